This design comes from an exercise in tuning for small area on the open sky130 flow, not from production work.
At most, simulation tests tie the RTL to the original design; equivalence was not proved.
Runs are listed by start time; runs that overlapped did not see each other's results, and the first one shown may already differ from the original design.
The series may have gaps, and a smaller design here may also do less where the tests do not look.
Function not checked in run 3: the RTL went through the layout flow alone.
No activity file was given, so power comes from the tool's default toggle rates.

===== flow/run.sh =====
#!/bin/bash
# synth_recipe.tcl (not shown) runs the flow's synth.tcl, then flattens the netlist and writes it again
# the make line also repeats each setting of config.mk as NAME=value (left out here)
make -C /OpenROAD-flow-scripts/flow DESIGN_CONFIG=/design/flow/config.mk WORK_HOME=/design/flow/orfs CLKGATE_MAP_FILE= SYNTH_SCRIPT=/design/flow/synth_recipe.tcl finish

===== flow/design.v =====
`timescale 10 ns / 1 ns
module alu(
	input  [32 - 1:0]  A,
	input  [32 - 1:0]  B,
	input  [              2:0]  ALUop,
	output                      Overflow,
	output                      CarryOut,
	output                      Zero,
	output [32 - 1:0]  Result
); 
	wire[32-1:0] ADD_ ={32{ALUop==3'b010}};
	wire[32-1:0] AND_ ={32{ALUop==3'b000}};
	wire[32-1:0] SUB_ ={32{ALUop==3'b110}};
	wire[32-1:0] SLT_ ={32{ALUop==3'b111}};
	wire[32-1:0] OR_ ={32{ALUop==3'b001}};
	wire[32-1:0] XOR_={32{ALUop==3'b100}};
	wire[32-1:0]NOR_={32{ALUop==3'b101}};
	wire[32-1:0]SLTU_={32{ALUop==3'b011}};
	wire cin,Cout;
	wire[31:0]a;
	wire[31:0]b;
	wire[32-1:0]sum;
	assign {Cout,sum}=a+b+cin;
	assign a=A;
	assign b=(ADD_&B)|(SUB_&~B)|(SLT_&~B)|(SLTU_&~B); 
	assign cin=	((ALUop==3'b110)&1)|
			((ALUop==3'b111)&1)|
			((ALUop==3'b011)&1);
	assign Result=	(AND_&(A&B))|
			(OR_&(A|B))|
			(ADD_&sum)|
			(SUB_&sum)|
			{32{ALUop==3'b111}}&{31'b0,(Overflow^sum[32-1])}|
			({32{(ALUop==3'b100)}}&((A&~B)|(~A&B)))|
			({32{(ALUop==3'b101)}}&~(A|B))| 
			({32{ALUop==3'b011}}&{31'b0,(~Cout)}); 
	assign CarryOut=(ALUop==3'b110)?(B?~Cout:0):Cout;
	assign Zero=(Result==32'b0)?1:0;
	assign Overflow=(ALUop==3'b010)?(A[31]==B[31]?((~sum[31]==A[31])?1:0):0):((A[31]==B[31])?0:((sum[31]==~A[31])?1:0));
endmodule
`timescale 10 ns / 1 ns
module shifter (
	input  [32 - 1:0] A,
	input  [              4:0] B,
	input  [              1:0] Shiftop,
	output [32 - 1:0] Result
);
	assign Result =	{(32){~Shiftop[1] & ~Shiftop[0]}} & (A<<B)
				  |	{(32){ Shiftop[1] & ~Shiftop[0]}} & (A>>B)	 
				  |	{(32){ Shiftop[1] &  Shiftop[0]}} & (		 
					(A>>B) | ~((~32'b0)>>B) & {(32){A[31]}}
				);
endmodule
`timescale 10 ns / 1 ns
module reg_file(
	input                       clk,
	input  [5 - 1:0]  waddr,
	input  [5 - 1:0]  raddr1,
	input  [5 - 1:0]  raddr2,
	input                       wen,
	input  [32 - 1:0]  wdata,
	output [32 - 1:0]  rdata1,
	output [32 - 1:0]  rdata2
);
	reg [32-1:0] rf[31:0];
	always @(posedge clk ) begin
		if(wen&&waddr!=0)
		rf[waddr]<=wdata;
	end
	assign rdata1=(raddr1==32'b0)?32'b0:rf[raddr1];
	assign rdata2=(raddr2==32'b0)?32'b0:rf[raddr2];
endmodule
`timescale 10ns / 1ns
module simple_cpu(
	input             clk,
	input             rst,
	output reg [31:0] PC,
	input  [31:0]     Instruction,
	output [31:0]     Address,
	output            MemWrite,
	output [31:0]     Write_data,
	output [ 3:0]     Write_strb,
	input  [31:0]     Read_data,
	output            MemRead
);
	wire			RF_wen;
	wire [4:0]		RF_waddr;
	wire [31:0]		RF_wdata;
	wire[5:0]opcode,func;
	wire[4:0]rs,rt,rd,shamt;
	wire[15:0]immediate;
	wire[25:0]target_addr;
	wire RegDst,ALUSrc,MemtoReg,Branch,RFtoALU; 
	assign {opcode,rs,rt,rd,shamt,func}=Instruction[31:0];
	assign immediate=Instruction[15:0];
	assign target_addr=Instruction[25:0];
	wire Rtype,REGIMM,Jtype,Itype_branch,Itype_calc,Itype_r,Itype_w,Itype;
	wire[31:0]SWL_data,SWR_data;
	wire[31:0]Load_WL,Load_WR;
	wire [7:0] Load_B;
	wire [15:0] Load_H;
	wire[31:0] Readdata1,Readdata2;
	reg_file SM_reg_file(
		.clk(clk),
		.waddr(RF_waddr),
		.raddr1(rs),
		.raddr2(rt),
		.rdata1(Readdata1),
		.rdata2(Readdata2),
		.wen(RF_wen),
		.wdata(RF_wdata)
	);
	wire[31:0] result,ALU_B;
	wire[2:0]ALUop;
	wire Zero;
	wire [31:0]Wdata_IR;
	alu SM_alu(
		.A(Readdata1),
		.B(ALU_B),
		.ALUop(ALUop),
		.Overflow(), 
		.CarryOut(),
		.Zero(Zero),
		.Result(result)
	);
	assign ALU_B=RFtoALU?Readdata2:(
		{32{Itype_r||Itype_w||opcode[5:1]==5'b00100||opcode[5:1]==5'b00101}}&{{16{Instruction[15]}},Instruction[15:0]}|
		{32{opcode[5:2]==4'b0011&&(~opcode[1]|~opcode[0])}}&{16'd0,Instruction[15:0]}|
		{32{opcode==6'b001111}}&({16'd0,Instruction[15:0]}<<16)
	);
	wire[31:0] Shifter_Result;
	wire[1:0]Shiftop;
	wire[4:0]Shifter_B;
	shifter SM_Shifter(
		.A(Readdata2),
		.B(Shifter_B),
		.Shiftop(Shiftop),
		.Result(Shifter_Result)
	);
	assign Rtype = (opcode == 6'b000000);
	assign REGIMM = (opcode == 6'b000001);
	assign Jtype = (opcode[5:1] == 5'b00001);
	assign Itype_branch = (opcode[5:2] == 4'b0001);
	assign Itype_calc = (opcode[5:3] == 3'b001);
	assign Itype_r = (opcode[5:3] == 3'b100);
	assign Itype_w = (opcode[5:3] == 3'b101);
	assign Itype=Itype_branch|Itype_calc|Itype_r|Itype_w;
	assign RF_waddr=Jtype?5'b11111:(({5{RegDst}}&rd)|{5{~{RegDst}}}&rt);
	assign RF_wdata=(
		{32{(Rtype&func[5])||(Itype_calc)}}&result|
		{32{(Rtype&&func[5:3]==3'b000)}}&Shifter_Result|
		{32{Rtype&&{func[5:3],func[1]}==4'b0010||Jtype}}&(PC+32'd8)|
		{32{Rtype&&{func[5:3],func[1]}==4'b0011}}&Readdata1|
		{32{Itype_r}}&Wdata_IR
	);
	wire[15:0]SignEX_lh;
	wire[23:0]SignEX_lb;
	assign SignEX_lh=(opcode[2]?16'b0:{16{Load_H[15]}});
	assign SignEX_lb=(opcode[2]?24'b0:{24{Load_B[7]}});
	assign Wdata_IR=(
		{32{opcode[1:0]==2'b00}}&{SignEX_lb,Load_B}|
		{32{opcode[1:0]==2'b01}}&{SignEX_lh,Load_H}|
		{32{opcode[1:0]==2'b10}}&(opcode[2]?Load_WR:Load_WL)|
		{32{opcode[1:0]==2'b11}}&Read_data
	);
	assign Load_B=Read_data[{result[1:0],3'd0}+:8];
	assign Load_H=Read_data[{result[1],4'd0}+:16];
	assign Load_WL=(
		{32{result[1:0]==2'b00}}&{Read_data[7:0],Readdata2[23:0]}|
		{32{result[1:0]==2'b01}}&{Read_data[15:0],Readdata2[15:0]}|
		{32{result[1:0]==2'b10}}&{Read_data[23:0],Readdata2[7:0]}|
		{32{result[1:0]==2'b11}}&Read_data
	);
	assign Load_WR=(
		{32{result[1:0]==2'b00}}&Read_data |
		{32{result[1:0]==2'b01}}&{Readdata2[31:24],Read_data[31:8]}|
		{32{result[1:0]==2'b10}}&{Readdata2[31:16],Read_data[31:16]}|
		{32{result[1:0]==2'b11}}&{Readdata2[31:8],Read_data[31:24]}
	);
	assign RF_wen=((Rtype&&func[5:0]!=6'b001000&&func[5:1]!=5'b00101)|(Rtype&&func[5:1] == 5'b00101&&(|Readdata2)==func[0]))|(Jtype&&(opcode[0]))|Itype_calc|Itype_r;
	assign Shiftop=func[1:0];
	assign Shifter_B=func[2]?Readdata1:Instruction[10:6];
	wire[31:0]PC4;
	assign PC4=PC+32'd4;
	always @(posedge clk) begin
		if(rst!=1'b0)begin
				PC<=32'b0;
		end
		else begin
			if(Rtype&&({func[3],func[1]}==2'b10))begin
				PC<=Readdata1;
			end
			else if((Zero^(REGIMM&~Instruction[16]|Itype_branch&(opcode[0]^(opcode[1]&|Readdata1))))&Branch)
				begin
					PC<=(PC+32'd4)+({{16{Instruction[15]}},Instruction[15:0]}<<2);
				end
			else if(Jtype)begin
					PC<={PC4[31:28],Instruction[25:0],2'b00};
			end
			else
				PC<=PC4;
		end
	end
	assign RegDst=Rtype;
	assign ALUSrc=Itype_branch|REGIMM;
	assign RFtoALU=(Rtype&&func[5]==1||Itype_branch);
	assign Branch = REGIMM | Itype_branch;
	assign MemtoReg=Itype_r;
	assign MemWrite=opcode[5]&opcode[3];
	assign MemRead=opcode[5]&(~opcode[3]);
	assign ALUop= (
		({3{Rtype}}&(
			{3{func[3:2]==2'b00}}&{func[1],2'b10}|
			{3{func[3:2]==2'b01}}&{func[1],1'b0,func[0]}|
			{3{func[3:2]==2'b10}}&{~func[0],2'b11}
		))|
		({3{Itype_calc}}&(
			{3{opcode[2:1]==2'b00}}&{opcode[1],2'b10}|
			{3{opcode[2]==1'b1&&opcode!=6'b001111}}&{opcode[1],1'b0,opcode[0]}|
			{3{opcode[2:1]==2'b01}}&{~opcode[0],2'b11}|
			{3{opcode==6'b001111}}&{3'b001}
		))|
		({3{Itype_r|Itype_w}}&3'b010)|
		({3{Itype_branch}}&(({3{opcode[2:1]==2'b11}}&3'b111)|({3{opcode[2:1]==2'b10}}&3'b110)))|
		({3{REGIMM}}&3'b111)
	);
	assign Address={result[31:2],2'b00};
	assign Write_data={32{opcode[1]==0}}&Readdata2<<{result[1:0],3'd0}|
			{32{opcode[1:0]==2'b11}}&Readdata2|
			{32{opcode[1:0]==2'b10}}&(opcode[2]?SWR_data:SWL_data);
	assign SWL_data=(
		{32{result[1:0]==2'b11}}&Readdata2|
		{32{result[1:0]==2'b00}}&{24'b0,Readdata2[31:24]}|
		{32{result[1:0]==2'b01}}&{16'b0,Readdata2[31:16]}|
		{32{result[1:0]==2'b10}}&{8'b0,Readdata2[31:8]}
	);
	assign SWR_data=(
		{32{result[1:0]==2'b00}}&Readdata2|
		{32{result[1:0]==2'b01}}&{Readdata2[23:0],8'b0}|
		{32{result[1:0]==2'b10}}&{Readdata2[15:0],16'b0}|
		{32{result[1:0]==2'b11}}&{Readdata2[7:0],24'b0}
	);
	assign Write_strb=(
		{4{opcode[1:0]==2'b00}}&(4'd1<<result[1:0])|
		{4{opcode[1:0]==2'b01}}&(4'd3<<result[1:0])|
		{4{opcode[1:0]==2'b11}}&4'd15|
		{4{opcode[1:0]==2'b10}}&(opcode[2]?(4'd15<<result[1:0]):~(4'd14<<result[1:0]))
	);
endmodule

===== flow/constraint.sdc =====
create_clock -name core_clock -period 11.0 [get_ports {clk}]
set_input_delay 2.2000 -clock core_clock [delete_from_list [all_inputs] [get_ports {clk}]]
set_output_delay 2.2000 -clock core_clock [all_outputs]
set_load 0.01 [all_outputs]

===== flow/config.mk =====
export PLATFORM = sky130hd
export DESIGN_NAME = simple_cpu
export DESIGN_NICKNAME = simple_cpu
export VERILOG_FILES = /design/flow/design.v
export SDC_FILE = /design/flow/constraint.sdc
export NUM_CORES = 4
export LEC_CHECK = 0
export CAP_MARGIN = 20
export CORE_MARGIN = 2
export CORE_UTILIZATION = 40
export PLACE_DENSITY = 0.6
export SLEW_MARGIN = 20

==> impl_metrics.env, run 1 <==
export IMPL_synth_main_ff_cell="edfxtp_1"
export IMPL_h_tree_depth=3
export IMPL_grt_pass1_wl_um=380000
export IMPL_r2r_setup_slack_ps=2910
export IMPL_p_clk_share_pct=32.7
export IMPL_synth_seq_cells=1056
export IMPL_powerDensity_nw_per_um2=144
export IMPL_crit_family="compound AO/OA/AOI/OAI gates"
export IMPL_hpwlAfterDp_um=186000
export IMPL_firstDrtPassIters=13
export IMPL_switching_power_w=0.00351
export IMPL_pwr_share_seq_pct=40.5
export IMPL_fin_crit_sh_pct=98.9
export IMPL_crit_fanout=14
export IMPL_worst_path_max_delay_cell="mux4_2"
export IMPL_synth_async_reset_ratio_pct=0
export IMPL_vias=52200
export IMPL_status="no timing/DRC/antenna violations"
export IMPL_instances_no_fill=7667
export IMPL_syn_area_sq_um=64800
export IMPL_hold_viol=0
export IMPL_final_layout_size_suffix_gt1_share_pct=28.0
export IMPL_place_area_sq_um=73200
export IMPL_rows=147
export IMPL_cp_buffers_inverters=7
export IMPL_antenna_found_initial=12
export IMPL_cp_end_kind="primary output"
export IMPL_critPathRequiredTime_ps=8800
export IMPL_r2r_end="SM_reg_file.rf[23][27]"
export IMPL_postLayoutSetupSlackWorst_ps=123
export IMPL_hold_buffers=0
export IMPL_vdd_ir_drop_max_v=0.000141
export IMPL_core_area_sq_um=161000
export IMPL_final_area_sq_um=77100
export IMPL_areaGrowthSynthToFinish_pct=18.9
export IMPL_worst_r2r_startpoint="SM_reg_file.rf[7][0]"
export IMPL_clock_skew_ps=43.4
export IMPL_track_usage_pct=32.5
export IMPL_whs_path_depth=2
export IMPL_clk_latency_ps=760
export IMPL_avgRoutedWirePerCell_um=35.7
export IMPL_initial_utilization_pct=40.3
export IMPL_grt_overflow=0
export IMPL_worst_pin_slew_ps=1280
export IMPL_swShare_pct=31.5
export IMPL_dieHeight_um=407
export IMPL_hp_start="PC[1]"
export IMPL_synthCells=4889
export IMPL_cellLeakagePower_nw=27.5
export IMPL_setup_viol=0
export IMPL_drc=0
export IMPL_synth_warnings=2
export IMPL_internal_power_w=0.00762
export IMPL_combPwrFrac_pct=26.8
export IMPL_critPathArrivalTime_ps=8680
export IMPL_place_worst_setup_slack_ps=-168
export IMPL_timing_fmax_mhz=91.9
export IMPL_fill_cells=14100
export IMPL_crit_path_max_incr_delay_ps=630
export IMPL_cts_buffers=110
export IMPL_hold_path_endpoint="PC[1]"
export IMPL_crit_type="in -> out"
export IMPL_ios=168
export IMPL_cap_violations=0
export IMPL_slew_viol_final=0
export IMPL_startpoint_type="input port"
export IMPL_hold_path_class="reg -> reg"
export IMPL_rr_worst_depth=27
export IMPL_min_period_ps=10880
export IMPL_grt_max_degree=79
export IMPL_place_congestion=1.07
export IMPL_ys_types=97
export IMPL_drt_iter0_drc=8339
export IMPL_wl_um=274000
export IMPL_grt_pass1_vias=49600
export IMPL_postSynthAreaPerCell_sq_um=13.3
export IMPL_die_area_sq_um=165000
export IMPL_clk_path_buf_depth=3
export IMPL_io_buffers=165
export IMPL_clkSinkCount=1056
export IMPL_routed_via_density=6.81
export IMPL_cts_root_buffer_cell="clkbuf_16"
export IMPL_antenna_left=0
export IMPL_dp_cells=7443
export IMPL_synth_edf_count=1024
export IMPL_fin_util_pct=48.0
export IMPL_finalNetCount=5616
export IMPL_rsz0062_at_grt="true"
export IMPL_tritoncts="built"
export IMPL_die_width_um=407
export IMPL_relSlewSlack_pct=14.0
export IMPL_synth_seq_area_share_pct=48.4
export IMPL_clk_pin_slew_worst_paths_ps=100
[routing by layer]
metal  up-vias  share of wire (%)  routed length, um  global-route usage [%]
li1      21100                  -                  -                       -
met1     26600                 38             104000                    44.9
met2      3795                 44             120000                    49.0
met3       726                 12              34000                    7.40
met4        12                5.6              15300                    14.6
met5         -              0.032                 88                       0
[registers in the layout, indices dropped and copies added (netlist names)]
name            cells
SM_reg_file.rf   1024
PC                 32
[worst min-delay path, cell delays in order, from the launching register on]
cell and delay, ps:
dfxtp_1 340, nand3_1 70, a21oi_1 60
[layout make-up]
type	count	area (sq um)	area share, %
Inverter	95	367	0.476
Tap cell	2160	2700	3.51
Timing Repair Buffer	817	7290	9.46
Antenna cell	5	12.5	0.0162
Sequential cell	1056	31400	40.7
Clock inverter	68	578	0.750
Multi-Input combinational cell	3336	31900	41.3
Clock buffer	130	2870	3.72
[cells in the final DEF, fill, tap and decap left out, types with 33 or more instances in the layout]
master,netlist,final
buf_4,14,594
o211ai_1,42,42
buf_12,2,50
edfxtp_1,1024,1024
nand2_1,392,391
a22oi_1,143,134
a22o_1,42,40
xnor2_1,92,92
ha_1,131,126
o22ai_1,68,66
nor3_1,95,72
a21o_1,52,50
a21oi_1,224,219
conb_1,1,34
nand4_1,35,35
mux2i_1,185,183
nor2_1,267,262
xor2_1,33,33
nand3_1,99,98
inv_1,91,91
a221oi_1,63,60
mux4_2,563,563
a31oi_1,42,42
clkbuf_16,0,113
and3_1,35,34
clkdlybuf4s50_1,0,145
a211oi_1,60,59
o21ai_0,177,169
[logic make-up after synthesis]
logic type | share of synthesized area [%]
xor+xnor | 1.76
simple gates | 7.70
fa+ha+maj | 2.62
mux | 23.4
other cells | 0.00579
compound gates | 12.6
buf+inv | 3.50
flops | 48.4
[metrics by stage]
step,TNS [ps],power (W),hold slack [ps]
detailed placement,-1850,0.00743,492
global route,-40.2,0.0114,567
finish,0,0.0111,510
CTS,0,0.0111,507
floorplan,0,0.00614,504
global placement,-1360,0.00743,481
[Yosys cell counts, drive strengths merged, types with 36 or more instances]
| cell | instances | area share, % |
|---|---|---|
| mux2i | 185 | 2.9 |
| o211ai | 42 | 0.49 |
| mux4 | 577 | 20 |
| a22o | 42 | 0.57 |
| nor2 | 267 | 1.5 |
| a22oi | 143 | 1.7 |
| xnor2 | 93 | 1.3 |
| edfxtp | 1024 | 47 |
| a211oi | 60 | 0.69 |
| a21o | 52 | 0.60 |
| nand3 | 100 | 0.78 |
| a221oi | 63 | 0.85 |
| o21ai | 178 | 1.4 |
| a21oi | 224 | 1.7 |
| o22ai | 70 | 0.69 |
| a31oi | 42 | 0.41 |
| nand2 | 393 | 2.3 |
| ha | 131 | 2.5 |
| inv | 92 | 0.53 |
| nor4 | 36 | 0.37 |
| buf | 155 | 1.3 |
| clkbuf | 278 | 1.6 |
| nor3 | 96 | 0.75 |
[how the worst max path moves through the flow]
| stage | from | end | slack, ps | depth (start not counted) |
|---|---|---|---|---|
| floorplan | Instruction[16] | Write_data[20] | 2 | 32 |
| global placement | Instruction[16] | Write_data[4] | -130 | 26 |
| detailed placement | Instruction[16] | Write_data[4] | -170 | 26 |
| CTS | Instruction[19] | Write_data[4] | 6 | 25 |
| global route | Instruction[19] | Write_data[23] | -20 | 29 |
| finish | Instruction[19] | Write_data[23] | 120 | 27 |
[power groups by stage]
stage / combinational (W) / clock, W / sequential, W
2_1_floorplan: 0.00155 / 0 / 0.00459
3_3_place_gp: 0.00283 / 0 / 0.00460
3_5_place_dp: 0.00284 / 0 / 0.00460
4_1_cts: 0.00285 / 0.00369 / 0.00451
5_1_grt: 0.00309 / 0.00383 / 0.00451
6_report: 0.00298 / 0.00364 / 0.00451
[timing repair]
action,in CTS,in global routing
pin swaps,2,5
gates resized for setup,7,45
setup buffers,1,18
setup endpoints to repair,34,35
cloned,0,2
==> run 2, diff against run 1 <==
==> flow/design.v (replaced) <==
`timescale 10 ns / 1 ns
module alu(
	input  [31:0] A,
	input  [31:0] B,
	input         sub,
	input         sgn,
	input         sl,
	input         st,
	input  [ 3:0] lop,
	output [31:0] Sum,
	output [31:0] Result
);
	assign Sum = A + (sub ? ~B : B) + {31'd0, sub};
	wire lt = (A[31] ^ B[31]) ? (sgn ? A[31] : B[31]) : Sum[31];
	reg [31:0] logic_r;
	integer i;
	always @(*)
		for (i = 0; i < 32; i = i + 1)
			logic_r[i] = lop[{A[i], B[i]}];
	assign Result = sl ? logic_r : st ? {31'd0, lt} : Sum;
endmodule
`timescale 10 ns / 1 ns
module shifter (
	input  [31:0] A,
	input  [ 4:0] R,
	output [31:0] Rot
);
	wire [31:0] s0 = R[0] ? {A[0],     A[31:1]}  : A;
	wire [31:0] s1 = R[1] ? {s0[1:0],  s0[31:2]} : s0;
	wire [31:0] s2 = R[2] ? {s1[3:0],  s1[31:4]} : s1;
	wire [31:0] s3 = R[3] ? {s2[7:0],  s2[31:8]} : s2;
	assign Rot     = R[4] ? {s3[15:0], s3[31:16]} : s3;
endmodule
`timescale 10 ns / 1 ns
module reg_file(
	input         clk,
	input  [4:0]  waddr,
	input  [4:0]  raddr1,
	input  [4:0]  raddr2,
	input         wen,
	input  [31:0] wdata,
	output [31:0] rdata1,
	output [31:0] rdata2
);
	reg [31:0] rf [31:1];
	genvar r;
	generate
		for (r = 1; r < 32; r = r + 1) begin : g_row
			always @(posedge clk)
				if (wen && waddr == r)
					rf[r] <= wdata;
		end
	endgenerate
	reg [31:0] d1, d2;
	integer k;
	always @(*) begin
		d1 = 32'd0;
		d2 = 32'd0;
		for (k = 1; k < 32; k = k + 1) begin
			d1 = d1 | ({32{raddr1 == k}} & rf[k]);
			d2 = d2 | ({32{raddr2 == k}} & rf[k]);
		end
	end
	assign rdata1 = d1;
	assign rdata2 = d2;
endmodule
`timescale 10ns / 1ns
module simple_cpu(
	input             clk,
	input             rst,
	output reg [31:0] PC,
	input  [31:0]     Instruction,
	output [31:0]     Address,
	output            MemWrite,
	output [31:0]     Write_data,
	output [ 3:0]     Write_strb,
	input  [31:0]     Read_data,
	output            MemRead
);
	wire [5:0] op = Instruction[31:26];
	wire [5:0] fn = Instruction[5:0];
	wire [4:0] rs = Instruction[25:21];
	wire [4:0] rt = Instruction[20:16];
	wire [4:0] rd = Instruction[15:11];
	wire [4:0] sa = Instruction[10:6];
	wire [15:0] imm = Instruction[15:0];
	wire Rtype  = op == 6'b000000;
	wire REGIMM = op == 6'b000001;
	wire Jtype  = op[5:1] == 5'b00001;
	wire Branch = op[5:2] == 4'b0001;
	wire Icalc  = op[5:3] == 3'b001;
	wire Load   = op[5] & ~op[3];
	wire Store  = op[5] & op[3];
	wire jal    = Jtype & op[0];
	wire r_jr   = Rtype & fn[3] & ~fn[1];           
	wire jalr   = r_jr & fn[0];
	wire r_mov  = fn[3] & fn[1] & ~fn[5];           
	wire r_sh   = Rtype & ~fn[5] & ~fn[3];          
	wire link   = jal | jalr;
	assign MemRead  = Load;
	assign MemWrite = Store;
	wire [31:0] rdata1, rdata2, wdata;
	wire rt_zero = rdata2 == 32'd0;
	wire wen_r = ~(fn[3] & ~fn[5] & (fn[1] ? ~(rt_zero ^ fn[0]) : ~fn[0]));
	wire wen = (Rtype & wen_r) | jal | Icalc | Load;
	wire [4:0] waddr = jal ? 5'd31 : Rtype ? rd : rt;
	reg_file u_rf(
		.clk(clk), .waddr(waddr), .raddr1(rs), .raddr2(rt),
		.wen(wen), .wdata(wdata), .rdata1(rdata1), .rdata2(rdata2)
	);
	wire use_rt = ~op[5] & ~op[3];
	wire sext   = op[5] | ~op[2];
	wire lui    = op[1] & op[0];
	wire [15:0] b_hi = sext ? {16{imm[15]}} : lui ? imm : 16'd0;
	wire [15:0] b_lo = (~sext & lui) ? 16'd0 : imm;
	wire [31:0] alu_b = use_rt ? rdata2 : {b_hi, b_lo};
	wire sub = Rtype ? fn[1] : (~op[5] & (~op[3] | op[1]));
	wire sgn = ~(Rtype ? fn[0] : op[0]);
	wire sl  = Rtype ? (fn[2] | ~fn[5]) : op[2];
	wire st  = Rtype ? fn[3] : op[1];
	wire [1:0] lsel = Rtype ? fn[1:0] : op[1:0];
	reg  [3:0] lop;
	always @(*) begin
		case (lsel)
			2'b00: lop = 4'b1000;                   
			2'b01: lop = 4'b1110;                   
			2'b10: lop = 4'b0110;                   
			default: lop = Rtype ? 4'b0001 : 4'b1110;  
		endcase
		if (Rtype & ~fn[5])
			lop = 4'b1100;                          
	end
	wire [31:0] sum, alu_res;
	alu u_alu(
		.A(rdata1), .B(alu_b), .sub(sub), .sgn(sgn), .sl(sl), .st(st),
		.lop(lop), .Sum(sum), .Result(alu_res)
	);
	wire [1:0] e = sum[1:0];
	assign Address = {sum[31:2], 2'b00};
	wire [4:0] s_amt = fn[2] ? rdata1[4:0] : sa;
	reg  [1:0] m_amt;
	always @(*) begin
		case (op[1:0])
			2'b00: m_amt = op[3] ? -e : e;                               
			2'b01: m_amt = op[3] ? -e : {e[1], 1'b0};                    
			2'b10: m_amt = op[3] ? (op[2] ? -e : ~e) : (op[2] ? e : e + 2'd1);  
			default: m_amt = 2'b00;                                      
		endcase
	end
	wire [4:0] rot_amt = Rtype ? (fn[1] ? s_amt : -s_amt) : {m_amt, 3'b000};
	wire [31:0] sh_in = Load ? Read_data : rdata2;
	wire [31:0] rot;
	shifter u_sh(.A(sh_in), .R(rot_amt), .Rot(rot));
	assign Write_data = rot;
	reg [31:0] keep, take_rt;
	reg fill;
	integer i;
	always @(*) begin
		if (Rtype) begin
			for (i = 0; i < 32; i = i + 1)
				keep[i] = fn[1] ? ({1'b0, s_amt} <= 6'd31 - i) : ({1'b0, s_amt} <= i);
			take_rt = 32'd0;
			fill = fn[1] & fn[0] & rdata2[31];
		end else begin
			for (i = 0; i < 4; i = i + 1) begin
				case (op[1:0])
					2'b00: keep[8*i +: 8] = {8{i == 0}};
					2'b01: keep[8*i +: 8] = {8{i <= 1}};
					2'b10: keep[8*i +: 8] = {8{op[2] ? (i <= 3 - e) : (i >= 3 - e)}};
					default: keep[8*i +: 8] = 8'hff;
				endcase
				take_rt[8*i +: 8] = {8{op[1] & ~op[0]}};
			end
			fill = ~op[2] & (op[0] ? rot[15] : rot[7]);
		end
	end
	wire [31:0] sh_res;
	genvar g;
	generate
		for (g = 0; g < 32; g = g + 1) begin : g_sel
			assign sh_res[g] = keep[g] ? rot[g] : take_rt[g] ? rdata2[g] : fill;
		end
	endgenerate
	wire [31:0] pc4 = {PC[31:2] + 30'd1, PC[1:0]};
	wire [15:0] boff = link ? 16'd1 : imm;
	wire [31:0] bt = {pc4[31:2] + {{14{boff[15]}}, boff}, PC[1:0]};
	wire zero = sum == 32'd0;
	wire taken = (Branch & (op[0] ^ (zero | (op[1] & rdata1[31])))) |
	             (REGIMM & (rt[0] ^ rdata1[31]));
	assign wdata = link ? bt : (r_sh | Load) ? sh_res : alu_res;
	always @(posedge clk) begin
		if (rst)
			PC <= 32'd0;
		else if (r_jr)
			PC <= rdata1;
		else if (taken)
			PC <= bt;
		else if (Jtype)
			PC <= {pc4[31:28], Instruction[25:0], 2'b00};
		else
			PC <= pc4;
	end
	assign Write_strb =
		{4{op[1:0] == 2'b00}} & (4'd1 << e) |
		{4{op[1:0] == 2'b01}} & (4'd3 << e) |
		{4{op[1:0] == 2'b11}} & 4'd15 |
		{4{op[1:0] == 2'b10}} & (op[2] ? (4'd15 << e) : ~(4'd14 << e));
endmodule
==> impl_metrics.env, run 2 <==
export IMPL_areaGrowthSynthToFinish_pct=23.0
export IMPL_antenna_found_initial=16
export IMPL_syn_area_sq_um=53900
export IMPL_drt_iter0_drc=11800
export IMPL_io_buffers=165
export IMPL_top_register="u_rf.rf"
export IMPL_clk_latency_ps=780
export IMPL_startpoint_type="input port"
export IMPL_r2r_end="PC[18]"
export IMPL_grt_pass1_wl_um=398000
export IMPL_cts_root_buffer_cell="clkbuf_16"
export IMPL_critPathArrivalTime_ps=8400
export IMPL_dieHeight_um=371
export IMPL_multi_input_area_sq_um=22900
export IMPL_synth_area_leaders="edfxtp_1 (55%), a22oi_1 (12%), nand2_1 (2.7%)"
export IMPL_top_regs="u_rf.rf x992, PC x32"
export IMPL_cp_end_kind="primary output"
export IMPL_netlist_top_cells_count="edfxtp_1 (992), a22oi_1 (855), nand2_1 (381), nor2_1 (327), clkbuf_1 (291)"
export IMPL_status="no timing/DRC/antenna violations"
export IMPL_vias=51700
export IMPL_hold_viol=0
export IMPL_synth_seq_cells=1024
export IMPL_hpwlAfterDp_um=198000
export IMPL_antenna_left=0
export IMPL_h_tree_depth=3
export IMPL_critPathRequiredTime_ps=8800
export IMPL_track_usage_pct=42.1
export IMPL_clk_path_buf_depth=3
export IMPL_timing_fmax_mhz=94.3
export IMPL_setup_viol=0
export IMPL_r2r_setup_slack_ps=2740
export IMPL_synth_main_ff_cell="edfxtp_1"
export IMPL_rr_worst_depth=26
export IMPL_grt_overflow=0
export IMPL_initial_utilization_pct=40.4
export IMPL_final_cell_mix="edfxtp_1 (992), a22oi_1 (855), buf_4 (555)"
export IMPL_rsz0062_at_grt="false"
export IMPL_worst_r2r_startpoint="u_rf.rf[31][0]"
export IMPL_synthCells=4704
export IMPL_vdd_ir_drop_max_v=0.000172
export IMPL_fill_cells=11800
export IMPL_clkSinkCount=1024
export IMPL_grt_max_degree=64
export IMPL_rows=134
export IMPL_crit_fanout=14
export IMPL_ys_types=89
export IMPL_firstDrtPassIters=14
export IMPL_grt_pass1_vias=47800
export IMPL_cellLeakagePower_nw=23.2
export IMPL_cts_buffers=108
export IMPL_crit_path_end="Address[26]"
export IMPL_synth_seq_area_share_pct=56.4
export IMPL_postLayoutSetupSlackWorst_ps=400
export IMPL_synth_edf_count=992
export IMPL_final_layout_size_suffix_gt1_share_pct=19.9
export IMPL_place_worst_setup_slack_ps=-82.5
export IMPL_synth_warnings=4
export IMPL_hold_path_class="reg -> reg"
export IMPL_slew_viol_final=0
export IMPL_synth_top_area_cell="edfxtp_1"
export IMPL_clk_pin_slew_worst_paths_ps=60
export IMPL_core_area_sq_um=134000
export IMPL_drc=0
export IMPL_avgRoutedWirePerCell_um=41.9
export IMPL_synth_async_reset_ratio_pct=0
export IMPL_tritoncts="built"
export IMPL_die_area_sq_um=138000
export IMPL_finalNetCount=5375
export IMPL_mostFrequentLayoutCell="edfxtp_1"
export IMPL_powerDensity_nw_per_um2=177
export IMPL_synth_most_common_cell="edfxtp_1"
export IMPL_cap_violations=0
export IMPL_clock_skew_ps=60.5
export IMPL_synth_top_area_share_pct=55.2
export IMPL_crit_type="in -> out"
export IMPL_wl_um=297000
export IMPL_die_width_um=371
export IMPL_layout_area_seq_sq_um=30400
export IMPL_relSlewSlack_pct=14.2
export IMPL_largest_reg_flops=992
export IMPL_routed_via_density=7.29
export IMPL_postSynthAreaPerCell_sq_um=11.5
export IMPL_fin_util_pct=49.7
export IMPL_fin_crit_sh_pct=96.4
export IMPL_ios=168
export IMPL_place_congestion=1.06
export IMPL_min_period_ps=10600
export IMPL_cp_startpoint="Instruction[20]"
export IMPL_worst_pin_slew_ps=1290
## run 2: changes by cell type after synthesis, sizes merged, moves of 44 or more
cell,change
a22oi,+712
mux4,-544
buf,-100
mux2i,-89
nand4,+85
nor2,+62
ha,-60
o21ai,-57
o22ai,-57
a221oi,-45
a222oi,+44
mux2,+44
## run 2: how the worst min path moves through the flow
stage	start	end	slack, ps	cells after the start
2_1_floorplan	PC[0]	PC[0]	500	2
3_3_place_gp	PC[0]	PC[0]	490	2
3_5_place_dp	PC[0]	PC[0]	500	2
4_1_cts	PC[0]	PC[0]	510	2
5_1_grt	PC[0]	PC[0]	550	2
6_report	PC[0]	PC[0]	510	2
## run 2: per-layer routing
metal  vias up  GRT usage (%)  share of wire (%)
met4        14           30.7                9.4
met3      1456           14.8                 15
met1     24900           52.6                 35
li1      20000              -                  -
met2      5338           60.1                 41
met5         -              0              0.038
## run 2: cell type report
class / count / share of cell area [%]
Antenna cell: 4 / 0.0151
Clock buffer: 120 / 4.14
Clock inverter: 80 / 1.61
Inverter: 63 / 0.356
Multi-Input combinational cell: 3272 / 34.5
Sequential cell: 1024 / 45.8
Tap cell: 1768 / 3.33
Timing Repair Buffer: 767 / 10.2
## run 2: kinds of logic (layout without fill, tap and decap cells)
group	Yosys count	after routing	synth area share, %
compound gates	1584	1584	20.8
fa+ha+maj	73	73	1.72
flops	1024	1024	56.4
simple gates	1298	1298	11.6
buf+inv	409	1030	2.92
other cells	1	6	0.00695
xor+xnor	118	118	1.92
mux	197	197	4.59
## run 2: power by group
group          total [W]  switching, W  internal (W)
Combinational    0.00310       0.00201       0.00109
Clock            0.00398       0.00167       0.00231
Sequential       0.00464     0.0000320       0.00461
Total             0.0117       0.00371       0.00801
## run 2: worst max-delay path, cell delays in order
cell             delay (ps)
clkdlybuf4s50_1         520
buf_12                  150
or3b_1                  350
buf_4                   190
nor2_4                  240
buf_4                   200
buf_4                   420
a22oi_1                 150
nand4_1                 140
nor2_1                   60
nand2_1                 280
a21oi_1                 170
xnor2_1                 160
ha_1                    320
nor3_1                   50
nor2_1                  100
a31oi_1                 130
buf_4                   170
o211ai_1                250
nand3_1                 180
a31oi_1                 240
o21a_1                  150
o21ai_0                  70
a21boi_0                320
buf_4                   170
nor2_1                   50
xnor2_2                 320
clkdlybuf4s50_1         620
## run 2: timing repair
| item | in CTS | in global routing |
|---|---|---|
| setup endpoints to repair | 1 | 6 |
| resized for setup | 2 | 13 |
| hold buffers | 0 | 0 |
| cloned | 0 | 0 |
| buffers inserted | 0 | 4 |
| hold endpoints to repair | 0 | 0 |
| pin swaps | 0 | 2 |
## run 2: stage by stage
step	hold slack (ps)	setup TNS [ps]	cells	instance area [sq um]	total power [W]
after detailed placement	498	-82.5	6890	62400	0.00767
after floorplan	505	0	4705	54000	0.00609
after CTS	510	0	7090	66300	0.0116
after global routing	554	0	7094	66400	0.0120
final	511	0	7098	66400	0.0117
after global placement	494	-72.3	6890	62400	0.00767
==> run 3, diff against run 2 <==
--- a/flow/design.v
+++ b/flow/design.v
@@ -33,35 +33,98 @@
 endmodule
 `timescale 10 ns / 1 ns
+module rf_hold(input q, input w, input we, input hold, output d);
+	assign d = (q & hold) | (w & we);
+endmodule
+module rf_aoi222(input a0, input b0, input a1, input b1, input a2, input b2, output y);
+	assign y = ~((a0 & b0) | (a1 & b1) | (a2 & b2));
+endmodule
+module rf_nand2(input a, input b, output y);
+	assign y = ~(a & b);
+endmodule
+module rf_nand3(input a, input b, input c, output y);
+	assign y = ~(a & b & c);
+endmodule
+module rf_nand4(input a, input b, input c, input d, output y);
+	assign y = ~(a & b & c & d);
+endmodule
+module rf_or3(input a, input b, input c, output y);
+	assign y = a | b | c;
+endmodule
+module reg_dec(
+	input  [4:0]  a,
+	output [30:0] y
+);
+	genvar r;
+	generate
+		for (r = 1; r < 32; r = r + 1) begin : g
+			assign y[r-1] = a == r;
+		end
+	endgenerate
+endmodule
+module reg_wdec(
+	input  [4:0]  waddr,
+	input         wen,
+	output [30:0] we,
+	output [30:0] hold
+);
+	genvar r;
+	generate
+		for (r = 1; r < 32; r = r + 1) begin : g
+			assign we[r-1]   = wen & (waddr == r);
+			assign hold[r-1] = ~(wen & (waddr == r));
+		end
+	endgenerate
+endmodule
+module reg_rbit(
+	input  [30:0] sel,
+	input  [30:0] q,
+	output        y
+);
+	wire [10:0] n;
+	genvar k;
+	generate
+		for (k = 0; k < 10; k = k + 1) begin : g
+			rf_aoi222 u(.a0(sel[3*k]), .b0(q[3*k]), .a1(sel[3*k+1]), .b1(q[3*k+1]),
+			            .a2(sel[3*k+2]), .b2(q[3*k+2]), .y(n[k]));
+		end
+	endgenerate
+	rf_nand2 u_n(.a(sel[30]), .b(q[30]), .y(n[10]));
+	wire x0, x1, x2;
+	rf_nand4 u_x0(.a(n[0]), .b(n[1]), .c(n[2]), .d(n[3]), .y(x0));
+	rf_nand4 u_x1(.a(n[4]), .b(n[5]), .c(n[6]), .d(n[7]), .y(x1));
+	rf_nand3 u_x2(.a(n[8]), .b(n[9]), .c(n[10]), .y(x2));
+	rf_or3 u_y(.a(x0), .b(x1), .c(x2), .y(y));
+endmodule
 module reg_file(
-	input         clk,
-	input  [4:0]  waddr,
-	input  [4:0]  raddr1,
-	input  [4:0]  raddr2,
-	input         wen,
-	input  [31:0] wdata,
-	output [31:0] rdata1,
-	output [31:0] rdata2
-);
-	reg [31:0] rf [31:1];
-	genvar r;
-	generate
-		for (r = 1; r < 32; r = r + 1) begin : g_row
-			always @(posedge clk)
-				if (wen && waddr == r)
-					rf[r] <= wdata;
-		end
-	endgenerate
-	reg [31:0] d1, d2;
-	integer k;
-	always @(*) begin
-		d1 = 32'd0;
-		d2 = 32'd0;
-		for (k = 1; k < 32; k = k + 1) begin
-			d1 = d1 | ({32{raddr1 == k}} & rf[k]);
-			d2 = d2 | ({32{raddr2 == k}} & rf[k]);
-		end
-	end
-	assign rdata1 = d1;
-	assign rdata2 = d2;
+	input  [4:0]   waddr,
+	input  [4:0]   raddr1,
+	input  [4:0]   raddr2,
+	input          wen,
+	input  [31:0]  wdata,
+	input  [991:0] q,
+	output [991:0] d,
+	output [31:0]  rdata1,
+	output [31:0]  rdata2
+);
+	wire [30:0] we, hold, s1, s2;
+	reg_wdec u_wdec(.waddr(waddr), .wen(wen), .we(we), .hold(hold));
+	reg_dec u_dec1(.a(raddr1), .y(s1));
+	reg_dec u_dec2(.a(raddr2), .y(s2));
+	genvar r, b;
+	generate
+		for (r = 0; r < 31; r = r + 1) begin : g_row
+			for (b = 0; b < 32; b = b + 1) begin : g_b
+				rf_hold u(.q(q[32*r + b]), .w(wdata[b]), .we(we[r]), .hold(hold[r]), .d(d[32*r + b]));
+			end
+		end
+		for (b = 0; b < 32; b = b + 1) begin : g_bit
+			wire [30:0] col;
+			for (r = 0; r < 31; r = r + 1) begin : g_c
+				assign col[r] = q[32*r + b];
+			end
+			reg_rbit u_r1(.sel(s1), .q(col), .y(rdata1[b]));
+			reg_rbit u_r2(.sel(s2), .q(col), .y(rdata2[b]));
+		end
+	endgenerate
 endmodule
 `timescale 10ns / 1ns
@@ -105,6 +168,9 @@
 	wire wen = (Rtype & wen_r) | jal | Icalc | Load;
 	wire [4:0] waddr = jal ? 5'd31 : Rtype ? rd : rt;
+	reg [991:0] rf_q;
+	wire [991:0] rf_d;
+	always @(posedge clk) rf_q <= rf_d;
 	reg_file u_rf(
-		.clk(clk), .waddr(waddr), .raddr1(rs), .raddr2(rt),
+		.q(rf_q), .d(rf_d), .waddr(waddr), .raddr1(rs), .raddr2(rt),
 		.wen(wen), .wdata(wdata), .rdata1(rdata1), .rdata2(rdata2)
 	);
--- a/flow/config.mk
+++ b/flow/config.mk
@@ -8,5 +8,7 @@
 export CAP_MARGIN = 20
 export CORE_MARGIN = 2
-export CORE_UTILIZATION = 40
-export PLACE_DENSITY = 0.6
+export CORE_UTILIZATION = 55
+export CTS_BUF_LIST = sky130_fd_sc_hd__clkbuf_4 sky130_fd_sc_hd__clkbuf_8
+export PLACE_DENSITY = 0.7
 export SLEW_MARGIN = 20
+export SYNTH_HIERARCHICAL = 1
==> impl_metrics.env, run 3 <==
export IMPL_synth_top_family_by_area="compound AO/OA/AOI/OAI gates"
export IMPL_avgRoutedWirePerCell_um=38.6
export IMPL_clk_latency_ps=870
export IMPL_cap_violations=0
export IMPL_netlist_top_cells_count="a22o_1 (1037), dfxtp_1 (1024), a222oi_1 (641), nand2_1 (248), nor2_1 (240)"
export IMPL_drc=0
export IMPL_h_tree_depth=4
export IMPL_syn_area_sq_um=50700
export IMPL_synth_warnings=8
export IMPL_fin_tns_setup_ps=-273
export IMPL_top_register="rf_q"
export IMPL_synth_compound_area_share_pct=36.8
export IMPL_place_congestion=1.09
export IMPL_timing_fmax_mhz=90.2
export IMPL_place_area_sq_um=56400
export IMPL_synth_async_reset_ratio_pct=0
export IMPL_synth_main_ff_cell="dfxtp_1"
export IMPL_hpwlAfterDp_um=165000
export IMPL_drt_iter0_drc=13900
export IMPL_crit_fanout=31
export IMPL_die_area_sq_um=94600
export IMPL_setup_viol=5
export IMPL_final_cell_mix="a22o_1 (1037), dfxtp_1 (1024), a222oi_1 (641)"
export IMPL_power_w=0.0118
export IMPL_cts_buffers=164
export IMPL_mostFrequentLayoutCell="a22o_1"
export IMPL_areaGrowthSynthToFinish_pct=19.0
export IMPL_grt_pass1_vias=50600
export IMPL_vdd_ir_drop_max_v=0.000158
export IMPL_synth_simple_gate_area_share_pct=10.7
export IMPL_clk_pin_slew_worst_paths_ps=60
export IMPL_antenna_found_initial=28
export IMPL_synth_most_common_cell="a22o_1"
export IMPL_rows=111
export IMPL_largest_reg_flops=992
export IMPL_clk_path_buf_depth=3
export IMPL_die_width_um=308
export IMPL_synth_area_leaders="dfxtp_1 (40%), a22o_1 (18%), a222oi_1 (13%)"
export IMPL_powerDensity_nw_per_um2=196
export IMPL_hold_viol=0
export IMPL_fill_cells=7406
export IMPL_slew_viol_final=0
export IMPL_grt_overflow=0
export IMPL_worst_pin_slew_ps=1290
export IMPL_fin_crit_sh_pct=101
export IMPL_initial_utilization_pct=55.4
export IMPL_crit_type="in -> out"
export IMPL_firstDrtPassIters=17
export IMPL_clkSinkCount=1024
export IMPL_postSynthAreaPerCell_sq_um=10.5
export IMPL_synth_seq_area_share_pct=40.5
export IMPL_fin_util_pct=65.9
export IMPL_critPathRequiredTime_ps=8800
export IMPL_clock_skew_ps=78.9
export IMPL_grt_pass1_wl_um=359000
export IMPL_instances_no_fill=6634
export IMPL_status="complete, but fails checks"
export IMPL_layout_area_seq_sq_um=20500
export IMPL_rsz0062_at_grt="false"
export IMPL_track_usage_pct=51.5
export IMPL_ios=168
export IMPL_postLayoutSetupSlackWorst_ps=-84.1
export IMPL_ys_types=101
export IMPL_top_regs="rf_q x992, PC x32"
export IMPL_min_period_ps=11080
export IMPL_synth_top_area_cell="dfxtp_1"
export IMPL_synthCells=4818
export IMPL_synthXorXnorAreaFrac_pct=2.02
export IMPL_dieHeight_um=308
export IMPL_cp_end_kind="primary output"
export IMPL_cellLeakagePower_nw=22.7
export IMPL_finalNetCount=5440
export IMPL_final_area_sq_um=60300
export IMPL_core_area_sq_um=91500
export IMPL_vias=55000
export IMPL_final_layout_size_suffix_gt1_share_pct=17.9
export IMPL_critPathArrivalTime_ps=8880
export IMPL_yosys_area_share_adder_pct=1.71
export IMPL_so_violations="negative setup slack"
export IMPL_multi_input_area_sq_um=30300
export IMPL_synth_top_area_share_pct=40.5
export IMPL_cts_root_buffer_cell="clkbuf_8"
export IMPL_antenna_left=0
export IMPL_routed_via_density=8.29
export IMPL_relSlewSlack_pct=13.9
export IMPL_dp_cells=6316
export IMPL_startpoint_type="input port"
export IMPL_synth_seq_cells=1024
export IMPL_wl_um=256000
export IMPL_synth_edf_count=0
export IMPL_synthMuxAreaShare_pct=6.62
export IMPL_hold_path_class="reg -> reg"
export IMPL_tritoncts="built"
export IMPL_io_buffers=165
export IMPL_grt_max_degree=54
## run 3: cell count changes in the layout (fill, tap and decap cells not counted), moves of 108 or more
cell      change
a21oi_1     -108
a222oi_1    +585
a22o_1     +1029
a22oi_1     -853
buf_4       -260
clkbuf_8    +209
dfxtp_1     +992
edfxtp_1    -992
nand2_1     -135
## run 3: what timing repair did
item                                    4_1_cts  5_1_grt
hold endpoints to repair                      0        0
endpoints found under the setup margin        0       41
buffers inserted                              0        4
hold buffers                                  0        0
resized for setup                             0       22
## run 3: kinds of logic after synthesis
| family | after synthesis |
|---|---|
| XOR/XNOR | 116 |
| buffers and inverters | 196 |
| adder cells (fa/ha/maj) | 68 |
| multiplexers | 206 |
| flip-flops | 1024 |
| other | 1 |
| AND/OR/NAND/NOR | 1049 |
| AO/OA/AOI/OAI | 2158 |
## run 3: worst max-delay path: stages
cell and delay, ps:
clkdlybuf4s50_1 680, buf_4 210, nand3b_1 400, nor2_4 70
buf_4 330, a222oi_1 360, nand4_1 720, or3_4 680
ha_1 450, nand2_1 110, o211ai_1 300, o211ai_1 240
a31oi_1 380, o211ai_1 150, a2111o_1 460, nor2b_1 180
xnor2_1 310, clkdlybuf4s50_1 600
## run 3: path summary, 6_finish.rpt
kind                         from          end  slack [ps]  cells past startpoint
setup reg to reg        rf_q[673]    rf_q[370]        3060                     32
hold / removal          rf_q[349]    rf_q[349]         510                      1
hold reg to reg         rf_q[349]    rf_q[349]         510                      1
setup / recovery  Instruction[21]  Address[28]         -80                     18
## run 3: area by class of cell
class	count	area share, %
multi-input combinational	3600	50.2
sequential	1024	34.0
timing repair buffer	478	7.05
clock buffer	260	5.40
tap	1186	2.46
clock inverter	37	0.604
inverter	38	0.236
antenna	11	0.0456
## run 3: power breakdown
group / switching (W) / internal (W)
Clock: 0.00162 / 0.00199
Combinational: 0.00192 / 0.00141
Sequential: 0.000525 / 0.00436
## run 3: through the flow
stage | worst slack [ps] | hold slack, ps
6_report | -84.1 | 508
3_3_place_gp | 102 | 486
2_1_floorplan | 517 | 475
3_5_place_dp | 80.5 | 492
4_1_cts | 67.9 | 503
5_1_grt | 16.2 | 520
## run 3: routing by layer
metal,share of wire [%],track usage [%],routed length [um],vias to the layer above
li1,-,-,-,22100
met1,34,62.7,86800,26100
met2,40,71.8,102000,5458
met3,17,21.6,43200,1349
met4,9.5,39.3,24300,26
met5,0.077,0.310,198,-
## run 3: modules after synthesis, one instance, submodules excluded, excerpt
| module | copies in the design | flip-flops and latches | area [sq um] | cells inside |
|---|---|---|---|---|
| rf_nand2 | 64 | 0 | 3.75 | 1 |
| shifter | 1 | 0 | 1950 | 116 |
| rf_nand4 | 128 | 0 | 6.26 | 1 |
| rf_hold | 992 | 0 | 8.76 | 1 |
| simple_cpu | 1 | 1024 | 27600 | 2149 |
| rf_aoi222 | 640 | 0 | 10.0 | 1 |
| rf_or3 | 64 | 0 | 6.26 | 1 |
| rf_nand3 | 64 | 0 | 5.00 | 1 |
| alu | 1 | 0 | 3370 | 413 |
| reg_dec | 2 | 0 | 218 | 46 |
| reg_wdec | 1 | 0 | 492 | 96 |
==> run 4, diff against run 3 <==
==> flow/design.v (replaced) <==
`timescale 10 ns / 1 ns
module alu_se(
	input  a, input rt, input ix, input use_rt, input sub,
	input  c, input s_x, input s_g, input s_sum, input s_inv,
	output p, output g, output res
);
	wire bx = use_rt ? (rt ^ sub) : ix;
	assign p = a ^ bx;
	assign g = a & bx;
	wire qn = ~((s_x & p) | (s_g & g));
	wire tn = ~((c & s_sum) | s_inv);
	assign res = qn ^ tn;
endmodule
module alu_so(
	input  a, input rt, input ix, input use_rt, input sub,
	input  cn, input s_xn, input s_gn, input s_sum_n, input s_inv_n,
	output pn, output gn, output res
);
	wire bx = use_rt ? (rt ^ sub) : ix;
	c_xnor2 u_p(.a(a), .b(bx), .y(pn));
	c_nand2 u_g(.a(a), .b(bx), .y(gn));
	wire q = ~((s_xn | pn) & (s_gn | gn));
	wire t = ~((cn | s_sum_n) & s_inv_n);
	assign res = q ^ t;
endmodule
module alu(
	input  [31:0] A,
	input  [31:0] rt,
	input  [31:0] ix,
	input         use_rt,
	input         sub,
	input         sgn,
	input         slt,
	input         s_x,
	input         s_g,
	input         s_sum,
	input         s_inv,
	output [31:0] Result,
	output [ 1:0] Low,       
	output        Equal
);
	wire [32:0] c;         
	wire [31:0] pz;        
	wire [31:0] gz;        
	wire [31:0] res;
	assign c[0] = sub;
	wire s_xn = ~s_x, s_gn = ~s_g, s_sum_n = ~s_sum, s_inv_n = ~s_inv;
	genvar i;
	generate
		for (i = 0; i < 32; i = i + 2) begin : g
			alu_se u_e(.a(A[i]), .rt(rt[i]), .ix(ix[i]), .use_rt(use_rt), .sub(sub),
			           .c(c[i]), .s_x(s_x), .s_g(s_g), .s_sum(s_sum), .s_inv(s_inv),
			           .p(pz[i]), .g(gz[i]), .res(res[i]));
			alu_so u_o(.a(A[i+1]), .rt(rt[i+1]), .ix(ix[i+1]), .use_rt(use_rt), .sub(sub),
			           .cn(c[i+1]), .s_xn(s_xn), .s_gn(s_gn), .s_sum_n(s_sum_n), .s_inv_n(s_inv_n),
			           .pn(pz[i+1]), .gn(gz[i+1]), .res(res[i+1]));
		end
		for (i = 0; i < 16; i = i + 2) begin : g_lo
			c_a21oi u_e(.a0(pz[i]), .a1(c[i]), .b(gz[i]), .y(c[i+1]));
			c_o21ai u_o(.a0(pz[i+1]), .a1(c[i+1]), .b(gz[i+1]), .y(c[i+2]));
		end
	endgenerate
	wire [31:17] c0, c1;
	assign c0[17] = ~gz[16];
	assign c1[17] = ~(pz[16] | gz[16]);
	generate
		for (i = 17; i < 31; i = i + 1) begin : g_hi
			if (i % 2) begin : g_o
				c_o21ai u0(.a0(pz[i]), .a1(c0[i]), .b(gz[i]), .y(c0[i+1]));
				c_o21ai u1(.a0(pz[i]), .a1(c1[i]), .b(gz[i]), .y(c1[i+1]));
			end else begin : g_e
				c_a21oi u0(.a0(pz[i]), .a1(c0[i]), .b(gz[i]), .y(c0[i+1]));
				c_a21oi u1(.a0(pz[i]), .a1(c1[i]), .b(gz[i]), .y(c1[i+1]));
			end
		end
		for (i = 17; i < 32; i = i + 1) begin : g_sel
			c_mux2 u(.a0(c0[i]), .a1(c1[i]), .s(c[16]), .y(c[i]));
		end
	endgenerate
	wire lt = pz[31] ? ~(A[31] ^ sgn) : c[31];
	assign Result = {res[31:1], res[0] | (slt & lt)};
	assign Low = res[1:0];
	assign Equal = ~|(pz & 32'h55555555) & &(pz | 32'h55555555);
endmodule
`timescale 10 ns / 1 ns
module shifter (
	input  [31:0] A,
	input  [31:0] B,
	input         selb,
	input  [ 4:0] amt,
	input         left,
	input         fill,
	output [31:0] Y
);
	wire [31:0] x [0:5];
	wire [4:0] L = {5{left}} & amt;
	wire [4:0] R = {5{~left}} & amt;
	wire [4:0] N = ~amt;
	wire [4:0] fp = {~fill, fill, ~fill, fill, ~fill};
	genvar i, k;
	generate
		for (i = 0; i < 32; i = i + 1) begin : g_in
			c_mux2i u(.a0(A[i]), .a1(B[i]), .s(selb), .y(x[0][i]));
		end
		for (k = 0; k < 5; k = k + 1) begin : g_st
			for (i = 0; i < 32; i = i + 1) begin : g_b
				if (i + (1 << k) > 31) begin : g_r
					c_a222oi u(.a0(L[k]), .b0(x[k][i - (1 << k)]), .a1(N[k]), .b1(x[k][i]),
					           .a2(R[k]), .b2(fp[k]), .y(x[k+1][i]));
				end else if (i < (1 << k)) begin : g_l
					if (k % 2 == 0) begin : g_e
						c_a222oi u(.a0(R[k]), .b0(x[k][i + (1 << k)]), .a1(N[k]), .b1(x[k][i]),
						           .a2(L[k]), .b2(L[k]), .y(x[k+1][i]));
					end else begin : g_o
						c_a22oi u(.a0(R[k]), .b0(x[k][i + (1 << k)]), .a1(N[k]), .b1(x[k][i]),
						          .y(x[k+1][i]));
					end
				end else begin : g_m
					c_a222oi u(.a0(L[k]), .b0(x[k][i - (1 << k)]), .a1(R[k]), .b1(x[k][i + (1 << k)]),
					           .a2(N[k]), .b2(x[k][i]), .y(x[k+1][i]));
				end
			end
		end
	endgenerate
	assign Y = x[5];
endmodule
`timescale 10 ns / 1 ns
module c_a22o(input a0, input b0, input a1, input b1, output y);
	assign y = (a0 & b0) | (a1 & b1);
endmodule
module c_a222oi(input a0, input b0, input a1, input b1, input a2, input b2, output y);
	assign y = ~((a0 & b0) | (a1 & b1) | (a2 & b2));
endmodule
module c_a21oi(input a0, input a1, input b, output y);
	assign y = ~((a0 & a1) | b);
endmodule
module c_o21ai(input a0, input a1, input b, output y);
	assign y = ~((a0 | a1) & b);
endmodule
module c_nand2(input a, input b, output y);
	assign y = ~(a & b);
endmodule
module c_nand3(input a, input b, input c, output y);
	assign y = ~(a & b & c);
endmodule
module c_nand4(input a, input b, input c, input d, output y);
	assign y = ~(a & b & c & d);
endmodule
module c_or3(input a, input b, input c, output y);
	assign y = a | b | c;
endmodule
module c_mux2i(input a0, input a1, input s, output y);
	assign y = ~(s ? a1 : a0);
endmodule
module c_ha(input a, input b, output s, output c);
	assign s = a ^ b;
	assign c = a & b;
endmodule
module c_a22oi(input a0, input b0, input a1, input b1, output y);
	assign y = ~((a0 & b0) | (a1 & b1));
endmodule
module c_a221oi(input a0, input b0, input a1, input b1, input c, output y);
	assign y = ~((a0 & b0) | (a1 & b1) | c);
endmodule
module c_xnor2(input a, input b, output y);
	assign y = ~(a ^ b);
endmodule
module c_xor2(input a, input b, output y);
	assign y = a ^ b;
endmodule
module c_mux2(input a0, input a1, input s, output y);
	assign y = s ? a1 : a0;
endmodule
module reg_dec(
	input  [4:0]  a,
	output [30:0] y
);
	genvar r;
	generate
		for (r = 1; r < 32; r = r + 1) begin : g
			assign y[r-1] = a == r;
		end
	endgenerate
endmodule
module reg_wdec(
	input  [4:0]  waddr,
	input         wen,
	output [30:0] we,
	output [30:0] hold
);
	genvar r;
	generate
		for (r = 1; r < 32; r = r + 1) begin : g
			assign we[r-1]   = wen & (waddr == r);
			assign hold[r-1] = ~(wen & (waddr == r));
		end
	endgenerate
endmodule
module reg_rbit(
	input  [30:0] sel,
	input  [30:0] q,
	output        y
);
	wire [10:0] n;
	genvar k;
	generate
		for (k = 0; k < 10; k = k + 1) begin : g
			c_a222oi u(.a0(sel[3*k]), .b0(q[3*k]), .a1(sel[3*k+1]), .b1(q[3*k+1]),
			           .a2(sel[3*k+2]), .b2(q[3*k+2]), .y(n[k]));
		end
	endgenerate
	c_nand2 u_n(.a(sel[30]), .b(q[30]), .y(n[10]));
	wire x0, x1, x2;
	c_nand4 u_x0(.a(n[0]), .b(n[1]), .c(n[2]), .d(n[3]), .y(x0));
	c_nand4 u_x1(.a(n[4]), .b(n[5]), .c(n[6]), .d(n[7]), .y(x1));
	c_nand3 u_x2(.a(n[8]), .b(n[9]), .c(n[10]), .y(x2));
	c_or3 u_y(.a(x0), .b(x1), .c(x2), .y(y));
endmodule
module reg_file(
	input  [4:0]   waddr,
	input  [4:0]   raddr1,
	input  [4:0]   raddr2,
	input          wen,
	input  [31:0]  wdata,
	input  [991:0] q,
	output [991:0] d,
	output [31:0]  rdata1,
	output [31:0]  rdata2
);
	wire [30:0] we, hold, s1, s2;
	reg_wdec u_wdec(.waddr(waddr), .wen(wen), .we(we), .hold(hold));
	reg_dec u_dec1(.a(raddr1), .y(s1));
	reg_dec u_dec2(.a(raddr2), .y(s2));
	genvar r, b;
	generate
		for (r = 0; r < 31; r = r + 1) begin : g_row
			for (b = 0; b < 32; b = b + 1) begin : g_b
				c_a22o u(.a0(q[32*r + b]), .b0(hold[r]), .a1(wdata[b]), .b1(we[r]), .y(d[32*r + b]));
			end
		end
		for (b = 0; b < 32; b = b + 1) begin : g_bit
			wire [30:0] col;
			for (r = 0; r < 31; r = r + 1) begin : g_c
				assign col[r] = q[32*r + b];
			end
			reg_rbit u_r1(.sel(s1), .q(col), .y(rdata1[b]));
			reg_rbit u_r2(.sel(s2), .q(col), .y(rdata2[b]));
		end
	endgenerate
endmodule
`timescale 10ns / 1ns
module add_se(input a, input b, input c, output cn, output s);
	wire p = a ^ b;
	wire g = a & b;
	c_a21oi u_c(.a0(p), .a1(c), .b(g), .y(cn));
	assign s = p ^ c;
endmodule
module add_so(input a, input b, input cn, output c, output s);
	wire pn, gn;
	c_xnor2 u_p(.a(a), .b(b), .y(pn));
	c_nand2 u_g(.a(a), .b(b), .y(gn));
	c_o21ai u_c(.a0(pn), .a1(cn), .b(gn), .y(c));
	c_xor2 u_s(.a(pn), .b(cn), .y(s));
endmodule
module wd_bit(
	input sh, input rt, input alu, input bt,
	input k, input r, input a, input l, input f,
	output y
);
	assign y = (sh & k) | (rt & r) | (alu & a) | (bt & l) | f;
endmodule
module pc_bit(
	input rs, input bt, input jt, input p4,
	input sj, input st, input sjt, input sp4,
	output y
);
	assign y = (rs & sj) | (bt & st) | (jt & sjt) | (p4 & sp4);
endmodule
module simple_cpu(
	input             clk,
	input             rst,
	output reg [31:0] PC,
	input  [31:0]     Instruction,
	output [31:0]     Address,
	output            MemWrite,
	output [31:0]     Write_data,
	output [ 3:0]     Write_strb,
	input  [31:0]     Read_data,
	output            MemRead
);
	wire [5:0] op = Instruction[31:26];
	wire [5:0] fn = Instruction[5:0];
	wire [4:0] rs = Instruction[25:21];
	wire [4:0] rt = Instruction[20:16];
	wire [4:0] rd = Instruction[15:11];
	wire [4:0] sa = Instruction[10:6];
	wire [15:0] imm = Instruction[15:0];
	wire Rtype  = op == 6'b000000;
	wire REGIMM = op == 6'b000001;
	wire Jtype  = op[5:1] == 5'b00001;
	wire Branch = op[5:2] == 4'b0001;
	wire Icalc  = op[5:3] == 3'b001;
	wire Load   = op[5] & ~op[3];
	wire Store  = op[5] & op[3];
	wire jal    = Jtype & op[0];
	wire r_jr   = Rtype & fn[3] & ~fn[1];           
	wire jalr   = r_jr & fn[0];
	wire r_mov  = Rtype & fn[3] & fn[1] & ~fn[5];   
	wire r_sh   = Rtype & ~fn[5] & ~fn[3];          
	wire link   = jal | jalr;
	assign MemRead  = Load;
	assign MemWrite = Store;
	reg  [991:0] rf_q;
	wire [991:0] rf_d;
	always @(posedge clk) rf_q <= rf_d;
	wire [31:0] rdata1, rdata2, wdata;
	wire rt_zero = rdata2 == 32'd0;
	wire wen_r = ~(fn[3] & ~fn[5] & (fn[1] ? ~(rt_zero ^ fn[0]) : ~fn[0]));
	wire wen = (Rtype & wen_r) | jal | Icalc | Load;
	wire [4:0] waddr = jal ? 5'd31 : Rtype ? rd : rt;
	reg_file u_rf(
		.q(rf_q), .d(rf_d), .waddr(waddr), .raddr1(rs), .raddr2(rt),
		.wen(wen), .wdata(wdata), .rdata1(rdata1), .rdata2(rdata2)
	);
	wire lg  = Rtype ? (fn[2] | ~fn[5]) : (Icalc & op[2]);            
	wire slt = Rtype ? (fn[5] & ~fn[2] & fn[3]) : (Icalc & ~op[2] & op[1]);
	wire [1:0] lc = Rtype ? (fn[5] ? fn[1:0] : 2'b01) : (op[1:0] == 2'b11 ? 2'b01 : op[1:0]);
	wire s_sum = ~lg & ~slt;
	wire s_x   = s_sum | (lg & lc != 2'b00);
	wire s_g   = lg & lc != 2'b10;
	wire s_inv = lg & lc == 2'b11;
	wire sub   = Rtype ? (fn[5] & ~fn[2] & fn[1]) : (Icalc & ~op[2] & op[1]);
	wire sgn   = ~(Rtype ? fn[0] : op[0]);
	wire use_rt = ~op[5] & ~op[3] & ~r_mov;
	wire sext   = op[5] | ~op[2];
	wire lui    = ~op[5] & op[2] & op[1] & op[0];
	wire [15:0] b_lo = imm & {16{~Rtype & ~lui}};
	wire [15:0] b_hi = lui ? imm : {16{sext & imm[15] & ~Rtype}};
	wire [31:0] ix = {b_hi, b_lo} ^ {32{sub}};
	wire [31:0] alu_res;
	wire equal;
	wire [1:0] e;
	alu u_alu(
		.A(rdata1), .rt(rdata2), .ix(ix), .use_rt(use_rt), .sub(sub), .sgn(sgn),
		.slt(slt), .s_x(s_x), .s_g(s_g), .s_sum(s_sum), .s_inv(s_inv),
		.Result(alu_res), .Low(e), .Equal(equal)
	);
	assign Address = {alu_res[31:2], 2'b00};
	reg  [1:0] m_amt;
	reg        m_left;
	always @(*) begin
		case (op[1:0])
			2'b00: begin m_amt = e; m_left = op[3]; end                        
			2'b01: begin m_amt = op[3] ? e : {e[1], 1'b0}; m_left = op[3]; end  
			2'b10: begin m_amt = op[2] ? e : ~e; m_left = op[3] ~^ op[2]; end   
			default: begin m_amt = 2'b00; m_left = 1'b0; end                   
		endcase
	end
	wire [4:0] sh_amt  = Rtype ? (fn[2] ? rdata1[4:0] : sa) : {m_amt, 3'b000};
	wire       sh_left = Rtype ? ~fn[1] : m_left;
	wire       sh_fill = Rtype & fn[1] & fn[0] & rdata2[31];
	wire [31:0] sh;
	shifter u_sh(.A(rdata2), .B(Read_data), .selb(Load), .amt(sh_amt), .left(sh_left),
	             .fill(sh_fill), .Y(sh));
	assign Write_data = sh;
	reg [3:0] lk, lr, lf;
	integer l;
	always @(*)
		for (l = 0; l < 4; l = l + 1) begin
			case (op[1:0])
				2'b00: lk[l] = l == 0;
				2'b01: lk[l] = l <= 1;
				2'b10: lk[l] = op[2] ? (l <= 3 - e) : (l >= 3 - e);
				default: lk[l] = 1'b1;
			endcase
			lr[l] = op[1] & ~op[0] & ~lk[l];
			lf[l] = ~op[1] & ~lk[l];
		end
	wire ext = ~op[2] & (op[0] ? sh[15] : sh[7]);
	wire [3:0] wk = {4{r_sh}} | ({4{Load}} & lk);
	wire [3:0] wr = {4{Load}} & lr;
	wire [3:0] wf = {4{Load & ext}} & lf;
	wire wa = ~link & ~r_sh & ~Load;
	wire [31:0] bt;
	genvar j;
	generate
		for (j = 0; j < 32; j = j + 1) begin : g_wd
			wd_bit u(.sh(sh[j]), .rt(rdata2[j]), .alu(alu_res[j]), .bt(bt[j]),
			         .k(wk[j/8]), .r(wr[j/8]), .a(wa), .l(link), .f(wf[j/8]), .y(wdata[j]));
		end
	endgenerate
	wire [31:0] pc4;
	wire [31:3] pc4c;
	assign pc4[1:0] = PC[1:0];
	assign pc4[2] = ~PC[2];
	assign pc4c[3] = PC[2];
	generate
		for (j = 3; j < 31; j = j + 1) begin : g_inc
			c_ha u(.a(PC[j]), .b(pc4c[j]), .s(pc4[j]), .c(pc4c[j+1]));
		end
	endgenerate
	assign pc4[31] = PC[31] ^ pc4c[31];
	wire [15:0] x = link ? 16'd1 : imm;
	wire [29:0] xb = {{14{x[15]}}, x};
	wire [30:0] bc;       
	assign bc[0] = 1'b1;
	assign bt[1:0] = PC[1:0];
	generate
		for (j = 0; j < 30; j = j + 2) begin : g_bt
			add_se u_e(.a(PC[j+2]), .b(xb[j]), .c(bc[j]), .cn(bc[j+1]), .s(bt[j+2]));
			add_so u_o(.a(PC[j+3]), .b(xb[j+1]), .cn(bc[j+1]), .c(bc[j+2]), .s(bt[j+3]));
		end
	endgenerate
	wire taken = (Branch & (op[0] ^ (equal | (op[1] & rdata1[31])))) |
	             (REGIMM & (rt[0] ^ rdata1[31]));
	wire p_jr  = ~rst & r_jr;
	wire p_bt  = ~rst & ~r_jr & taken;
	wire p_j   = ~rst & ~r_jr & ~taken & Jtype;
	wire p_seq = ~rst & ~r_jr & ~taken & ~Jtype;
	wire [31:0] jt = {pc4[31:28], Instruction[25:0], 2'b00};
	wire [31:0] pc_next;
	assign pc_next[1:0] = (rdata1[1:0] & {2{p_jr}}) | (PC[1:0] & {2{p_bt | p_seq}});
	generate
		for (j = 2; j < 32; j = j + 1) begin : g_pc
			pc_bit u(.rs(rdata1[j]), .bt(bt[j]), .jt(jt[j]), .p4(pc4[j]),
			         .sj(p_jr), .st(p_bt), .sjt(p_j), .sp4(p_seq), .y(pc_next[j]));
		end
	endgenerate
	always @(posedge clk) PC <= pc_next;
	assign Write_strb =
		{4{op[1:0] == 2'b00}} & (4'd1 << e) |
		{4{op[1:0] == 2'b01}} & (4'd3 << e) |
		{4{op[1:0] == 2'b11}} & 4'd15 |
		{4{op[1:0] == 2'b10}} & (op[2] ? (4'd15 << e) : ~(4'd14 << e));
endmodule
==> flow/flow/run.sh (new file) <==
#!/bin/bash
# Layout: the standard ORFS flow (standard.sh) with three changes:
#  - port buffers are buf_2 (the default pick is the slow clkdlybuf4s50_1),
#  - the clock tree uses clkbuf_8 leaves over clusters of up to 16 flip-flops
#    and no dummy loads,
#  - abc is told a module output drives 10 fF (the platform's setting reads as
#    5 pF, which upsizes every gate at a module boundary).
# standard.sh writes each tool's log under orfs/logs; its own output goes to
# standard.log here.
export BUFFER_PORTS_ARGS="-buffer_cell sky130_fd_sc_hd__buf_2"
export CTS_ARGS="-sink_clustering_enable -repair_clock_nets -dont_use_dummy_load -sink_clustering_size 16 -sink_clustering_max_diameter 50 -buf_list {sky130_fd_sc_hd__clkbuf_8}"
bash standard.sh ABC_LOAD_IN_FF=0.01 finish > standard.log 2>&1
==> flow/standard.sh (new file) <==
#!/bin/bash
# synth_recipe.tcl (not shown) runs the flow's synth.tcl, then flattens the netlist and writes it again
# the make line also repeats each setting of config.mk as NAME=value (left out here)
make -C /OpenROAD-flow-scripts/flow DESIGN_CONFIG=/design/flow/config.mk WORK_HOME=/design/flow/orfs CLKGATE_MAP_FILE= SYNTH_SCRIPT=/design/flow/synth_recipe.tcl "${@:-finish}"
--- a/flow/config.mk
+++ b/flow/config.mk
@@ -8,7 +8,7 @@
 export CAP_MARGIN = 20
 export CORE_MARGIN = 2
-export CORE_UTILIZATION = 55
-export CTS_BUF_LIST = sky130_fd_sc_hd__clkbuf_4 sky130_fd_sc_hd__clkbuf_8
-export PLACE_DENSITY = 0.7
+export CORE_UTILIZATION = 45
+export PLACE_DENSITY = 0.65
+export SETUP_SLACK_MARGIN = 0.2
 export SLEW_MARGIN = 20
 export SYNTH_HIERARCHICAL = 1
removed: flow/run.sh
==> impl_metrics.env, run 4 <==
export IMPL_slew_viol_final=0
export IMPL_top_register="rf_q"
export IMPL_final_layout_size_suffix_gt1_share_pct=15.8
export IMPL_clk_path_buf_depth=3
export IMPL_place_area_sq_um=52100
export IMPL_rows=117
export IMPL_critPathRequiredTime_ps=8800
export IMPL_fin_crit_sh_pct=97.2
export IMPL_core_area_sq_um=102000
export IMPL_postSynthAreaPerCell_sq_um=10.8
export IMPL_top_regs="rf_q x992, PC x32"
export IMPL_hpwlAfterDp_um=165000
export IMPL_cellLeakagePower_nw=20.3
export IMPL_powerDensity_nw_per_um2=237
export IMPL_largest_reg_flops=992
export IMPL_dieHeight_um=325
export IMPL_h_tree_depth=3
export IMPL_worst_path_max_delay_cell="or3_4"
export IMPL_grt_pass1_wl_um=347000
export IMPL_mostFrequentLayoutCell="dfxtp_1"
export IMPL_vdd_ir_drop_max_v=0.000230
export IMPL_final_cell_mix="dfxtp_1 (1024), a22o_1 (992), a222oi_1 (822)"
export IMPL_hold_path_class="reg -> reg"
export IMPL_grt_pass1_vias=45700
export IMPL_io_buffers=165
export IMPL_hold_buffers=0
export IMPL_ios=168
export IMPL_crit_fanout=14
export IMPL_synthCells=4284
export IMPL_routed_via_density=8.15
export IMPL_fin_tns_setup_ps=0
export IMPL_status="no timing/DRC/antenna violations"
export IMPL_grt_max_degree=53
export IMPL_cts_root_buffer_cell="clkbuf_8"
export IMPL_drt_iter0_drc=13400
export IMPL_setup_viol=0
export IMPL_track_usage_pct=44.3
export IMPL_clk_latency_ps=870
export IMPL_firstDrtPassIters=20
export IMPL_final_area_sq_um=53900
export IMPL_die_width_um=325
export IMPL_avgRoutedWirePerCell_um=39.8
export IMPL_relSlewSlack_pct=13.5
export IMPL_clock_skew_ps=139
export IMPL_areaGrowthSynthToFinish_pct=16.0
export IMPL_fill_cells=9162
export IMPL_vias=50800
export IMPL_clkSinkCount=1024
export IMPL_cap_violations=0
export IMPL_rsz0062_at_grt="true"
export IMPL_cp_end_kind="primary output"
export IMPL_synth_warnings=8
export IMPL_initial_utilization_pct=45.5
export IMPL_hold_viol=0
export IMPL_die_area_sq_um=106000
export IMPL_timing_fmax_mhz=93.5
export IMPL_antenna_found_initial=13
export IMPL_finalNetCount=4989
export IMPL_min_period_ps=10690
export IMPL_power_w=0.0128
export IMPL_antenna_left=0
export IMPL_drc=0
export IMPL_tritoncts="built"
export IMPL_place_congestion=1.10
export IMPL_clk_pin_slew_worst_paths_ps=30
export IMPL_cts_buffers=108
export IMPL_wl_um=248000
export IMPL_crit_path_max_incr_delay_ps=510
export IMPL_worst_pin_slew_ps=1290
export IMPL_critPathArrivalTime_ps=8490
export IMPL_grt_overflow=0
export IMPL_crit_type="in -> out"
export IMPL_startpoint_type="input port"
export IMPL_syn_area_sq_um=46400
## run 4: through the flow
stage	hold WS (ps)	setup slack [ps]	utilization, %	std cells
2_1_floorplan	455	451	-	4294
5_1_grt	518	129	52.8	6227
3_3_place_gp	486	510	51.0	6100
3_5_place_dp	493	432	51.0	6102
6_report	511	309	52.8	6233
4_1_cts	507	396	52.5	6210
## run 4: metal layers
layer | vias up | track usage, % | routed length (um)
met2 | 5047 | 61.8 | 97800
met3 | 968 | 14.6 | 39400
met5 | - | 0 | 65
met1 | 24300 | 57.7 | 89600
met4 | 8 | 29.9 | 21000
li1 | 20400 | - | -
## run 4: power by group
group / leakage [nW] / total [W] / internal (W) / switching [W]
Sequential: 8.46 / 0.00584 / 0.00487 / 0.000969
Clock: 0.777 / 0.00218 / 0.000864 / 0.00131
Combinational: 11.1 / 0.00476 / 0.00185 / 0.00291
Total: 20.3 / 0.0128 / 0.00758 / 0.00519
## run 4: layout make-up
| class | instances | area, sq um | share of cell area, % |
|---|---|---|---|
| flip-flops and latches | 1024 | 20500 | 38.1 |
| multi-input cells | 3205 | 26400 | 49.1 |
| clock buffers | 108 | 1490 | 2.76 |
| diodes | 9 | 22.5 | 0.0418 |
| inverters | 24 | 90.1 | 0.167 |
| repair buffers | 495 | 3610 | 6.70 |
| well taps | 1368 | 1710 | 3.18 |
## run 4: worst paths after layout
check / to / slack (ps) / cells after the start / start
max: Address[23] / 310 / 32 / Instruction[17]
min: rf_q[807] / 510 / 1 / rf_q[807]
max reg2reg: rf_q[543] / 3310 / 35 / PC[2]
min reg2reg: rf_q[807] / 510 / 1 / rf_q[807]
## run 4: worst max-delay path, delay by kind of cell
| family | cells | cell delay, ps |
|---|---|---|
| compound gates | 18 | 3270 |
| xor+xnor | 3 | 420 |
| buf+inv | 6 | 1100 |
| mux | 1 | 320 |
| simple gates | 4 | 1160 |
## run 4: what timing repair did
item / in CTS / in global routing
setup buffers: 0 / 11
resized for setup: 0 / 23
hold endpoints to repair: 0 / 0
setup endpoints to repair: 0 / 15
==> run 5, diff against run 4 <==
==> flow/flow/run.sh (replaced) <==
#!/bin/bash
# Layout: the standard ORFS flow (standard.sh) with two changes:
#  - port buffers are buf_2 (the default pick is the slow clkdlybuf4s50_1),
#  - the clock tree uses clkbuf_8 leaves over clusters of up to 16 flip-flops
#    and no dummy loads.
# standard.sh writes each tool's log under orfs/logs; its own output goes to
# standard.log here.
export BUFFER_PORTS_ARGS="-buffer_cell sky130_fd_sc_hd__buf_2"
export CTS_ARGS="-sink_clustering_enable -repair_clock_nets -dont_use_dummy_load -sink_clustering_size 16 -sink_clustering_max_diameter 50 -buf_list {sky130_fd_sc_hd__clkbuf_8}"
bash standard.sh > standard.log 2>&1
--- a/flow/config.mk
+++ b/flow/config.mk
@@ -10,5 +10,5 @@
 export CORE_UTILIZATION = 45
 export PLACE_DENSITY = 0.65
-export SETUP_SLACK_MARGIN = 0.2
+export SETUP_SLACK_MARGIN = 0.15
 export SLEW_MARGIN = 20
 export SYNTH_HIERARCHICAL = 1
==> impl_metrics.env, run 5 <==
export IMPL_status="no timing/DRC/antenna violations"
export IMPL_routed_via_density=8.11
export IMPL_hpwlAfterDp_um=164000
export IMPL_avgRoutedWirePerCell_um=39.8
export IMPL_grt_pass1_vias=44800
export IMPL_critPathRequiredTime_ps=8800
export IMPL_crit_family="compound AO/OA/AOI/OAI gates"
export IMPL_synthCells=4284
export IMPL_grt_pass1_wl_um=343000
export IMPL_cp_buffers_inverters=3
export IMPL_fin_tns_setup_ps=0
export IMPL_cap_violations=0
export IMPL_top_register="rf_q"
export IMPL_postSynthAreaPerCell_sq_um=10.9
export IMPL_antenna_left=0
export IMPL_track_usage_pct=43.8
export IMPL_layout_area_seq_sq_um=20500
export IMPL_drc=0
export IMPL_min_period_ps=10780
export IMPL_syn_area_sq_um=46700
export IMPL_combPwrFrac_pct=37.2
export IMPL_cellLeakagePower_nw=20.1
export IMPL_worst_path_max_delay_cell="a222oi_1"
export IMPL_clk_pin_slew_worst_paths_ps=70
export IMPL_crit_path_max_incr_delay_ps=630
export IMPL_final_cell_mix="dfxtp_1 (1024), a22o_1 (992), a222oi_1 (822)"
export IMPL_initial_utilization_pct=45.2
export IMPL_swShare_pct=41.0
export IMPL_clk_path_buf_depth=3
export IMPL_worst_pin_slew_ps=1300
export IMPL_fin_crit_sh_pct=98.0
export IMPL_io_buffers=165
export IMPL_p_clk_share_pct=17.0
export IMPL_die_area_sq_um=106000
export IMPL_pwr_share_seq_pct=45.8
export IMPL_hold_path_class="reg -> reg"
export IMPL_mostFrequentLayoutCell="dfxtp_1"
export IMPL_vias=50100
export IMPL_wl_um=246000
export IMPL_top_regs="rf_q x992, PC x32"
export IMPL_drt_iter0_drc=13300
export IMPL_ios=168
export IMPL_grt_max_degree=51
export IMPL_critPathArrivalTime_ps=8580
export IMPL_place_congestion=1.06
export IMPL_hold_viol=0
export IMPL_switching_power_w=0.00523
export IMPL_dieHeight_um=326
export IMPL_crit_fanout=31
export IMPL_synth_warnings=8
export IMPL_clock_skew_ps=103
export IMPL_rsz0062_at_grt="false"
export IMPL_fill_cells=9400
export IMPL_postLayoutSetupSlackWorst_ps=216
export IMPL_die_width_um=326
export IMPL_areaGrowthSynthToFinish_pct=14.9
export IMPL_hold_buffers=0
export IMPL_antenna_found_initial=36
export IMPL_h_tree_depth=3
export IMPL_slew_viol_final=0
export IMPL_tritoncts="built"
export IMPL_cpMostUsedCell="a21oi_2"
export IMPL_vdd_ir_drop_max_v=0.000223
export IMPL_relSlewSlack_pct=13.3
export IMPL_crit_type="in -> out"
export IMPL_final_layout_size_suffix_gt1_share_pct=15.8
export IMPL_firstDrtPassIters=17
export IMPL_finalNetCount=4916
export IMPL_cts_root_buffer_cell="clkbuf_8"
export IMPL_setup_viol=0
export IMPL_internal_power_w=0.00752
export IMPL_timing_fmax_mhz=92.7
export IMPL_cp_end_kind="primary output"
export IMPL_place_worst_setup_slack_ps=455
export IMPL_largest_reg_flops=992
export IMPL_startpoint_type="input port"
export IMPL_rows=118
export IMPL_grt_overflow=0
export IMPL_multi_input_area_sq_um=26600
export IMPL_core_area_sq_um=103000
export IMPL_cts_buffers=107
export IMPL_clk_latency_ps=840
export IMPL_powerDensity_nw_per_um2=238
export IMPL_clkSinkCount=1024
==> run 5: cell types whose count changed in the layout (fill, tap and decap cells not counted), sizes merged <==
cell / delta
clkbuf: -2
buf: -71
diode: +7
==> run 5: worst paths after layout <==
check,cells past startpoint,to,from,slack [ps]
setup / recovery,27,Address[31],Instruction[18],220
hold / removal,1,rf_q[968],rf_q[968],510
setup reg to reg,26,rf_q[160],rf_q[210],3360
hold reg to reg,1,rf_q[968],rf_q[968],510
==> run 5: what timing repair did <==
action	in CTS	in global routing
resized for setup	0	9
endpoints found under the hold margin	0	0
setup buffers	0	8
setup endpoints to repair	0	11
==> run 5: power groups by stage <==
stage / combinational, W / clock (W) / sequential, W
floorplan: 0.00269 / 0 / 0.00557
global placement: 0.00445 / 0 / 0.00582
detailed placement: 0.00449 / 0 / 0.00584
CTS: 0.00450 / 0.00216 / 0.00577
global route: 0.00484 / 0.00229 / 0.00594
finish: 0.00475 / 0.00217 / 0.00583
==> run 5: area by class of cell <==
type	instances	share of cell area, %
Timing Repair Buffer	423	6.00
Antenna cell	16	0.0746
Inverter	24	0.168
Tap cell	1380	3.22
Sequential cell	1024	38.2
Multi-Input combinational cell	3205	49.6
Clock buffer	107	2.74
==> run 5: worst reg2reg max path, stage by stage, from the launching register on <==
cell and delay (ps):
dfxtp_1 330, a222oi_1 690, nand4_1 610, or3_4 580, xnor2_1 230, a21oi_1 110, ha_2 430, a21oi_2 90
o21ai_2 220, a21oi_2 100, o21ai_1 230, a21oi_2 90, o21ai_1 210, a21oi_2 90, o21ai_1 200, a21oi_2 90
o21ai_1 230, a21oi_2 90, o21ai_1 230, a21oi_2 80, mux2_4 290, a31oi_1 930, nand2_1 250, a222oi_1 380
nand2_1 160, buf_4 290, a22o_1 280
==> run 5: metrics by stage <==
stage	utilization [%]	total power [W]	hold slack, ps	cell area [sq um]	instances
finish	52.0	0.0128	509	53700	6179
global route	52.0	0.0131	521	53600	6167
CTS	51.8	0.0124	509	53400	6152
global placement	50.2	0.0103	486	51800	6040
detailed placement	50.3	0.0103	493	52000	6045
floorplan	-	0.00826	455	46700	4294
==> run 5: per-layer routing <==
metal  GRT usage [%]  routed length (um)  vias to the layer above
li1                -                   -                    20300
met1            55.7               88400                    24300
met2            62.9               99600                     4596
met3            13.3               35900                      950
met4            31.1               21800                       18
met5               0                 126                        -
==> run 6, diff against run 5 <==
--- a/flow/design.v
+++ b/flow/design.v
@@ -335,7 +335,17 @@
 	wire sext   = op[5] | ~op[2];
 	wire lui    = ~op[5] & op[2] & op[1] & op[0];
-	wire [15:0] b_lo = imm & {16{~Rtype & ~lui}};
-	wire [15:0] b_hi = lui ? imm : {16{sext & imm[15] & ~Rtype}};
-	wire [31:0] ix = {b_hi, b_lo} ^ {32{sub}};
+	wire lo_en = ~Rtype & ~lui;
+	wire lo_1  = lo_en & ~sub;          
+	wire lo_0  = lo_en & sub;           
+	wire hi_x  = ((sext & imm[15]) ^ sub) & ~Rtype & ~lui;
+	wire [15:0] ix_lo, ix_hi;
+	genvar k;
+	generate
+		for (k = 0; k < 16; k = k + 1) begin : g_ix
+			assign ix_lo[k] = imm[k] ? lo_1 : lo_0;
+			assign ix_hi[k] = (imm[k] & lui) | hi_x;
+		end
+	endgenerate
+	wire [31:0] ix = {ix_hi, ix_lo};
 	wire [31:0] alu_res;
 	wire equal;
==> flow/flow/run.sh (replaced) <==
#!/bin/bash
# Layout: the standard ORFS flow (standard.sh) with two changes:
#  - port buffers are buf_1 (the default pick is the slow clkdlybuf4s50_1;
#    repair upsizes the ones that need it),
#  - the clock tree uses clkbuf_8 leaves over clusters of up to 18 flip-flops
#    and no dummy loads.
# standard.sh writes each tool's log under orfs/logs; its own output goes to
# standard.log here.
export BUFFER_PORTS_ARGS="-buffer_cell sky130_fd_sc_hd__buf_1"
export CTS_ARGS="-sink_clustering_enable -repair_clock_nets -dont_use_dummy_load -sink_clustering_size 18 -sink_clustering_max_diameter 60 -buf_list {sky130_fd_sc_hd__clkbuf_8}"
bash standard.sh > standard.log 2>&1
--- a/flow/config.mk
+++ b/flow/config.mk
@@ -8,6 +8,6 @@
 export CAP_MARGIN = 20
 export CORE_MARGIN = 2
-export CORE_UTILIZATION = 45
-export PLACE_DENSITY = 0.65
+export CORE_UTILIZATION = 50
+export PLACE_DENSITY = 0.7
 export SETUP_SLACK_MARGIN = 0.15
 export SLEW_MARGIN = 20
==> impl_metrics.env, run 6 <==
export IMPL_min_period_ps=10740
export IMPL_synthCells=4283
export IMPL_combPwrFrac_pct=37.7
export IMPL_swShare_pct=41.4
export IMPL_critPathRequiredTime_ps=8800
export IMPL_clkSinkCount=1024
export IMPL_hpwlAfterDp_um=164000
export IMPL_clk_path_buf_depth=3
export IMPL_dp_cells=5964
export IMPL_grt_pass1_wl_um=338000
export IMPL_internal_power_w=0.00723
export IMPL_grt_pass1_vias=45300
export IMPL_crit_family="compound AO/OA/AOI/OAI gates"
export IMPL_worst_pin_slew_ps=1330
export IMPL_h_tree_depth=3
export IMPL_tritoncts="built"
export IMPL_top_register="rf_q"
export IMPL_pwr_share_seq_pct=46.9
export IMPL_antenna_found_initial=20
export IMPL_largest_reg_flops=992
export IMPL_final_cell_mix="dfxtp_1 (1024), a22o_1 (992), a222oi_1 (822)"
export IMPL_fin_hold_ws_ps=516
export IMPL_top_regs="rf_q x992, PC x32"
export IMPL_switching_power_w=0.00511
export IMPL_track_usage_pct=48.6
export IMPL_powerDensity_nw_per_um2=233
export IMPL_clk_pin_slew_worst_paths_ps=80
export IMPL_rsz0062_at_grt="false"
export IMPL_ios=168
export IMPL_setup_viol=0
export IMPL_mostFrequentLayoutCell="dfxtp_1"
export IMPL_crit_path_max_incr_delay_ps=600
export IMPL_crit_type="in -> out"
export IMPL_core_area_sq_um=92900
export IMPL_hold_viol=0
export IMPL_rows=112
export IMPL_critPathArrivalTime_ps=8540
export IMPL_grt_max_degree=37
export IMPL_timing_fmax_mhz=93.1
export IMPL_cts_root_buffer_cell="clkbuf_8"
export IMPL_finalNetCount=4939
export IMPL_dieHeight_um=310
export IMPL_fin_util_pct=57.1
export IMPL_place_congestion=1.10
export IMPL_cap_violations=0
export IMPL_hold_buffers=0
export IMPL_wl_um=244000
export IMPL_p_clk_share_pct=15.4
export IMPL_crit_fanout=16
export IMPL_cp_buffers_inverters=5
export IMPL_antenna_left=0
export IMPL_postSynthAreaPerCell_sq_um=10.9
export IMPL_status="no timing/DRC/antenna violations"
export IMPL_die_area_sq_um=95800
export IMPL_worst_path_max_delay_cell="or3_1"
export IMPL_instances_no_fill=6077
export IMPL_vias=50600
export IMPL_fin_tns_setup_ps=0
export IMPL_hold_path_class="reg -> reg"
export IMPL_avgRoutedWirePerCell_um=40.1
export IMPL_fin_crit_sh_pct=97.6
export IMPL_io_buffers=165
export IMPL_areaGrowthSynthToFinish_pct=13.6
export IMPL_relSlewSlack_pct=11.2
export IMPL_clk_latency_ps=850
export IMPL_syn_area_sq_um=46700
export IMPL_cts_buffers=80
export IMPL_firstDrtPassIters=20
export IMPL_routed_via_density=8.32
export IMPL_synth_warnings=8
export IMPL_slew_viol_final=0
export IMPL_drc=0
export IMPL_final_layout_size_suffix_gt1_share_pct=13.1
export IMPL_die_width_um=310
export IMPL_grt_overflow=0
export IMPL_cp_end_kind="primary output"
export IMPL_cpMostUsedCell="a21oi_2"
export IMPL_initial_utilization_pct=50.2
export IMPL_vdd_ir_drop_max_v=0.000211
export IMPL_clock_skew_ps=115
export IMPL_cellLeakagePower_nw=19.6
export IMPL_startpoint_type="input port"
export IMPL_drt_iter0_drc=14600
export IMPL_power_w=0.0123
run 6: cell count changes in the layout (fill, tap and decap cells not counted), sizes merged, moves of 3 or more:
cell	change
nand2	+17
a21oi	-3
xnor2	-15
nand3	+11
buf	+44
o41ai	+3
clkbuf	-20
nor2	-12
run 6: stage by stage:
| step | setup WS, ps | instance area (sq um) |
|---|---|---|
| finish | 261 | 53000 |
| floorplan | 507 | 46700 |
| CTS | 364 | 52700 |
| global route | 164 | 53000 |
| global placement | 512 | 51600 |
| detailed placement | 392 | 51600 |
run 6: what timing repair did:
item                                    in CTS  in global routing
setup buffers                                0                  6
resized for setup                            0                 14
endpoints found under the setup margin       0                 18
run 6: power groups by stage:
stage	Combinational, W	Clock (W)	Sequential, W
finish	0.00465	0.00190	0.00579
global route	0.00473	0.00201	0.00588
CTS	0.00434	0.00188	0.00571
detailed placement	0.00434	0	0.00578
global placement	0.00428	0	0.00577
floorplan	0.00260	0	0.00551
run 6: path summary, 6_finish.rpt:
kind                    from     endpoint  slack, ps  cells past startpoint
min reg2reg        rf_q[525]    rf_q[525]        520                      1
min                rf_q[525]    rf_q[525]        520                      1
max reg2reg        rf_q[674]    rf_q[435]       3420                     28
max          Instruction[17]  Address[29]        260                     29
run 6: cell type report:
type / count / area (sq um)
Antenna cell: 17 / 42.5
Clock buffer: 80 / 1100
Fill cell: 8276 / 39900
Inverter: 25 / 93.8
Multi-Input combinational cell: 3203 / 26600
Sequential cell: 1024 / 20500
Tap cell: 1254 / 1570
Timing Repair Buffer: 474 / 3120
run 6: routing by layer:
metal | vias to the layer above | global-route usage (%) | part of all wire [%]
li1 | 20300 | - | -
met1 | 24400 | 60.3 | 36
met2 | 4738 | 68.5 | 40
met3 | 1036 | 19.3 | 16
met4 | 12 | 33.8 | 8.6
met5 | - | 0 | 0.045
==> run 7, diff against run 6 <==
==> flow/flow/run.sh (replaced) <==
#!/bin/bash
# Layout: the standard ORFS flow (standard.sh) with two changes:
#  - port buffers are buf_2 (the default pick is the slow clkdlybuf4s50_1),
#  - the clock tree uses clkbuf_16 leaves over clusters of up to 30 flip-flops
#    and no dummy loads.
# standard.sh writes each tool's log under orfs/logs; its own output goes to
# standard.log here.
export BUFFER_PORTS_ARGS="-buffer_cell sky130_fd_sc_hd__buf_2"
export CTS_ARGS="-sink_clustering_enable -repair_clock_nets -dont_use_dummy_load -sink_clustering_size 30 -sink_clustering_max_diameter 100 -buf_list {sky130_fd_sc_hd__clkbuf_16}"
bash standard.sh > standard.log 2>&1
==> impl_metrics.env, run 7 <==
export IMPL_status="no timing/DRC/antenna violations"
export IMPL_multi_input_area_sq_um=26600
export IMPL_synth_warnings=8
export IMPL_rr_worst_depth=35
export IMPL_postLayoutSetupSlackWorst_ps=293
export IMPL_die_area_sq_um=95800
export IMPL_dp_cells=5927
export IMPL_hp_start="rf_q[417]"
export IMPL_clk_pin_slew_worst_paths_ps=110
export IMPL_cellLeakagePower_nw=19.9
export IMPL_avgRoutedWirePerCell_um=39.3
export IMPL_final_cell_mix="dfxtp_1 (1024), a22o_1 (992), a222oi_1 (822)"
export IMPL_worst_pin_slew_ps=1370
export IMPL_grt_overflow=0
export IMPL_drc=0
export IMPL_areaGrowthSynthToFinish_pct=13.6
export IMPL_top_regs="rf_q x992, PC x32"
export IMPL_grt_pass1_wl_um=331000
export IMPL_drt_met1_wl_um=83400
export IMPL_slew_viol_final=0
export IMPL_switching_power_w=0.00504
export IMPL_wl_met2_um=93900
export IMPL_p_clk_share_pct=15.4
export IMPL_pwr_share_seq_pct=46.9
export IMPL_grt_pass1_vias=44400
export IMPL_place_congestion=1.09
export IMPL_vdd_ir_drop_max_v=0.000177
export IMPL_antenna_found_initial=26
export IMPL_whs_path_depth=1
export IMPL_io_buffers=165
export IMPL_hold_path_endpoint="rf_q[417]"
export IMPL_instances_no_fill=6013
export IMPL_worst_r2r_startpoint="PC[2]"
export IMPL_cts_buffers=43
export IMPL_core_area_sq_um=92900
export IMPL_powerDensity_nw_per_um2=233
export IMPL_cpMostUsedCell="a222oi_1"
export IMPL_crit_path_max_incr_delay_ps=890
export IMPL_clk_path_buf_depth=3
export IMPL_routed_via_density=8.27
export IMPL_wl_um=237000
export IMPL_rsz0062_at_grt="false"
export IMPL_min_period_ps=10710
export IMPL_dieHeight_um=310
export IMPL_startpoint_type="input port"
export IMPL_layout_area_seq_sq_um=20500
export IMPL_internal_power_w=0.00730
export IMPL_fill_cells=8179
export IMPL_wl_met3_um=36800
export IMPL_hold_path_class="reg -> reg"
export IMPL_crit_fanout=32
export IMPL_largest_reg_flops=992
export IMPL_syn_area_sq_um=46700
export IMPL_synthCells=4283
export IMPL_final_layout_size_suffix_gt1_share_pct=15.2
export IMPL_initial_utilization_pct=50.2
export IMPL_track_usage_pct=47.1
export IMPL_clk_latency_ps=690
export IMPL_r2r_end="rf_q[895]"
export IMPL_finalNetCount=4872
export IMPL_hpwlAfterDp_um=156000
export IMPL_fin_util_pct=57.1
export IMPL_top_register="rf_q"
export IMPL_crit_type="in -> out"
export IMPL_r2r_setup_slack_ps=3620
export IMPL_timing_fmax_mhz=93.4
export IMPL_hold_viol=0
export IMPL_fin_hold_ws_ps=521
export IMPL_antenna_left=0
export IMPL_mostFrequentLayoutCell="dfxtp_1"
export IMPL_place_worst_setup_slack_ps=449
export IMPL_tritoncts="built"
export IMPL_combPwrFrac_pct=37.8
export IMPL_relSlewSlack_pct=8.86
export IMPL_clock_skew_ps=93.1
export IMPL_cap_violations=0
export IMPL_critPathRequiredTime_ps=8800
export IMPL_cts_root_buffer_cell="clkbuf_16"
export IMPL_ios=168
export IMPL_die_width_um=310
export IMPL_fin_crit_sh_pct=97.3
export IMPL_fin_tns_setup_ps=0
export IMPL_worstPathCellList="buf_2, or3b_4, nor2_4, a222oi_1, nand4_1, or3_1, mux2i_1, nor2_1, inv_1, a222oi_1, a222oi_1, a222oi_1, a222oi_1, a222oi_1, buf_2"
export IMPL_rows=112
export IMPL_postSynthAreaPerCell_sq_um=10.9
export IMPL_cp_end_kind="primary output"
export IMPL_critPathArrivalTime_ps=8510
export IMPL_clkSinkCount=1024
export IMPL_grt_max_degree=59
export IMPL_vias=49700
export IMPL_drt_iter0_drc=13700
export IMPL_setup_viol=0
export IMPL_top_layer_used="met5"
export IMPL_firstDrtPassIters=17
export IMPL_swShare_pct=40.9
export IMPL_h_tree_depth=2
export IMPL_worst_path_max_delay_cell="a222oi_1"
run 7: cell type report:
type                    count  share of cell area (%)
well taps                1254                    2.96
multi-input cells        3203                    50.1
diodes                     20                  0.0944
repair buffers            444                    5.95
inverters                  25                   0.177
clock buffers              43                    2.03
flip-flops and latches   1024                    38.7
run 7: metrics by stage:
| step | area (sq um) | total power, W |
|---|---|---|
| after floorplan | 46700 | 0.00811 |
| after CTS | 52700 | 0.0119 |
| after detailed placement | 51600 | 0.0101 |
| after global routing | 53000 | 0.0126 |
| final | 53000 | 0.0123 |
| after global placement | 51600 | 0.0100 |
run 7: layer usage:
metal | vias to the layer above | global-route usage [%]
met5 | - | 1.62
met4 | 24 | 35.0
met3 | 967 | 17.1
met2 | 4681 | 66.5
met1 | 23800 | 58.6
li1 | 20200 | -
run 7: worst max-delay path, delay by kind of cell:
family | cells | cell delay (ps)
AND/OR/NAND/NOR | 5 | 2110
buffers and inverters | 3 | 1070
AO/OA/AOI/OAI | 6 | 2920
multiplexers | 1 | 180
run 7: repair_timing:
| item | CTS | global route |
|---|---|---|
| resized for setup | 0 | 9 |
| hold buffers | 0 | 0 |
| setup buffers | 0 | 8 |
| setup endpoints to repair | 0 | 15 |
| endpoints found under the hold margin | 0 | 0 |
run 7: how the worst max path moves through the flow:
| stage | from | end | depth (start not counted) |
|---|---|---|---|
| after detailed placement | Instruction[20] | Address[25] | 29 |
| after floorplan | Instruction[29] | Address[31] | 30 |
| after global placement | Instruction[19] | Address[25] | 28 |
| final | Instruction[23] | Write_data[0] | 15 |
| after CTS | Instruction[20] | Address[25] | 30 |
| after global routing | Instruction[16] | Address[25] | 31 |
run 7: power groups by stage:
stage | sequential, W | combinational (W) | clock, W
after floorplan | 0.00551 | 0.00260 | 0
after global placement | 0.00577 | 0.00428 | 0
after detailed placement | 0.00578 | 0.00433 | 0
after CTS | 0.00571 | 0.00434 | 0.00188
after global routing | 0.00588 | 0.00476 | 0.00200
final | 0.00578 | 0.00466 | 0.00190

==> static timing again, ports no longer ideal <==
How much do the figures lean on ideal ports? The routed layouts below were timed once more, with nothing changed but the port constraints. Step 1 (the two cells are an assumption about what drives the block):
set clk [get_ports {clk}]
set_driving_cell -lib_cell sky130_fd_sc_hd__clkbuf_16 $clk
set_driving_cell -lib_cell sky130_fd_sc_hd__buf_2 [delete_from_list [all_inputs] $clk]
Step 2 adds t to the input delays and takes it off the output delays; t is the mean of the earliest and latest rising clock arrival at the registers after step 1. Input paths then give back, and output paths get back, about the clock's delay inside the block. Three values: no drivers, after step 1, after step 2; two values: the first two.
run | t, ns | setup slack, ns | pins driven straight from the clock port
run 1 | 0.809 | 0.123 / -0.040 / -0.040 | 1
run 2 | 0.821 | 0.400 / 0.372 / 0.106 | 1
run 3 | 0.901 | -0.084 / -0.136 / -0.136 | 1
run 4 | 0.873 | 0.309 / 0.198 / 0.198 | 1
run 5 | 0.867 | 0.216 / 0.136 / 0.136 | 1
run 6 | 0.862 | 0.261 / 0.220 / 0.220 | 1
run 7 | 0.720 | 0.293 / 0.236 / 0.236 | 1
Met with ideal ports but missed after step 2: setup timing in run 1. For run 2, which loses most, drivers alone change the setup slack by -0.028 ns; drivers and shift together by -0.294 ns.
